Background: an optimization exercise with open tools, aiming at small area, a short achievable clock period and few clock cycles. Do not read the settings as production practice.
In this exercise RTL edits were held to simulation tests only and were not proved equivalent to the original.
Runs are listed by start time; runs that overlapped did not see each other's results, and the first one shown may already differ from the original design.
Not every run is shown, and edits may drop behaviour that the tests do not exercise.

### flow/flow/run.sh
#!/bin/bash
set -euo pipefail
bash standard.sh SETUP_SLACK_MARGIN=8 finish > standard_flow.log 2>&1
### flow/standard.sh
#!/bin/bash
# synth_recipe.tcl (not shown) runs the flow's synth.tcl, then flattens the netlist and writes it again
# the make line also repeats each setting of config.mk as NAME=value (left out here)
make -C /OpenROAD-flow-scripts/flow DESIGN_CONFIG=/design/flow/config.mk WORK_HOME=/design/flow/orfs CLKGATE_MAP_FILE= SYNTH_SCRIPT=/design/flow/synth_recipe.tcl "${@:-finish}"
### flow/config.mk
export PLATFORM = sky130hd
export DESIGN_NAME = MDU
export DESIGN_NICKNAME = MDU
export VERILOG_FILES = /design/flow/design.v
export SDC_FILE = /design/flow/constraint.sdc
export NUM_CORES = 4
export LEC_CHECK = 0
export ABC_CLOCK_PERIOD_IN_PS = 4000
export CAP_MARGIN = 20
export CORE_MARGIN = 2
export CORE_UTILIZATION = 40
export SLEW_MARGIN = 20
### flow/constraint.sdc
create_clock -name core_clock -period 13.0 [get_ports {clock}]
set_input_delay 2.6000 -clock core_clock [delete_from_list [all_inputs] [get_ports {clock}]]
set_output_delay 2.6000 -clock core_clock [all_outputs]
set_load 0.01 [all_outputs]
### flow/design.v
module Multiplier(
  input  [65:0] s, c,
  input  [66:0] r0, r1, r2, r3,
  input  [3:0]  ng,
  output [73:0] so, co
);
  wire x0 = c[0] ^ s[0] ^ ng[0];
  wire y0 = (c[0] & s[0]) | (c[0] & ng[0]) | (s[0] & ng[0]);
  wire x1 = c[1] ^ s[1] ^ y0;
  wire y1 = (c[1] & s[1]) | (c[1] & y0) | (s[1] & y0);
  wire x2 = c[2] ^ s[2] ^ ng[1];
  wire y2 = (c[2] & s[2]) | (c[2] & ng[1]) | (s[2] & ng[1]);
  wire x3 = r0[2] ^ r1[0] ^ x2;
  wire y3 = (r0[2] & r1[0]) | (r0[2] & x2) | (r1[0] & x2);
  wire x4 = c[3] ^ s[3] ^ y2;
  wire y4 = (c[3] & s[3]) | (c[3] & y2) | (s[3] & y2);
  wire x5 = r0[3] ^ r1[1] ^ y3;
  wire y5 = (r0[3] & r1[1]) | (r0[3] & y3) | (r1[1] & y3);
  wire x6 = c[4] ^ s[4] ^ ng[2];
  wire y6 = (c[4] & s[4]) | (c[4] & ng[2]) | (s[4] & ng[2]);
  wire x7 = r0[4] ^ r1[2] ^ r2[0];
  wire y7 = (r0[4] & r1[2]) | (r0[4] & r2[0]) | (r1[2] & r2[0]);
  wire x8 = x6 ^ y4 ^ x7;
  wire y8 = (x6 & y4) | (x6 & x7) | (y4 & x7);
  wire x9 = c[5] ^ s[5] ^ y6;
  wire y9 = (c[5] & s[5]) | (c[5] & y6) | (s[5] & y6);
  wire x10 = r0[5] ^ r1[3] ^ r2[1];
  wire y10 = (r0[5] & r1[3]) | (r0[5] & r2[1]) | (r1[3] & r2[1]);
  wire x11 = y7 ^ x9 ^ x10;
  wire y11 = (y7 & x9) | (y7 & x10) | (x9 & x10);
  wire x12 = c[6] ^ s[6] ^ ng[3];
  wire y12 = (c[6] & s[6]) | (c[6] & ng[3]) | (s[6] & ng[3]);
  wire x13 = r0[6] ^ r1[4] ^ r2[2];
  wire y13 = (r0[6] & r1[4]) | (r0[6] & r2[2]) | (r1[4] & r2[2]);
  wire x14 = r3[0] ^ x12 ^ y9;
  wire y14 = (r3[0] & x12) | (r3[0] & y9) | (x12 & y9);
  wire x15 = y10 ^ x13 ^ x14;
  wire y15 = (y10 & x13) | (y10 & x14) | (x13 & x14);
  wire x16 = c[7] ^ s[7] ^ y12;
  wire y16 = (c[7] & s[7]) | (c[7] & y12) | (s[7] & y12);
  wire x17 = r0[7] ^ r1[5] ^ r2[3];
  wire y17 = (r0[7] & r1[5]) | (r0[7] & r2[3]) | (r1[5] & r2[3]);
  wire x18 = r3[1] ^ y13 ^ x16;
  wire y18 = (r3[1] & y13) | (r3[1] & x16) | (y13 & x16);
  wire x19 = x17 ^ y14 ^ x18;
  wire y19 = (x17 & y14) | (x17 & x18) | (y14 & x18);
  wire x20 = c[8] ^ s[8] ^ r0[8];
  wire y20 = (c[8] & s[8]) | (c[8] & r0[8]) | (s[8] & r0[8]);
  wire x21 = r1[6] ^ r2[4] ^ r3[2];
  wire y21 = (r1[6] & r2[4]) | (r1[6] & r3[2]) | (r2[4] & r3[2]);
  wire x22 = y16 ^ y17 ^ x20;
  wire y22 = (y16 & y17) | (y16 & x20) | (y17 & x20);
  wire x23 = x21 ^ y18 ^ x22;
  wire y23 = (x21 & y18) | (x21 & x22) | (y18 & x22);
  wire x24 = c[9] ^ s[9] ^ r0[9];
  wire y24 = (c[9] & s[9]) | (c[9] & r0[9]) | (s[9] & r0[9]);
  wire x25 = r1[7] ^ r2[5] ^ r3[3];
  wire y25 = (r1[7] & r2[5]) | (r1[7] & r3[3]) | (r2[5] & r3[3]);
  wire x26 = y20 ^ y21 ^ x24;
  wire y26 = (y20 & y21) | (y20 & x24) | (y21 & x24);
  wire x27 = x25 ^ y22 ^ x26;
  wire y27 = (x25 & y22) | (x25 & x26) | (y22 & x26);
  wire x28 = c[10] ^ s[10] ^ r0[10];
  wire y28 = (c[10] & s[10]) | (c[10] & r0[10]) | (s[10] & r0[10]);
  wire x29 = r1[8] ^ r2[6] ^ r3[4];
  wire y29 = (r1[8] & r2[6]) | (r1[8] & r3[4]) | (r2[6] & r3[4]);
  wire x30 = y24 ^ y25 ^ x28;
  wire y30 = (y24 & y25) | (y24 & x28) | (y25 & x28);
  wire x31 = x29 ^ y26 ^ x30;
  wire y31 = (x29 & y26) | (x29 & x30) | (y26 & x30);
  wire x32 = c[11] ^ s[11] ^ r0[11];
  wire y32 = (c[11] & s[11]) | (c[11] & r0[11]) | (s[11] & r0[11]);
  wire x33 = r1[9] ^ r2[7] ^ r3[5];
  wire y33 = (r1[9] & r2[7]) | (r1[9] & r3[5]) | (r2[7] & r3[5]);
  wire x34 = y28 ^ y29 ^ x32;
  wire y34 = (y28 & y29) | (y28 & x32) | (y29 & x32);
  wire x35 = x33 ^ y30 ^ x34;
  wire y35 = (x33 & y30) | (x33 & x34) | (y30 & x34);
  wire x36 = c[12] ^ s[12] ^ r0[12];
  wire y36 = (c[12] & s[12]) | (c[12] & r0[12]) | (s[12] & r0[12]);
  wire x37 = r1[10] ^ r2[8] ^ r3[6];
  wire y37 = (r1[10] & r2[8]) | (r1[10] & r3[6]) | (r2[8] & r3[6]);
  wire x38 = y32 ^ y33 ^ x36;
  wire y38 = (y32 & y33) | (y32 & x36) | (y33 & x36);
  wire x39 = x37 ^ y34 ^ x38;
  wire y39 = (x37 & y34) | (x37 & x38) | (y34 & x38);
  wire x40 = c[13] ^ s[13] ^ r0[13];
  wire y40 = (c[13] & s[13]) | (c[13] & r0[13]) | (s[13] & r0[13]);
  wire x41 = r1[11] ^ r2[9] ^ r3[7];
  wire y41 = (r1[11] & r2[9]) | (r1[11] & r3[7]) | (r2[9] & r3[7]);
  wire x42 = y36 ^ y37 ^ x40;
  wire y42 = (y36 & y37) | (y36 & x40) | (y37 & x40);
  wire x43 = x41 ^ y38 ^ x42;
  wire y43 = (x41 & y38) | (x41 & x42) | (y38 & x42);
  wire x44 = c[14] ^ s[14] ^ r0[14];
  wire y44 = (c[14] & s[14]) | (c[14] & r0[14]) | (s[14] & r0[14]);
  wire x45 = r1[12] ^ r2[10] ^ r3[8];
  wire y45 = (r1[12] & r2[10]) | (r1[12] & r3[8]) | (r2[10] & r3[8]);
  wire x46 = y40 ^ y41 ^ x44;
  wire y46 = (y40 & y41) | (y40 & x44) | (y41 & x44);
  wire x47 = x45 ^ y42 ^ x46;
  wire y47 = (x45 & y42) | (x45 & x46) | (y42 & x46);
  wire x48 = c[15] ^ s[15] ^ r0[15];
  wire y48 = (c[15] & s[15]) | (c[15] & r0[15]) | (s[15] & r0[15]);
  wire x49 = r1[13] ^ r2[11] ^ r3[9];
  wire y49 = (r1[13] & r2[11]) | (r1[13] & r3[9]) | (r2[11] & r3[9]);
  wire x50 = y44 ^ y45 ^ x48;
  wire y50 = (y44 & y45) | (y44 & x48) | (y45 & x48);
  wire x51 = x49 ^ y46 ^ x50;
  wire y51 = (x49 & y46) | (x49 & x50) | (y46 & x50);
  wire x52 = c[16] ^ s[16] ^ r0[16];
  wire y52 = (c[16] & s[16]) | (c[16] & r0[16]) | (s[16] & r0[16]);
  wire x53 = r1[14] ^ r2[12] ^ r3[10];
  wire y53 = (r1[14] & r2[12]) | (r1[14] & r3[10]) | (r2[12] & r3[10]);
  wire x54 = y48 ^ y49 ^ x52;
  wire y54 = (y48 & y49) | (y48 & x52) | (y49 & x52);
  wire x55 = x53 ^ y50 ^ x54;
  wire y55 = (x53 & y50) | (x53 & x54) | (y50 & x54);
  wire x56 = c[17] ^ s[17] ^ r0[17];
  wire y56 = (c[17] & s[17]) | (c[17] & r0[17]) | (s[17] & r0[17]);
  wire x57 = r1[15] ^ r2[13] ^ r3[11];
  wire y57 = (r1[15] & r2[13]) | (r1[15] & r3[11]) | (r2[13] & r3[11]);
  wire x58 = y52 ^ y53 ^ x56;
  wire y58 = (y52 & y53) | (y52 & x56) | (y53 & x56);
  wire x59 = x57 ^ y54 ^ x58;
  wire y59 = (x57 & y54) | (x57 & x58) | (y54 & x58);
  wire x60 = c[18] ^ s[18] ^ r0[18];
  wire y60 = (c[18] & s[18]) | (c[18] & r0[18]) | (s[18] & r0[18]);
  wire x61 = r1[16] ^ r2[14] ^ r3[12];
  wire y61 = (r1[16] & r2[14]) | (r1[16] & r3[12]) | (r2[14] & r3[12]);
  wire x62 = y56 ^ y57 ^ x60;
  wire y62 = (y56 & y57) | (y56 & x60) | (y57 & x60);
  wire x63 = x61 ^ y58 ^ x62;
  wire y63 = (x61 & y58) | (x61 & x62) | (y58 & x62);
  wire x64 = c[19] ^ s[19] ^ r0[19];
  wire y64 = (c[19] & s[19]) | (c[19] & r0[19]) | (s[19] & r0[19]);
  wire x65 = r1[17] ^ r2[15] ^ r3[13];
  wire y65 = (r1[17] & r2[15]) | (r1[17] & r3[13]) | (r2[15] & r3[13]);
  wire x66 = y60 ^ y61 ^ x64;
  wire y66 = (y60 & y61) | (y60 & x64) | (y61 & x64);
  wire x67 = x65 ^ y62 ^ x66;
  wire y67 = (x65 & y62) | (x65 & x66) | (y62 & x66);
  wire x68 = c[20] ^ s[20] ^ r0[20];
  wire y68 = (c[20] & s[20]) | (c[20] & r0[20]) | (s[20] & r0[20]);
  wire x69 = r1[18] ^ r2[16] ^ r3[14];
  wire y69 = (r1[18] & r2[16]) | (r1[18] & r3[14]) | (r2[16] & r3[14]);
  wire x70 = y64 ^ y65 ^ x68;
  wire y70 = (y64 & y65) | (y64 & x68) | (y65 & x68);
  wire x71 = x69 ^ y66 ^ x70;
  wire y71 = (x69 & y66) | (x69 & x70) | (y66 & x70);
  wire x72 = c[21] ^ s[21] ^ r0[21];
  wire y72 = (c[21] & s[21]) | (c[21] & r0[21]) | (s[21] & r0[21]);
  wire x73 = r1[19] ^ r2[17] ^ r3[15];
  wire y73 = (r1[19] & r2[17]) | (r1[19] & r3[15]) | (r2[17] & r3[15]);
  wire x74 = y68 ^ y69 ^ x72;
  wire y74 = (y68 & y69) | (y68 & x72) | (y69 & x72);
  wire x75 = x73 ^ y70 ^ x74;
  wire y75 = (x73 & y70) | (x73 & x74) | (y70 & x74);
  wire x76 = c[22] ^ s[22] ^ r0[22];
  wire y76 = (c[22] & s[22]) | (c[22] & r0[22]) | (s[22] & r0[22]);
  wire x77 = r1[20] ^ r2[18] ^ r3[16];
  wire y77 = (r1[20] & r2[18]) | (r1[20] & r3[16]) | (r2[18] & r3[16]);
  wire x78 = y72 ^ y73 ^ x76;
  wire y78 = (y72 & y73) | (y72 & x76) | (y73 & x76);
  wire x79 = x77 ^ y74 ^ x78;
  wire y79 = (x77 & y74) | (x77 & x78) | (y74 & x78);
  wire x80 = c[23] ^ s[23] ^ r0[23];
  wire y80 = (c[23] & s[23]) | (c[23] & r0[23]) | (s[23] & r0[23]);
  wire x81 = r1[21] ^ r2[19] ^ r3[17];
  wire y81 = (r1[21] & r2[19]) | (r1[21] & r3[17]) | (r2[19] & r3[17]);
  wire x82 = y76 ^ y77 ^ x80;
  wire y82 = (y76 & y77) | (y76 & x80) | (y77 & x80);
  wire x83 = x81 ^ y78 ^ x82;
  wire y83 = (x81 & y78) | (x81 & x82) | (y78 & x82);
  wire x84 = c[24] ^ s[24] ^ r0[24];
  wire y84 = (c[24] & s[24]) | (c[24] & r0[24]) | (s[24] & r0[24]);
  wire x85 = r1[22] ^ r2[20] ^ r3[18];
  wire y85 = (r1[22] & r2[20]) | (r1[22] & r3[18]) | (r2[20] & r3[18]);
  wire x86 = y80 ^ y81 ^ x84;
  wire y86 = (y80 & y81) | (y80 & x84) | (y81 & x84);
  wire x87 = x85 ^ y82 ^ x86;
  wire y87 = (x85 & y82) | (x85 & x86) | (y82 & x86);
  wire x88 = c[25] ^ s[25] ^ r0[25];
  wire y88 = (c[25] & s[25]) | (c[25] & r0[25]) | (s[25] & r0[25]);
  wire x89 = r1[23] ^ r2[21] ^ r3[19];
  wire y89 = (r1[23] & r2[21]) | (r1[23] & r3[19]) | (r2[21] & r3[19]);
  wire x90 = y84 ^ y85 ^ x88;
  wire y90 = (y84 & y85) | (y84 & x88) | (y85 & x88);
  wire x91 = x89 ^ y86 ^ x90;
  wire y91 = (x89 & y86) | (x89 & x90) | (y86 & x90);
  wire x92 = c[26] ^ s[26] ^ r0[26];
  wire y92 = (c[26] & s[26]) | (c[26] & r0[26]) | (s[26] & r0[26]);
  wire x93 = r1[24] ^ r2[22] ^ r3[20];
  wire y93 = (r1[24] & r2[22]) | (r1[24] & r3[20]) | (r2[22] & r3[20]);
  wire x94 = y88 ^ y89 ^ x92;
  wire y94 = (y88 & y89) | (y88 & x92) | (y89 & x92);
  wire x95 = x93 ^ y90 ^ x94;
  wire y95 = (x93 & y90) | (x93 & x94) | (y90 & x94);
  wire x96 = c[27] ^ s[27] ^ r0[27];
  wire y96 = (c[27] & s[27]) | (c[27] & r0[27]) | (s[27] & r0[27]);
  wire x97 = r1[25] ^ r2[23] ^ r3[21];
  wire y97 = (r1[25] & r2[23]) | (r1[25] & r3[21]) | (r2[23] & r3[21]);
  wire x98 = y92 ^ y93 ^ x96;
  wire y98 = (y92 & y93) | (y92 & x96) | (y93 & x96);
  wire x99 = x97 ^ y94 ^ x98;
  wire y99 = (x97 & y94) | (x97 & x98) | (y94 & x98);
  wire x100 = c[28] ^ s[28] ^ r0[28];
  wire y100 = (c[28] & s[28]) | (c[28] & r0[28]) | (s[28] & r0[28]);
  wire x101 = r1[26] ^ r2[24] ^ r3[22];
  wire y101 = (r1[26] & r2[24]) | (r1[26] & r3[22]) | (r2[24] & r3[22]);
  wire x102 = y96 ^ y97 ^ x100;
  wire y102 = (y96 & y97) | (y96 & x100) | (y97 & x100);
  wire x103 = x101 ^ y98 ^ x102;
  wire y103 = (x101 & y98) | (x101 & x102) | (y98 & x102);
  wire x104 = c[29] ^ s[29] ^ r0[29];
  wire y104 = (c[29] & s[29]) | (c[29] & r0[29]) | (s[29] & r0[29]);
  wire x105 = r1[27] ^ r2[25] ^ r3[23];
  wire y105 = (r1[27] & r2[25]) | (r1[27] & r3[23]) | (r2[25] & r3[23]);
  wire x106 = y100 ^ y101 ^ x104;
  wire y106 = (y100 & y101) | (y100 & x104) | (y101 & x104);
  wire x107 = x105 ^ y102 ^ x106;
  wire y107 = (x105 & y102) | (x105 & x106) | (y102 & x106);
  wire x108 = c[30] ^ s[30] ^ r0[30];
  wire y108 = (c[30] & s[30]) | (c[30] & r0[30]) | (s[30] & r0[30]);
  wire x109 = r1[28] ^ r2[26] ^ r3[24];
  wire y109 = (r1[28] & r2[26]) | (r1[28] & r3[24]) | (r2[26] & r3[24]);
  wire x110 = y104 ^ y105 ^ x108;
  wire y110 = (y104 & y105) | (y104 & x108) | (y105 & x108);
  wire x111 = x109 ^ y106 ^ x110;
  wire y111 = (x109 & y106) | (x109 & x110) | (y106 & x110);
  wire x112 = c[31] ^ s[31] ^ r0[31];
  wire y112 = (c[31] & s[31]) | (c[31] & r0[31]) | (s[31] & r0[31]);
  wire x113 = r1[29] ^ r2[27] ^ r3[25];
  wire y113 = (r1[29] & r2[27]) | (r1[29] & r3[25]) | (r2[27] & r3[25]);
  wire x114 = y108 ^ y109 ^ x112;
  wire y114 = (y108 & y109) | (y108 & x112) | (y109 & x112);
  wire x115 = x113 ^ y110 ^ x114;
  wire y115 = (x113 & y110) | (x113 & x114) | (y110 & x114);
  wire x116 = c[32] ^ s[32] ^ r0[32];
  wire y116 = (c[32] & s[32]) | (c[32] & r0[32]) | (s[32] & r0[32]);
  wire x117 = r1[30] ^ r2[28] ^ r3[26];
  wire y117 = (r1[30] & r2[28]) | (r1[30] & r3[26]) | (r2[28] & r3[26]);
  wire x118 = y112 ^ y113 ^ x116;
  wire y118 = (y112 & y113) | (y112 & x116) | (y113 & x116);
  wire x119 = x117 ^ y114 ^ x118;
  wire y119 = (x117 & y114) | (x117 & x118) | (y114 & x118);
  wire x120 = c[33] ^ s[33] ^ r0[33];
  wire y120 = (c[33] & s[33]) | (c[33] & r0[33]) | (s[33] & r0[33]);
  wire x121 = r1[31] ^ r2[29] ^ r3[27];
  wire y121 = (r1[31] & r2[29]) | (r1[31] & r3[27]) | (r2[29] & r3[27]);
  wire x122 = y116 ^ y117 ^ x120;
  wire y122 = (y116 & y117) | (y116 & x120) | (y117 & x120);
  wire x123 = x121 ^ y118 ^ x122;
  wire y123 = (x121 & y118) | (x121 & x122) | (y118 & x122);
  wire x124 = c[34] ^ s[34] ^ r0[34];
  wire y124 = (c[34] & s[34]) | (c[34] & r0[34]) | (s[34] & r0[34]);
  wire x125 = r1[32] ^ r2[30] ^ r3[28];
  wire y125 = (r1[32] & r2[30]) | (r1[32] & r3[28]) | (r2[30] & r3[28]);
  wire x126 = y120 ^ y121 ^ x124;
  wire y126 = (y120 & y121) | (y120 & x124) | (y121 & x124);
  wire x127 = x125 ^ y122 ^ x126;
  wire y127 = (x125 & y122) | (x125 & x126) | (y122 & x126);
  wire x128 = c[35] ^ s[35] ^ r0[35];
  wire y128 = (c[35] & s[35]) | (c[35] & r0[35]) | (s[35] & r0[35]);
  wire x129 = r1[33] ^ r2[31] ^ r3[29];
  wire y129 = (r1[33] & r2[31]) | (r1[33] & r3[29]) | (r2[31] & r3[29]);
  wire x130 = y124 ^ y125 ^ x128;
  wire y130 = (y124 & y125) | (y124 & x128) | (y125 & x128);
  wire x131 = x129 ^ y126 ^ x130;
  wire y131 = (x129 & y126) | (x129 & x130) | (y126 & x130);
  wire x132 = c[36] ^ s[36] ^ r0[36];
  wire y132 = (c[36] & s[36]) | (c[36] & r0[36]) | (s[36] & r0[36]);
  wire x133 = r1[34] ^ r2[32] ^ r3[30];
  wire y133 = (r1[34] & r2[32]) | (r1[34] & r3[30]) | (r2[32] & r3[30]);
  wire x134 = y128 ^ y129 ^ x132;
  wire y134 = (y128 & y129) | (y128 & x132) | (y129 & x132);
  wire x135 = x133 ^ y130 ^ x134;
  wire y135 = (x133 & y130) | (x133 & x134) | (y130 & x134);
  wire x136 = c[37] ^ s[37] ^ r0[37];
  wire y136 = (c[37] & s[37]) | (c[37] & r0[37]) | (s[37] & r0[37]);
  wire x137 = r1[35] ^ r2[33] ^ r3[31];
  wire y137 = (r1[35] & r2[33]) | (r1[35] & r3[31]) | (r2[33] & r3[31]);
  wire x138 = y132 ^ y133 ^ x136;
  wire y138 = (y132 & y133) | (y132 & x136) | (y133 & x136);
  wire x139 = x137 ^ y134 ^ x138;
  wire y139 = (x137 & y134) | (x137 & x138) | (y134 & x138);
  wire x140 = c[38] ^ s[38] ^ r0[38];
  wire y140 = (c[38] & s[38]) | (c[38] & r0[38]) | (s[38] & r0[38]);
  wire x141 = r1[36] ^ r2[34] ^ r3[32];
  wire y141 = (r1[36] & r2[34]) | (r1[36] & r3[32]) | (r2[34] & r3[32]);
  wire x142 = y136 ^ y137 ^ x140;
  wire y142 = (y136 & y137) | (y136 & x140) | (y137 & x140);
  wire x143 = x141 ^ y138 ^ x142;
  wire y143 = (x141 & y138) | (x141 & x142) | (y138 & x142);
  wire x144 = c[39] ^ s[39] ^ r0[39];
  wire y144 = (c[39] & s[39]) | (c[39] & r0[39]) | (s[39] & r0[39]);
  wire x145 = r1[37] ^ r2[35] ^ r3[33];
  wire y145 = (r1[37] & r2[35]) | (r1[37] & r3[33]) | (r2[35] & r3[33]);
  wire x146 = y140 ^ y141 ^ x144;
  wire y146 = (y140 & y141) | (y140 & x144) | (y141 & x144);
  wire x147 = x145 ^ y142 ^ x146;
  wire y147 = (x145 & y142) | (x145 & x146) | (y142 & x146);
  wire x148 = c[40] ^ s[40] ^ r0[40];
  wire y148 = (c[40] & s[40]) | (c[40] & r0[40]) | (s[40] & r0[40]);
  wire x149 = r1[38] ^ r2[36] ^ r3[34];
  wire y149 = (r1[38] & r2[36]) | (r1[38] & r3[34]) | (r2[36] & r3[34]);
  wire x150 = y144 ^ y145 ^ x148;
  wire y150 = (y144 & y145) | (y144 & x148) | (y145 & x148);
  wire x151 = x149 ^ y146 ^ x150;
  wire y151 = (x149 & y146) | (x149 & x150) | (y146 & x150);
  wire x152 = c[41] ^ s[41] ^ r0[41];
  wire y152 = (c[41] & s[41]) | (c[41] & r0[41]) | (s[41] & r0[41]);
  wire x153 = r1[39] ^ r2[37] ^ r3[35];
  wire y153 = (r1[39] & r2[37]) | (r1[39] & r3[35]) | (r2[37] & r3[35]);
  wire x154 = y148 ^ y149 ^ x152;
  wire y154 = (y148 & y149) | (y148 & x152) | (y149 & x152);
  wire x155 = x153 ^ y150 ^ x154;
  wire y155 = (x153 & y150) | (x153 & x154) | (y150 & x154);
  wire x156 = c[42] ^ s[42] ^ r0[42];
  wire y156 = (c[42] & s[42]) | (c[42] & r0[42]) | (s[42] & r0[42]);
  wire x157 = r1[40] ^ r2[38] ^ r3[36];
  wire y157 = (r1[40] & r2[38]) | (r1[40] & r3[36]) | (r2[38] & r3[36]);
  wire x158 = y152 ^ y153 ^ x156;
  wire y158 = (y152 & y153) | (y152 & x156) | (y153 & x156);
  wire x159 = x157 ^ y154 ^ x158;
  wire y159 = (x157 & y154) | (x157 & x158) | (y154 & x158);
  wire x160 = c[43] ^ s[43] ^ r0[43];
  wire y160 = (c[43] & s[43]) | (c[43] & r0[43]) | (s[43] & r0[43]);
  wire x161 = r1[41] ^ r2[39] ^ r3[37];
  wire y161 = (r1[41] & r2[39]) | (r1[41] & r3[37]) | (r2[39] & r3[37]);
  wire x162 = y156 ^ y157 ^ x160;
  wire y162 = (y156 & y157) | (y156 & x160) | (y157 & x160);
  wire x163 = x161 ^ y158 ^ x162;
  wire y163 = (x161 & y158) | (x161 & x162) | (y158 & x162);
  wire x164 = c[44] ^ s[44] ^ r0[44];
  wire y164 = (c[44] & s[44]) | (c[44] & r0[44]) | (s[44] & r0[44]);
  wire x165 = r1[42] ^ r2[40] ^ r3[38];
  wire y165 = (r1[42] & r2[40]) | (r1[42] & r3[38]) | (r2[40] & r3[38]);
  wire x166 = y160 ^ y161 ^ x164;
  wire y166 = (y160 & y161) | (y160 & x164) | (y161 & x164);
  wire x167 = x165 ^ y162 ^ x166;
  wire y167 = (x165 & y162) | (x165 & x166) | (y162 & x166);
  wire x168 = c[45] ^ s[45] ^ r0[45];
  wire y168 = (c[45] & s[45]) | (c[45] & r0[45]) | (s[45] & r0[45]);
  wire x169 = r1[43] ^ r2[41] ^ r3[39];
  wire y169 = (r1[43] & r2[41]) | (r1[43] & r3[39]) | (r2[41] & r3[39]);
  wire x170 = y164 ^ y165 ^ x168;
  wire y170 = (y164 & y165) | (y164 & x168) | (y165 & x168);
  wire x171 = x169 ^ y166 ^ x170;
  wire y171 = (x169 & y166) | (x169 & x170) | (y166 & x170);
  wire x172 = c[46] ^ s[46] ^ r0[46];
  wire y172 = (c[46] & s[46]) | (c[46] & r0[46]) | (s[46] & r0[46]);
  wire x173 = r1[44] ^ r2[42] ^ r3[40];
  wire y173 = (r1[44] & r2[42]) | (r1[44] & r3[40]) | (r2[42] & r3[40]);
  wire x174 = y168 ^ y169 ^ x172;
  wire y174 = (y168 & y169) | (y168 & x172) | (y169 & x172);
  wire x175 = x173 ^ y170 ^ x174;
  wire y175 = (x173 & y170) | (x173 & x174) | (y170 & x174);
  wire x176 = c[47] ^ s[47] ^ r0[47];
  wire y176 = (c[47] & s[47]) | (c[47] & r0[47]) | (s[47] & r0[47]);
  wire x177 = r1[45] ^ r2[43] ^ r3[41];
  wire y177 = (r1[45] & r2[43]) | (r1[45] & r3[41]) | (r2[43] & r3[41]);
  wire x178 = y172 ^ y173 ^ x176;
  wire y178 = (y172 & y173) | (y172 & x176) | (y173 & x176);
  wire x179 = x177 ^ y174 ^ x178;
  wire y179 = (x177 & y174) | (x177 & x178) | (y174 & x178);
  wire x180 = c[48] ^ s[48] ^ r0[48];
  wire y180 = (c[48] & s[48]) | (c[48] & r0[48]) | (s[48] & r0[48]);
  wire x181 = r1[46] ^ r2[44] ^ r3[42];
  wire y181 = (r1[46] & r2[44]) | (r1[46] & r3[42]) | (r2[44] & r3[42]);
  wire x182 = y176 ^ y177 ^ x180;
  wire y182 = (y176 & y177) | (y176 & x180) | (y177 & x180);
  wire x183 = x181 ^ y178 ^ x182;
  wire y183 = (x181 & y178) | (x181 & x182) | (y178 & x182);
  wire x184 = c[49] ^ s[49] ^ r0[49];
  wire y184 = (c[49] & s[49]) | (c[49] & r0[49]) | (s[49] & r0[49]);
  wire x185 = r1[47] ^ r2[45] ^ r3[43];
  wire y185 = (r1[47] & r2[45]) | (r1[47] & r3[43]) | (r2[45] & r3[43]);
  wire x186 = y180 ^ y181 ^ x184;
  wire y186 = (y180 & y181) | (y180 & x184) | (y181 & x184);
  wire x187 = x185 ^ y182 ^ x186;
  wire y187 = (x185 & y182) | (x185 & x186) | (y182 & x186);
  wire x188 = c[50] ^ s[50] ^ r0[50];
  wire y188 = (c[50] & s[50]) | (c[50] & r0[50]) | (s[50] & r0[50]);
  wire x189 = r1[48] ^ r2[46] ^ r3[44];
  wire y189 = (r1[48] & r2[46]) | (r1[48] & r3[44]) | (r2[46] & r3[44]);
  wire x190 = y184 ^ y185 ^ x188;
  wire y190 = (y184 & y185) | (y184 & x188) | (y185 & x188);
  wire x191 = x189 ^ y186 ^ x190;
  wire y191 = (x189 & y186) | (x189 & x190) | (y186 & x190);
  wire x192 = c[51] ^ s[51] ^ r0[51];
  wire y192 = (c[51] & s[51]) | (c[51] & r0[51]) | (s[51] & r0[51]);
  wire x193 = r1[49] ^ r2[47] ^ r3[45];
  wire y193 = (r1[49] & r2[47]) | (r1[49] & r3[45]) | (r2[47] & r3[45]);
  wire x194 = y188 ^ y189 ^ x192;
  wire y194 = (y188 & y189) | (y188 & x192) | (y189 & x192);
  wire x195 = x193 ^ y190 ^ x194;
  wire y195 = (x193 & y190) | (x193 & x194) | (y190 & x194);
  wire x196 = c[52] ^ s[52] ^ r0[52];
  wire y196 = (c[52] & s[52]) | (c[52] & r0[52]) | (s[52] & r0[52]);
  wire x197 = r1[50] ^ r2[48] ^ r3[46];
  wire y197 = (r1[50] & r2[48]) | (r1[50] & r3[46]) | (r2[48] & r3[46]);
  wire x198 = y192 ^ y193 ^ x196;
  wire y198 = (y192 & y193) | (y192 & x196) | (y193 & x196);
  wire x199 = x197 ^ y194 ^ x198;
  wire y199 = (x197 & y194) | (x197 & x198) | (y194 & x198);
  wire x200 = c[53] ^ s[53] ^ r0[53];
  wire y200 = (c[53] & s[53]) | (c[53] & r0[53]) | (s[53] & r0[53]);
  wire x201 = r1[51] ^ r2[49] ^ r3[47];
  wire y201 = (r1[51] & r2[49]) | (r1[51] & r3[47]) | (r2[49] & r3[47]);
  wire x202 = y196 ^ y197 ^ x200;
  wire y202 = (y196 & y197) | (y196 & x200) | (y197 & x200);
  wire x203 = x201 ^ y198 ^ x202;
  wire y203 = (x201 & y198) | (x201 & x202) | (y198 & x202);
  wire x204 = c[54] ^ s[54] ^ r0[54];
  wire y204 = (c[54] & s[54]) | (c[54] & r0[54]) | (s[54] & r0[54]);
  wire x205 = r1[52] ^ r2[50] ^ r3[48];
  wire y205 = (r1[52] & r2[50]) | (r1[52] & r3[48]) | (r2[50] & r3[48]);
  wire x206 = y200 ^ y201 ^ x204;
  wire y206 = (y200 & y201) | (y200 & x204) | (y201 & x204);
  wire x207 = x205 ^ y202 ^ x206;
  wire y207 = (x205 & y202) | (x205 & x206) | (y202 & x206);
  wire x208 = c[55] ^ s[55] ^ r0[55];
  wire y208 = (c[55] & s[55]) | (c[55] & r0[55]) | (s[55] & r0[55]);
  wire x209 = r1[53] ^ r2[51] ^ r3[49];
  wire y209 = (r1[53] & r2[51]) | (r1[53] & r3[49]) | (r2[51] & r3[49]);
  wire x210 = y204 ^ y205 ^ x208;
  wire y210 = (y204 & y205) | (y204 & x208) | (y205 & x208);
  wire x211 = x209 ^ y206 ^ x210;
  wire y211 = (x209 & y206) | (x209 & x210) | (y206 & x210);
  wire x212 = c[56] ^ s[56] ^ r0[56];
  wire y212 = (c[56] & s[56]) | (c[56] & r0[56]) | (s[56] & r0[56]);
  wire x213 = r1[54] ^ r2[52] ^ r3[50];
  wire y213 = (r1[54] & r2[52]) | (r1[54] & r3[50]) | (r2[52] & r3[50]);
  wire x214 = y208 ^ y209 ^ x212;
  wire y214 = (y208 & y209) | (y208 & x212) | (y209 & x212);
  wire x215 = x213 ^ y210 ^ x214;
  wire y215 = (x213 & y210) | (x213 & x214) | (y210 & x214);
  wire x216 = c[57] ^ s[57] ^ r0[57];
  wire y216 = (c[57] & s[57]) | (c[57] & r0[57]) | (s[57] & r0[57]);
  wire x217 = r1[55] ^ r2[53] ^ r3[51];
  wire y217 = (r1[55] & r2[53]) | (r1[55] & r3[51]) | (r2[53] & r3[51]);
  wire x218 = y212 ^ y213 ^ x216;
  wire y218 = (y212 & y213) | (y212 & x216) | (y213 & x216);
  wire x219 = x217 ^ y214 ^ x218;
  wire y219 = (x217 & y214) | (x217 & x218) | (y214 & x218);
  wire x220 = c[58] ^ s[58] ^ r0[58];
  wire y220 = (c[58] & s[58]) | (c[58] & r0[58]) | (s[58] & r0[58]);
  wire x221 = r1[56] ^ r2[54] ^ r3[52];
  wire y221 = (r1[56] & r2[54]) | (r1[56] & r3[52]) | (r2[54] & r3[52]);
  wire x222 = y216 ^ y217 ^ x220;
  wire y222 = (y216 & y217) | (y216 & x220) | (y217 & x220);
  wire x223 = x221 ^ y218 ^ x222;
  wire y223 = (x221 & y218) | (x221 & x222) | (y218 & x222);
  wire x224 = c[59] ^ s[59] ^ r0[59];
  wire y224 = (c[59] & s[59]) | (c[59] & r0[59]) | (s[59] & r0[59]);
  wire x225 = r1[57] ^ r2[55] ^ r3[53];
  wire y225 = (r1[57] & r2[55]) | (r1[57] & r3[53]) | (r2[55] & r3[53]);
  wire x226 = y220 ^ y221 ^ x224;
  wire y226 = (y220 & y221) | (y220 & x224) | (y221 & x224);
  wire x227 = x225 ^ y222 ^ x226;
  wire y227 = (x225 & y222) | (x225 & x226) | (y222 & x226);
  wire x228 = c[60] ^ s[60] ^ r0[60];
  wire y228 = (c[60] & s[60]) | (c[60] & r0[60]) | (s[60] & r0[60]);
  wire x229 = r1[58] ^ r2[56] ^ r3[54];
  wire y229 = (r1[58] & r2[56]) | (r1[58] & r3[54]) | (r2[56] & r3[54]);
  wire x230 = y224 ^ y225 ^ x228;
  wire y230 = (y224 & y225) | (y224 & x228) | (y225 & x228);
  wire x231 = x229 ^ y226 ^ x230;
  wire y231 = (x229 & y226) | (x229 & x230) | (y226 & x230);
  wire x232 = c[61] ^ s[61] ^ r0[61];
  wire y232 = (c[61] & s[61]) | (c[61] & r0[61]) | (s[61] & r0[61]);
  wire x233 = r1[59] ^ r2[57] ^ r3[55];
  wire y233 = (r1[59] & r2[57]) | (r1[59] & r3[55]) | (r2[57] & r3[55]);
  wire x234 = y228 ^ y229 ^ x232;
  wire y234 = (y228 & y229) | (y228 & x232) | (y229 & x232);
  wire x235 = x233 ^ y230 ^ x234;
  wire y235 = (x233 & y230) | (x233 & x234) | (y230 & x234);
  wire x236 = c[62] ^ s[62] ^ r0[62];
  wire y236 = (c[62] & s[62]) | (c[62] & r0[62]) | (s[62] & r0[62]);
  wire x237 = r1[60] ^ r2[58] ^ r3[56];
  wire y237 = (r1[60] & r2[58]) | (r1[60] & r3[56]) | (r2[58] & r3[56]);
  wire x238 = y232 ^ y233 ^ x236;
  wire y238 = (y232 & y233) | (y232 & x236) | (y233 & x236);
  wire x239 = x237 ^ y234 ^ x238;
  wire y239 = (x237 & y234) | (x237 & x238) | (y234 & x238);
  wire x240 = c[63] ^ s[63] ^ r0[63];
  wire y240 = (c[63] & s[63]) | (c[63] & r0[63]) | (s[63] & r0[63]);
  wire x241 = r1[61] ^ r2[59] ^ r3[57];
  wire y241 = (r1[61] & r2[59]) | (r1[61] & r3[57]) | (r2[59] & r3[57]);
  wire x242 = y236 ^ y237 ^ x240;
  wire y242 = (y236 & y237) | (y236 & x240) | (y237 & x240);
  wire x243 = x241 ^ y238 ^ x242;
  wire y243 = (x241 & y238) | (x241 & x242) | (y238 & x242);
  wire x244 = c[64] ^ s[64] ^ r0[64];
  wire y244 = (c[64] & s[64]) | (c[64] & r0[64]) | (s[64] & r0[64]);
  wire x245 = r1[62] ^ r2[60] ^ r3[58];
  wire y245 = (r1[62] & r2[60]) | (r1[62] & r3[58]) | (r2[60] & r3[58]);
  wire x246 = y240 ^ y241 ^ x244;
  wire y246 = (y240 & y241) | (y240 & x244) | (y241 & x244);
  wire x247 = x245 ^ y242 ^ x246;
  wire y247 = (x245 & y242) | (x245 & x246) | (y242 & x246);
  wire x248 = c[65] ^ s[65] ^ r0[65];
  wire y248 = (c[65] & s[65]) | (c[65] & r0[65]) | (s[65] & r0[65]);
  wire x249 = r1[63] ^ r2[61] ^ r3[59];
  wire y249 = (r1[63] & r2[61]) | (r1[63] & r3[59]) | (r2[61] & r3[59]);
  wire x250 = y244 ^ y245 ^ x248;
  wire y250 = (y244 & y245) | (y244 & x248) | (y245 & x248);
  wire x251 = x249 ^ y246 ^ x250;
  wire y251 = (x249 & y246) | (x249 & x250) | (y246 & x250);
  wire x252 = r0[66] ^ r1[64] ^ r2[62];
  wire y252 = (r0[66] & r1[64]) | (r0[66] & r2[62]) | (r1[64] & r2[62]);
  wire x253 = r3[60] ^ y248 ^ y249;
  wire y253 = (r3[60] & y248) | (r3[60] & y249) | (y248 & y249);
  wire x254 = x252 ^ x253 ^ y250;
  wire y254 = (x252 & x253) | (x252 & y250) | (x253 & y250);
  wire x255 = r1[65] ^ r2[63] ^ r3[61];
  wire y255 = (r1[65] & r2[63]) | (r1[65] & r3[61]) | (r2[63] & r3[61]);
  wire x256 = y252 ^ x255 ^ y253;
  wire y256 = (y252 & x255) | (y252 & y253) | (x255 & y253);
  wire x257 = r1[66] ^ r2[64] ^ r3[62];
  wire y257 = (r1[66] & r2[64]) | (r1[66] & r3[62]) | (r2[64] & r3[62]);
  wire x258 = y255 ^ x257 ^ y256;
  wire y258 = (y255 & x257) | (y255 & y256) | (x257 & y256);
  wire x259 = r2[65] ^ r3[63] ^ y257;
  wire y259 = (r2[65] & r3[63]) | (r2[65] & y257) | (r3[63] & y257);
  wire x260 = r2[66] ^ r3[64] ^ y259;
  wire y260 = (r2[66] & r3[64]) | (r2[66] & y259) | (r3[64] & y259);
  assign so[0] = r0[0];
  assign co[0] = x0;
  assign so[1] = r0[1];
  assign co[1] = x1;
  assign so[2] = y1;
  assign co[2] = x3;
  assign so[3] = x4;
  assign co[3] = x5;
  assign so[4] = y5;
  assign co[4] = x8;
  assign so[5] = y8;
  assign co[5] = x11;
  assign so[6] = y11;
  assign co[6] = x15;
  assign so[7] = y15;
  assign co[7] = x19;
  assign so[8] = y19;
  assign co[8] = x23;
  assign so[9] = y23;
  assign co[9] = x27;
  assign so[10] = y27;
  assign co[10] = x31;
  assign so[11] = y31;
  assign co[11] = x35;
  assign so[12] = y35;
  assign co[12] = x39;
  assign so[13] = y39;
  assign co[13] = x43;
  assign so[14] = y43;
  assign co[14] = x47;
  assign so[15] = y47;
  assign co[15] = x51;
  assign so[16] = y51;
  assign co[16] = x55;
  assign so[17] = y55;
  assign co[17] = x59;
  assign so[18] = y59;
  assign co[18] = x63;
  assign so[19] = y63;
  assign co[19] = x67;
  assign so[20] = y67;
  assign co[20] = x71;
  assign so[21] = y71;
  assign co[21] = x75;
  assign so[22] = y75;
  assign co[22] = x79;
  assign so[23] = y79;
  assign co[23] = x83;
  assign so[24] = y83;
  assign co[24] = x87;
  assign so[25] = y87;
  assign co[25] = x91;
  assign so[26] = y91;
  assign co[26] = x95;
  assign so[27] = y95;
  assign co[27] = x99;
  assign so[28] = y99;
  assign co[28] = x103;
  assign so[29] = y103;
  assign co[29] = x107;
  assign so[30] = y107;
  assign co[30] = x111;
  assign so[31] = y111;
  assign co[31] = x115;
  assign so[32] = y115;
  assign co[32] = x119;
  assign so[33] = y119;
  assign co[33] = x123;
  assign so[34] = y123;
  assign co[34] = x127;
  assign so[35] = y127;
  assign co[35] = x131;
  assign so[36] = y131;
  assign co[36] = x135;
  assign so[37] = y135;
  assign co[37] = x139;
  assign so[38] = y139;
  assign co[38] = x143;
  assign so[39] = y143;
  assign co[39] = x147;
  assign so[40] = y147;
  assign co[40] = x151;
  assign so[41] = y151;
  assign co[41] = x155;
  assign so[42] = y155;
  assign co[42] = x159;
  assign so[43] = y159;
  assign co[43] = x163;
  assign so[44] = y163;
  assign co[44] = x167;
  assign so[45] = y167;
  assign co[45] = x171;
  assign so[46] = y171;
  assign co[46] = x175;
  assign so[47] = y175;
  assign co[47] = x179;
  assign so[48] = y179;
  assign co[48] = x183;
  assign so[49] = y183;
  assign co[49] = x187;
  assign so[50] = y187;
  assign co[50] = x191;
  assign so[51] = y191;
  assign co[51] = x195;
  assign so[52] = y195;
  assign co[52] = x199;
  assign so[53] = y199;
  assign co[53] = x203;
  assign so[54] = y203;
  assign co[54] = x207;
  assign so[55] = y207;
  assign co[55] = x211;
  assign so[56] = y211;
  assign co[56] = x215;
  assign so[57] = y215;
  assign co[57] = x219;
  assign so[58] = y219;
  assign co[58] = x223;
  assign so[59] = y223;
  assign co[59] = x227;
  assign so[60] = y227;
  assign co[60] = x231;
  assign so[61] = y231;
  assign co[61] = x235;
  assign so[62] = y235;
  assign co[62] = x239;
  assign so[63] = y239;
  assign co[63] = x243;
  assign so[64] = y243;
  assign co[64] = x247;
  assign so[65] = y247;
  assign co[65] = x251;
  assign so[66] = x254;
  assign co[66] = y251;
  assign so[67] = x256;
  assign co[67] = y254;
  assign so[68] = x258;
  assign co[68] = 1'b0;
  assign so[69] = x259;
  assign co[69] = y258;
  assign so[70] = x260;
  assign co[70] = 1'b0;
  assign so[71] = r3[65];
  assign co[71] = y260;
  assign so[72] = r3[66];
  assign co[72] = 1'b0;
  assign so[73] = 1'b0;
  assign co[73] = 1'b0;
endmodule
module MDU(
  input         clock,
                reset,
                io_in_valid,
  input  [63:0] io_in_bits_src1,
                io_in_bits_src2,
  input  [6:0]  io_in_bits_func,
  output        io_out_valid,
  output [63:0] io_out_bits
);
  localparam IDLE = 0, MUL = 1, MFIN = 2, PREP = 3, ALIGN = 4, ITER = 5, DFIN = 6;
  reg  [6:0]  st;
  reg         vld;
  reg  [64:0] A;
  reg  [63:0] B;
  reg  [65:0] S, C;
  reg  [6:0]  cnt;
  reg         cy;       
  reg         fhigh;    
  reg         fword;    
  reg         fsign;    
  reg         frem;     
  reg  [3:0]  bone, btwo, bneg;   
  reg         msa;      
  reg         msb;      
  reg         fsel;     
  reg         finv;     
  reg         fmq;      
  reg         fdq;      
  reg         aneg;     
  reg         qneg;     
  assign io_out_valid = vld;
  assign io_out_bits  = C[63:0];
  function automatic [63:0] sext32(input [63:0] x);
    sext32 = {{32{x[31]}}, x[31:0]};
  endfunction
  function automatic [6:0] width64(input [63:0] x);
    reg [63:0]  v, nv;
    reg [383:0] p, np;   
    integer k, i;
    begin
      v = x;
      p = 384'd0;
      for (k = 0; k < 6; k = k + 1) begin
        nv = 64'd0;
        np = 384'd0;
        for (i = 0; i < 32; i = i + 1) begin
          nv[i] = v[2*i+1] | v[2*i];
          np[i*(k+1) +: 7] = v[2*i+1] ? ((p[(2*i+1)*k +: 6] & ((7'd1 << k) - 7'd1)) | (7'd1 << k))
                                      :  (p[(2*i)*k +: 6] & ((7'd1 << k) - 7'd1));
        end
        v = nv;
        p = np;
      end
      width64 = v[0] ? {1'b0, p[5:0]} + 7'd1 : 7'd0;
    end
  endfunction
  wire [3:0]  f      = io_in_bits_func[3:0];
  wire        in_div = f[2];
  wire        in_w   = f[3];
  wire        in_sgn = ~f[0];
  wire [63:0] in_a_div = in_w ? {{32{in_sgn & io_in_bits_src1[31]}}, io_in_bits_src1[31:0]}
                              : io_in_bits_src1;
  wire [63:0] in_b_div = in_w ? {{32{in_sgn & io_in_bits_src2[31]}}, io_in_bits_src2[31:0]}
                              : io_in_bits_src2;
  wire [63:0] in_b_mul = in_w ? sext32(io_in_bits_src2) : io_in_bits_src2;
  function automatic [11:0] booth4(input [8:0] w);
    integer k;
    reg b0, b1, b2;
    begin
      for (k = 0; k < 4; k = k + 1) begin
        b0 = w[2*k]; b1 = w[2*k+1]; b2 = w[2*k+2];
        booth4[k]     = b1 ^ b0;                                 
        booth4[4+k]   = (b2 & ~b1 & ~b0) | (~b2 & b1 & b0);      
        booth4[8+k]   = b2 & ~(b1 & b0);                         
      end
    end
  endfunction
  wire        ninth = fhigh & cnt[3];
  wire [64:0] As    = {msa & A[63], A[63:0]};
  wire [66:0] row [0:3];
  genvar j;
  generate
    for (j = 0; j < 4; j = j + 1) begin : booth
      wire [65:0] m = ({66{bone[j]}} & {As[64], As}) | ({66{btwo[j]}} & {As, 1'b0});
      wire [65:0] x = m ^ {66{bneg[j]}};
      assign row[j] = {~x[65], x};
    end
  endgenerate
  localparam [66:0] NBIAS4 = {5'd0, 62'h2AAA_AAAA_AAAA_AAAB};
  wire [66:0] row1 = ninth ? NBIAS4 : row[1];
  wire [73:0] so, co;
  Multiplier csa (
    .s(S), .c(C), .r0(row[0]), .r1(row1), .r2(row[2]), .r3(row[3]),
    .ng(bneg), .so(so), .co(co)
  );
  wire [8:0]  lowsum = {1'b0, so[7:0]} + {1'b0, co[7:0]} + {8'd0, cy};
  wire        mlast  = fhigh ? ninth : ((&B[63:7]) | ~(|B[63:7]));
  wire        bfill  = fhigh ? (msb & B[63]) : B[63];
  wire [63:0] Bnext  = {{8{bfill}}, B[63:8]};
  wire        p_aneg = fsign & B[63];
  wire        p_bneg = fsign & A[63];
  wire [63:0] p_absb = p_bneg ? (~A[63:0] + 64'd1) : A[63:0];
  wire [6:0]  p_wa   = p_aneg ? width64(~B) + 7'd1 : width64(B);
  wire [6:0]  p_wb   = p_bneg ? width64(~A[63:0]) : width64(A[63:0]);
  wire [7:0]  p_d    = {1'b0, p_wa} - {1'b0, p_wb};
  wire        p_bz   = ~(|A[63:0]);
  wire        p_q0   = p_d[7];
  wire [63:0] p_rema = fword ? sext32(B) : B;
  wire [65:0] it_sum = S + ({1'b0, A} ^ {66{~S[65]}}) + {65'd0, ~S[65]};
  wire        it_q1  = ~it_sum[65];
  wire [63:0] it_q   = {B[62:0], it_q1};
  wire [63:0] it_res = frem ? it_sum[63:0] : it_q;
  wire [63:0] fa_p   = (fsel ? B : S[63:0]) ^ {64{finv}};
  wire [63:0] fa_q   = fmq ? C[63:0] : fdq ? (A[63:0] ^ {64{aneg}}) : 64'd0;
  wire [1:0]  fa_c   = fmq ? {1'b0, cy} : {1'b0, finv} + {1'b0, fdq & aneg};
  wire [63:0] fa_sum = fa_p + fa_q + {62'd0, fa_c};
  always @(posedge clock) begin
    if (reset) begin
      st   <= 7'd1 << IDLE;
      vld  <= 1'b0;
      fsel <= 1'b0;
      finv <= 1'b0;
      fmq  <= 1'b0;
      fdq  <= 1'b0;
    end else begin
      vld  <= 1'b0;
      fsel <= 1'b0;
      finv <= 1'b0;
      fmq  <= 1'b0;
      fdq  <= 1'b0;
      st   <= 7'd0;
      if (st[IDLE]) begin
        if (io_in_valid & ~vld) begin
          if (in_div) begin
            st[PREP] <= 1'b1;
            fsel     <= 1'b1;
            finv     <= in_sgn & in_a_div[63];
          end else
            st[MUL] <= 1'b1;
        end else
          st[IDLE] <= 1'b1;
      end
      if (st[MUL]) begin
        if (mlast) begin
          st[MFIN] <= 1'b1;
          fmq      <= 1'b1;
        end else
          st[MUL] <= 1'b1;
      end
      if (st[MFIN]) begin
        vld      <= 1'b1;
        st[IDLE] <= 1'b1;
      end
      if (st[PREP]) begin
        if (p_bz | p_q0) begin
          vld      <= 1'b1;
          st[IDLE] <= 1'b1;
        end else if (p_d[6:0] == 7'd0)
          st[ITER] <= 1'b1;
        else
          st[ALIGN] <= 1'b1;
      end
      if (st[ALIGN]) st[ITER] <= 1'b1;
      if (st[ITER]) begin
        if (cnt == 7'd0) begin
          if (frem ? (aneg | it_sum[65]) : qneg) begin
            st[DFIN] <= 1'b1;
            fsel     <= ~frem;
            finv     <= frem ? aneg : qneg;
            fdq      <= frem & it_sum[65];
          end else begin
            vld      <= 1'b1;
            st[IDLE] <= 1'b1;
          end
        end else
          st[ITER] <= 1'b1;
      end
      if (st[DFIN]) begin
        vld      <= 1'b1;
        st[IDLE] <= 1'b1;
      end
    end
  end
  always @(posedge clock) begin
    if (st[IDLE]) begin
      cnt   <= 7'd0;
      cy    <= 1'b0;
      S     <= 66'd0;
      C     <= 66'd0;
      fword <= in_w;
      fsign <= in_sgn;
      frem  <= f[1];
      fhigh <= ~in_w & (f[1] | f[0]);
      msa   <= f[1] ^ f[0];
      msb   <= ~f[1] & f[0];
      {bneg, btwo, bone} <= booth4({in_b_mul[7:0], 1'b0});
      if (in_div) begin
        A <= {1'b0, in_b_div};
        B <= in_a_div;
      end else begin
        A <= {1'b0, io_in_bits_src1};
        B <= in_b_mul;
      end
    end
    if (st[MUL]) begin
      if (fhigh & ~ninth) begin
        S  <= so[73:8];
        C  <= co[73:8];
        cy <= lowsum[8];
      end else begin
        S  <= so[65:0];
        C  <= co[65:0];
      end
      if (~fhigh)
        A <= {1'b0, A[55:0], 8'd0};
      B   <= Bnext;
      {bneg, btwo, bone} <= booth4(B[15:7]);
      cnt <= cnt + 7'd1;
    end
    if (st[MFIN] | st[DFIN]) C <= {2'b0, fword ? sext32(fa_sum) : fa_sum};
    if (st[PREP]) begin
      aneg <= p_aneg;
      qneg <= p_aneg ^ p_bneg;
      cnt  <= p_d[6:0];
      S    <= {2'b0, fa_sum};
      A    <= {1'b0, p_absb};
      B    <= 64'd0;
      C    <= {2'b0, frem ? p_rema : {64{p_bz}}};
    end
    if (st[ALIGN]) A <= A << cnt;
    if (st[ITER]) begin
      S <= it_sum;
      B <= it_q;
      if (cnt != 7'd0) A <= A >> 1;
      C   <= {2'b0, fword ? sext32(it_res) : it_res};
      cnt <= cnt - 7'd1;
    end
  end
endmodule
==> flow_summary_export.csv, run 1 <==
group,metric,value,unit
clock_network,holdBufCountCts,0,
detailed_routing,drc_errors,0,
die,io_pins,203,
place,place_congestion,1.02,
logic_synthesis,ys.flop_type,"edfxtp_1",
place,io_buffers,199,
setup_path,cp_slowest_cell,"or4_1",
layout,area_growth,11.0,%
clock_network,clock-sinks,300,
clock_network,cts_tree,"built",
setup_path,crit_path_end_kind,"register",
clock_network,h-tree-depth,2,
worst_hold_path,holdCritPathClass,"register to register",
timing,hold_violations,0,
worst_hold_path,hp-start,"A[12]",
logic_synthesis,yosysSeqAreaShare,15.6,%
clock_network,cts_inserted_buffers,40,
timing,finClkSkew,0.0430,ns
setup_path,critPathMaxFanout,65,
timing,setup_tns,0,ns
timing,tightest_slew,1.18,ns
setup_path,worst_r2r_startpoint,"S[65]",
layout,layout_commonest_cell,"nand2_1",
detailed_routing,ant_nets,0,
timing,rsz0062_at_grt,"true",
layout,final_cell_mix,"nand2_1 (755), xnor2_1 (495), nor2_1 (469), a21oi_1 (458), o21ai_0 (423)",
setup_path,cp.required,13.36,ns
global_routing,antenna_found_initial,5,
detailed_routing,wirelength,270,mm
die,chipHeight,367,µm
place,dpl.hpwl,194,mm
clock_network,clk_pin_slew,0.07,ns
detailed_routing,wl_per_cell,32.2,µm
logic_synthesis,avgSynthCellArea,7.75,µm²
worst_hold_path,hold-path-endpoint,"A[11]",
detailed_routing,via_per_inst,6.77,
timing,finalSetupViolCount,0,
die,fp.dieW,367,µm
global_routing,grt_first_pass_wirelength,382,mm
die,core_area,131000,µm²
global_routing,grt_pass1_vias,52900,
clock_network,clock_latency,0.63,ns
timing,fmax,0.192,GHz
layout,postLayoutCoreUtil,44.6,%
detailed_routing,dr.first_iter.drc_count,9625,
setup_path,cp-start-kind,"register",
logic_synthesis,ys_warn_count,1,
layout,nFillCells,13200,
timing,finalCriticalPeriod,5.20,ns
job,drv_cap,0,
die,start_util,40.2,%
clock_network,clock_path_buffers,3,
setup_path,rrSetupSlack,7.80,ns
setup_path,rr_worst_depth,13,
setup_path,criticalPathCategory,"register to register",
timing,layout_setup_ws,7.80,ns
layout,fin_nets,7207,
worst_hold_path,hold_depth,1,
logic_synthesis,yosysUniqueCellTypes,96,
setup_path,path_cells,"buf_12, xnor2_1, ha_1, a21o_1, a41oi_2, a21oi_1, o31a_1, o211a_1, or4_1, a31o_2, nand2_2, a211oi_1, nor4_1",
setup_path,r2r_end,"C[58]",
global_routing,grt_start_max_net_pins,122,
logic_synthesis,syn_area,52600,µm²
layout,n_antenna_cell,0,
detailed_routing,vias,56600,
global_routing,globalRoute.totalOverflow,0,
detailed_routing,drtPass1Iterations,9,
logic_synthesis,async_reset_ff_share,0,%
setup_path,max_stage_delay,0.48,ns
setup_path,critPathArrivalTime,5.56,ns
timing,drv_slew,0,
logic_synthesis,synth_edf_count,221,
layout,final_layout_size_suffix_gt1_share,9.14,%
clock_network,cts_root_buf,"clkbuf_16",
logic_synthesis,syn-num-nets,7421,
place,place_ws,5.75,ns
die,rows,133,
global_routing,grt_use_total,38.2,%
status,outcome,"finished clean",
timing,period_share,40.0,%
timing,maxSlewHeadroom,21.0,%
logic_synthesis,syn_inst,6792,
die,dieArea,135000,µm²
logic_synthesis,synth-seq-cells,300,
[layout make-up]
type                       instances  area (µm²)  area share (%)
tap                             1755        2200            3.76
sequential                       300        8250            14.1
inverter                         340        1280            2.19
clock inverter                    24         184           0.315
clock buffer                      49        1070            1.82
timing repair buffer             484        4440            7.59
multi-input combinational       5412       41000            70.2
[critical path, delay by kind of cell, from the launching register on]
kind | cells | cell delay, ns
AO/OA/AOI/OAI | 7 | 2.11
XOR/XNOR | 1 | 0.27
adder cells (fa/ha/maj) | 1 | 0.37
buffers and inverters | 1 | 0.21
flip-flops | 1 | 0.45
AND/OR/NAND/NOR | 3 | 1.28
[cell families (layout without fill, tap and decap cells)]
kind of cell / count (synthesis) / after routing / share of synthesized area, %
AO/OA/AOI/OAI: 2083 / 2083 / 26.1
AND/OR/NAND/NOR: 1815 / 1817 / 15.6
buffers and inverters: 1082 / 897 / 8.23
XOR/XNOR: 655 / 655 / 10.9
adder cells (fa/ha/maj): 491 / 491 / 15.5
multiplexers: 366 / 366 / 8.10
flip-flops: 300 / 300 / 15.6
[synth_stat cells, types with 63 or more instances]
cell type  number  area (µm²)
fa_1          266        5330
a21o_1        114         856
a31oi_1        84         526
nor2_1        481        1810
ha_1          225        2820
nor3_1         73         365
xnor2_1       502        4400
o221ai_1       65         569
a22oi_1       276        2070
o21ai_0       434        2170
mux2i_1       299        2990
a21oi_1       464        2320
a211oi_1      106         796
clkbuf_1      511        1920
edfxtp_1      221        6640
nand2_1       760        2850
dfxtp_1        79        1580
nand4_1        82         513
xor2_1        153        1340
buf_1         145         544
nand3_1        85         425
a221oi_1       63         552
buf_4          65         488
nor2b_1        65         407
inv_1         334        1250
[per-layer routing]
| layer | up-vias | track usage (%) | part of all wire, % | routed length [µm] |
|---|---|---|---|---|
| met4 | 10 | 18.3 | 6.1 | 16600 |
| li1 | 23900 | - | - | - |
| met5 | - | 0.321 | 0.081 | 218 |
| met1 | 27300 | 50.8 | 38 | 102000 |
| met2 | 4553 | 56.3 | 41 | 111000 |
| met3 | 841 | 11.7 | 15 | 39900 |
[flip-flops by register name, indices dropped and copies added, names as in the netlist, 4 cells and up]
| name | cells |
|---|---|
| A | 65 |
| B | 64 |
| C | 66 |
| S | 66 |
| bneg | 4 |
| bone | 4 |
| btwo | 4 |
| cnt | 7 |
| st | 6 |
[stage by stage]
step                instances  area [µm²]  hold slack, ns
finish                   8364       58400           0.470
global route             8364       58400           0.497
CTS                      8336       57800           0.477
detailed placement       8183       55300           0.466
global placement         8183       55300           0.453
floorplan                6792       52600           0.465
[timing repair]
item                                    in CTS  in global routing
gates resized for setup                    114                 90
setup buffers                               77                 27
pin swaps                                   14                 26
gates cloned                                 3                  1
endpoints found under the setup margin     146                 63
[how the worst max path moves through the flow]
stage	endpoint	depth (start not counted)	slack [ns]	startpoint
finish	C[58]	13	7.80	S[65]
global route	C[58]	13	7.90	S[65]
CTS	C[63]	14	8.00	bone[3]
detailed placement	C[57]	16	5.75	fmq
global placement	C[57]	16	5.73	fmq
floorplan	C[57]	20	8.05	aneg
Testbench counts, summed over its fixed seeds: cycles 15,935.
Power of run 1 is not shown: the default activity estimate is doubtful for this run.
==> run 2: changes to the inputs <==
--- a/flow/design.v
+++ b/flow/design.v
@@ -686,6 +686,7 @@
   output [63:0] io_out_bits
 );
-  localparam IDLE = 0, MUL = 1, MFIN = 2, PREP = 3, ALIGN = 4, ITER = 5, DFIN = 6;
-  reg  [6:0]  st;
+  localparam IDLE = 0, MUL = 1, MFIN = 2, PREP = 3, ALIGN = 4, ITER = 5, DFIN = 6,
+             MFAST = 7;
+  reg  [7:0]  st;
   reg         vld;
   reg  [64:0] A;
@@ -704,5 +705,6 @@
   reg         finv;     
   reg         fmq;      
-  reg         fdq;      
+  reg         nA, nB;   
+  reg         fres;     
   reg         aneg;     
   reg         qneg;     
@@ -767,4 +769,6 @@
   localparam [66:0] NBIAS4 = {5'd0, 62'h2AAA_AAAA_AAAA_AAAB};
   wire [66:0] row1 = ninth ? NBIAS4 : row[1];
+  wire [7:0]  hsum  = {1'b0, wA} + {1'b0, wB};
+  wire        hfast = fhigh & (cnt == 7'd0) & (hsum <= 8'd62);
   wire [73:0] so, co;
   Multiplier csa (
@@ -776,9 +780,10 @@
   wire        bfill  = fhigh ? (msb & B[63]) : B[63];
   wire [63:0] Bnext  = {{8{bfill}}, B[63:8]};
-  wire        p_aneg = fsign & B[63];
-  wire        p_bneg = fsign & A[63];
-  wire [63:0] p_absb = p_bneg ? (~A[63:0] + 64'd1) : A[63:0];
-  wire [6:0]  p_wa   = p_aneg ? width64(~B) + 7'd1 : width64(B);
-  wire [6:0]  p_wb   = p_bneg ? width64(~A[63:0]) : width64(A[63:0]);
+  wire        p_aneg = nB;
+  wire        p_bneg = nA;
+  wire [6:0]  wB     = width64(B ^ {64{nB}});
+  wire [6:0]  wA     = width64(A[63:0] ^ {64{nA}});
+  wire [6:0]  p_wa   = wB + {6'd0, nB};
+  wire [6:0]  p_wb   = wA;
   wire [7:0]  p_d    = {1'b0, p_wa} - {1'b0, p_wb};
   wire        p_bz   = ~(|A[63:0]);
@@ -788,17 +793,15 @@
   wire        it_q1  = ~it_sum[65];
   wire [63:0] it_q   = {B[62:0], it_q1};
-  wire [63:0] it_res = frem ? it_sum[63:0] : it_q;
   wire [63:0] fa_p   = (fsel ? B : S[63:0]) ^ {64{finv}};
-  wire [63:0] fa_q   = fmq ? C[63:0] : fdq ? (A[63:0] ^ {64{aneg}}) : 64'd0;
-  wire [1:0]  fa_c   = fmq ? {1'b0, cy} : {1'b0, finv} + {1'b0, fdq & aneg};
-  wire [63:0] fa_sum = fa_p + fa_q + {62'd0, fa_c};
+  wire [63:0] fa_q   = fmq ? C[63:0] : 64'd0;
+  wire        fa_c   = fmq ? cy : finv;
+  wire [63:0] fa_sum = fa_p + fa_q + {63'd0, fa_c};
   always @(posedge clock) begin
     if (reset) begin
-      st   <= 7'd1 << IDLE;
+      st   <= 8'd1 << IDLE;
       vld  <= 1'b0;
       fsel <= 1'b0;
       finv <= 1'b0;
       fmq  <= 1'b0;
-      fdq  <= 1'b0;
     end else begin
       vld  <= 1'b0;
@@ -806,6 +809,5 @@
       finv <= 1'b0;
       fmq  <= 1'b0;
-      fdq  <= 1'b0;
-      st   <= 7'd0;
+      st   <= 8'd0;
       if (st[IDLE]) begin
         if (io_in_valid & ~vld) begin
@@ -820,5 +822,7 @@
       end
       if (st[MUL]) begin
-        if (mlast) begin
+        if (hfast)
+          st[MFAST] <= 1'b1;
+        else if (mlast) begin
           st[MFIN] <= 1'b1;
           fmq      <= 1'b1;
@@ -826,5 +830,5 @@
           st[MUL] <= 1'b1;
       end
-      if (st[MFIN]) begin
+      if (st[MFIN] | st[MFAST]) begin
         vld      <= 1'b1;
         st[IDLE] <= 1'b1;
@@ -842,9 +846,8 @@
       if (st[ITER]) begin
         if (cnt == 7'd0) begin
-          if (frem ? (aneg | it_sum[65]) : qneg) begin
+          if (frem | qneg) begin
             st[DFIN] <= 1'b1;
             fsel     <= ~frem;
             finv     <= frem ? aneg : qneg;
-            fdq      <= frem & it_sum[65];
           end else begin
             vld      <= 1'b1;
@@ -855,6 +858,12 @@
       end
       if (st[DFIN]) begin
-        vld      <= 1'b1;
-        st[IDLE] <= 1'b1;
+        if (frem & S[65])
+          st[DFIN] <= 1'b1;   
+        else begin
+          vld      <= 1'b1;
+          st[IDLE] <= 1'b1;
+        end
+        fsel <= fsel;
+        finv <= finv;
       end
     end
@@ -864,5 +873,5 @@
       cnt   <= 7'd0;
       cy    <= 1'b0;
-      S     <= 66'd0;
+      S     <= {in_div & ~(in_sgn & in_b_div[63]), 65'd0};
       C     <= 66'd0;
       fword <= in_w;
@@ -872,4 +881,11 @@
       msa   <= f[1] ^ f[0];
       msb   <= ~f[1] & f[0];
+      if (in_div) begin
+        nA <= in_sgn & in_b_div[63];
+        nB <= in_sgn & in_a_div[63];
+      end else begin
+        nA <= (f[1] ^ f[0]) & io_in_bits_src1[63];
+        nB <= ~f[1] & f[0] & io_in_bits_src2[63];
+      end
       {bneg, btwo, bone} <= booth4({in_b_mul[7:0], 1'b0});
       if (in_div) begin
@@ -894,7 +910,10 @@
       B   <= Bnext;
       {bneg, btwo, bone} <= booth4(B[15:7]);
+      fres <= (nA ^ nB) & (|A[63:0]) & (|B);
       cnt <= cnt + 7'd1;
     end
     if (st[MFIN] | st[DFIN]) C <= {2'b0, fword ? sext32(fa_sum) : fa_sum};
+    if (st[DFIN]) S <= it_sum;   
+    if (st[MFAST]) C <= {2'b0, {64{fres}}};
     if (st[PREP]) begin
       aneg <= p_aneg;
@@ -902,5 +921,5 @@
       cnt  <= p_d[6:0];
       S    <= {2'b0, fa_sum};
-      A    <= {1'b0, p_absb};
+      A    <= {1'b0, it_sum[63:0]};
       B    <= 64'd0;
       C    <= {2'b0, frem ? p_rema : {64{p_bz}}};
@@ -911,5 +930,5 @@
       B <= it_q;
       if (cnt != 7'd0) A <= A >> 1;
-      C   <= {2'b0, fword ? sext32(it_res) : it_res};
+      C   <= {2'b0, fword ? sext32(it_q) : it_q};
       cnt <= cnt - 7'd1;
     end
--- a/flow/config.mk
+++ b/flow/config.mk
@@ -9,4 +9,5 @@
 export CAP_MARGIN = 20
 export CORE_MARGIN = 2
-export CORE_UTILIZATION = 40
+export CORE_UTILIZATION = 60
+export PLACE_DENSITY = 0.72
 export SLEW_MARGIN = 20
==> run 2 against run 1 <==
Critical path depth up 11. Final cell count down 13%. Highest routed layer unchanged. Non-clock buffer count down 10. Largest cell class unchanged. Setup slack better by 0.11 ns. Critical path type unchanged. Sequential share of layout area up 1.2 points. Die area down 37%. First-iteration DRC count up 6.4%. Sequential cell count up 2. Critical endpoint is now vld.
==> flow_summary_export.csv, run 2 <==
group,metric,value,unit
status,outcome,"finished clean",
clock_network,clock_latency,0.62,ns
timing,finClkSkew,0.0251,ns
logic_synthesis,ys_warn_count,1,
detailed_routing,via_per_inst,7.55,
global_routing,globalRoute.totalOverflow,0,
layout,fin_nets,6711,
timing,period_share,39.1,%
logic_synthesis,synth_area_leaders,"edfxtp_1 (14%), fa_1 (11%), xnor2_1 (7.0%)",
clock_network,clock_path_buffers,3,
logic_synthesis,ys.flop_type,"edfxtp_1",
die,rows,105,
global_routing,antenna_found_initial,11,
place,io_buffers,199,
place,place_congestion,1.10,
logic_synthesis,async_reset_ff_share,0,%
logic_synthesis,synth_top_area_cell,"edfxtp_1",
logic_synthesis,syn-num-nets,6917,
layout,area_growth,10.2,%
setup_path,criticalPathCategory,"register to register",
worst_hold_path,holdCritPathClass,"register to register",
detailed_routing,ant_nets,0,
timing,finalCriticalPeriod,5.09,ns
timing,setup_tns,0,ns
logic_synthesis,syn_inst,6346,
setup_path,cp-start-kind,"register",
die,io_pins,203,
clock_network,clock-sinks,302,
clock_network,holdBufCountCts,0,
setup_path,critPathMaxFanout,5,
detailed_routing,drtPass1Iterations,13,
layout,final_layout_size_suffix_gt1_share,9.72,%
detailed_routing,drc_errors,0,
clock_network,h-tree-depth,2,
logic_synthesis,yosysSeqAreaShare,16.8,%
place,dpl.hpwl,176,mm
timing,maxSlewHeadroom,15.7,%
layout,largestRegisters,"C: 66 flops, S: 66 flops, A: 65 flops",
logic_synthesis,yosysUniqueCellTypes,101,
logic_synthesis,yosysTopAreaCellShare,13.6,%
logic_synthesis,synth_edf_count,223,
global_routing,grt_pass1_vias,50900,
logic_synthesis,avgSynthCellArea,7.79,µm²
job,drv_cap,0,
die,start_util,60.4,%
timing,tightest_slew,1.26,ns
setup_path,cp.required,13.48,ns
global_routing,grt_use_total,55.2,%
die,fp.dieW,291,µm
timing,rsz0062_at_grt,"true",
global_routing,grt_first_pass_wirelength,346,mm
clock_network,clk_pin_slew,0.06,ns
detailed_routing,vias,54800,
die,core_area,81800,µm²
layout,layout_commonest_cell,"nand2_1",
timing,finalSetupViolCount,0,
clock_network,cts_inserted_buffers,43,
detailed_routing,wl_per_cell,33.7,µm
global_routing,grt_start_max_net_pins,88,
logic_synthesis,synth-seq-cells,302,
clock_network,cts_tree,"built",
detailed_routing,dr.first_iter.drc_count,10200,
setup_path,crit_path_end_kind,"register",
logic_synthesis,syn_area,49400,µm²
detailed_routing,wirelength,244,mm
layout,nFillCells,7098,
timing,hold_violations,0,
die,chipHeight,291,µm
clock_network,cts_root_buf,"clkbuf_16",
logic_synthesis,synth_commonest_cells,"nand2_1 (712), clkbuf_1 (512), a21oi_1 (481)",
layout,final_cell_mix,"nand2_1 (706), a21oi_1 (465), xnor2_1 (393), o21ai_0 (392), nor2_1 (390)",
setup_path,critPathArrivalTime,5.57,ns
timing,fmax,0.197,GHz
logic_synthesis,synth.most_common_cell,"nand2_1",
die,dieArea,84700,µm²
timing,drv_slew,0,
==> run 2: final timing paths <==
path	to	start	slack (ns)	cells past startpoint
worst min register to register	cy	cy	0.53	2
worst max register to register	vld	B[57]	7.91	24
worst max-delay path	vld	B[57]	7.91	24
worst min-delay path	cy	cy	0.53	2
==> run 2: cell families after synthesis <==
group	Yosys count	share of synthesized area [%]
adder cells (fa/ha/maj)	433	15.0
flip-flops	302	16.8
XOR/XNOR	537	9.52
multiplexers	331	7.76
AND/OR/NAND/NOR	1739	16.3
buffers and inverters	1042	8.51
AO/OA/AOI/OAI	1962	26.2
==> run 2: repair_timing <==
item,CTS,global route
cloned,0,2
setup buffers,67,31
pin swaps,13,28
resized for setup,91,101
setup endpoints to repair,129,70
==> run 2: final cells by class <==
class                      count  area [µm²]  share of cell area, %
multi-input combinational   5002       37800                   69.5
sequential                   302        8320                   15.3
timing repair buffer         474        4340                   7.96
tap                         1070        1340                   2.46
inverter                     317        1190                   2.19
clock buffer                  56        1190                   2.18
clock inverter                22         226                  0.416
antenna                        8        20.0                 0.0368
==> run 2: critical path, stage by stage (launching register included) <==
cell,delay [ns]
edfxtp_1,0.54
buf_4,0.24
nand4_1,0.32
mux2i_4,0.28
and2_4,0.19
and3b_4,0.22
nand3_4,0.15
nor4_4,0.36
a21oi_2,0.11
buf_6,0.17
ha_4,0.26
nor2b_4,0.23
ha_4,0.25
ha_1,0.28
nor2b_4,0.13
o21ai_2,0.07
a21oi_2,0.13
o21ai_1,0.07
nand2b_1,0.12
a21oi_2,0.07
nor2b_1,0.17
o21a_1,0.19
inv_2,0.06
a221oi_4,0.27
nor2_1,0.07
==> run 2: per-stage QoR <==
| stage | cell area, µm² | std cells | hold slack, ns | setup slack [ns] | util [%] |
|---|---|---|---|---|---|
| global placement | 51200 | 7064 | 0.508 | 6.71 | 62.5 |
| CTS | 53600 | 7209 | 0.528 | 7.99 | 65.5 |
| finish | 54400 | 7251 | 0.532 | 7.91 | 66.5 |
| floorplan | 49400 | 6346 | 0.453 | 8.07 | - |
| global route | 54400 | 7245 | 0.583 | 7.80 | 66.5 |
| detailed placement | 51200 | 7064 | 0.519 | 6.63 | 62.5 |
==> run 2: routing by layer <==
layer,global-route usage (%),part of all wire [%]
met4,33.3,8.7
met5,0.681,0.072
met2,74.8,38
met3,29.1,19
met1,68.7,34
Testbench counts for the RTL of run 2, summed over its fixed seeds: cycles 15,629.
Power of run 2 is left out: the tool's default activity adds up to more than one toggle a clock period on the data nets, which glitch-free logic cannot reach.
==> run 3: changes to the inputs <==
--- a/flow/config.mk
+++ b/flow/config.mk
@@ -9,5 +9,4 @@
 export CAP_MARGIN = 20
 export CORE_MARGIN = 2
-export CORE_UTILIZATION = 60
-export PLACE_DENSITY = 0.72
+export CORE_UTILIZATION = 40
 export SLEW_MARGIN = 20
==> run 3 against run 2 <==
Final area grew 2.1%. Synthesized cell count unchanged. Utilization shrank 21 points.
==> flow_summary_export.csv, run 3 <==
group,metric,value,unit
detailed_routing,highest_layer,"met5",
logic_synthesis,async_reset_ff_share,0,%
logic_synthesis,synth-seq-cells,302,
layout,final_layout_size_suffix_gt1_share,10.4,%
status,outcome,"finished clean",
place,dpl.hpwl,185,mm
timing,finalCriticalPeriod,5.02,ns
detailed_routing,wl_per_cell,33.2,µm
detailed_routing,dr.first_iter.drc_count,9118,
logic_synthesis,synth_area_leaders,"edfxtp_1 (14%), fa_1 (11%), xnor2_1 (7.0%)",
logic_synthesis,ys.flop_type,"edfxtp_1",
logic_synthesis,yosysUniqueCellTypes,101,
global_routing,grt_pass1_vias,50300,
detailed_routing,met1_length,95.5,mm
global_routing,grt_first_pass_wirelength,364,mm
detailed_routing,wl_met3,43.4,mm
clock_network,clock-sinks,302,
global_routing,grt_use_total,39.6,%
detailed_routing,wirelength,260,mm
detailed_routing,via_per_inst,6.86,
timing,drv_slew,0,
die,io_pins,203,
layout,fin_nets,6732,
setup_path,critPathArrivalTime,5.53,ns
timing,finalSetupViolCount,0,
logic_synthesis,avgSynthCellArea,7.79,µm²
die,core_area,122000,µm²
timing,rsz0062_at_grt,"true",
logic_synthesis,synth.most_common_cell,"nand2_1",
clock_network,cts_root_buf,"clkbuf_16",
detailed_routing,drtPass1Iterations,7,
die,dieArea,126000,µm²
logic_synthesis,syn-num-nets,6917,
clock_network,h-tree-depth,2,
die,start_util,40.4,%
setup_path,path_cells,"clkbuf_8, buf_8, mux2i_2, a211oi_1, a21oi_1, nor2_1, a21oi_1, o22ai_1, nand2_1, o21ai_0",
detailed_routing,ant_nets,0,
layout,layout_commonest_cell,"nand2_1",
clock_network,clk_pin_slew,0.06,ns
logic_synthesis,synth_edf_count,223,
layout,final_cell_mix,"nand2_1 (704), a21oi_1 (465), o21ai_0 (391), xnor2_1 (391), nor2_1 (389)",
global_routing,globalRoute.totalOverflow,0,
clock_network,clock_path_buffers,3,
timing,maxSlewHeadroom,11.5,%
timing,setup_tns,0,ns
global_routing,grt_start_max_net_pins,122,
setup_path,cp-start-kind,"input port",
place,place_congestion,1.05,
detailed_routing,met2_length,102,mm
clock_network,cts_inserted_buffers,43,
job,drv_cap,0,
die,rows,128,
logic_synthesis,syn_area,49400,µm²
global_routing,antenna_found_initial,12,
die,chipHeight,355,µm
setup_path,criticalPathCategory,"input port to register",
logic_synthesis,yosysSeqAreaShare,16.8,%
clock_network,cts_tree,"built",
logic_synthesis,synth_top_area_cell,"edfxtp_1",
timing,period_share,38.6,%
setup_path,cp.required,13.50,ns
place,io_buffers,199,
clock_network,clock_latency,0.67,ns
logic_synthesis,ys_warn_count,1,
setup_path,crit_top_cell,"a21oi_1",
logic_synthesis,syn_inst,6346,
clock_network,holdBufCountCts,0,
logic_synthesis,yosysTopAreaCellShare,13.6,%
setup_path,cp_slowest_cell,"mux2i_2",
detailed_routing,drc_errors,0,
setup_path,crit_path_end_kind,"register",
timing,tightest_slew,1.32,ns
logic_synthesis,synth_commonest_cells,"nand2_1 (712), clkbuf_1 (512), a21oi_1 (481)",
layout,largestRegisters,"C: 66 flops, S: 66 flops, A: 65 flops",
detailed_routing,vias,53700,
layout,area_growth,12.5,%
setup_path,max_stage_delay,0.68,ns
die,fp.dieW,355,µm
worst_hold_path,holdCritPathClass,"register to register",
timing,hold_violations,0,
setup_path,critPathMaxFanout,86,
timing,fmax,0.199,GHz
timing,finClkSkew,0.0277,ns
-- run 3: cell counts after synthesis --
Identical to the previous run, type by type.
-- run 3: timing repair --
| action | 4_1_cts | 5_1_grt |
|---|---|---|
| endpoints found under the setup margin | 116 | 65 |
| buffers inserted | 70 | 37 |
| gates cloned | 1 | 1 |
| resized for setup | 113 | 102 |
| pin swaps | 10 | 44 |
-- run 3: worst max-delay path, delay by kind of cell --
family,cells,cell delay [ns]
AO/OA/AOI/OAI,5,0.91
AND/OR/NAND/NOR,2,0.18
buffers and inverters,2,1.04
multiplexers,1,0.68
-- run 3: per-layer routing --
metal	up-vias	track usage, %
li1	22300	-
met1	25900	51.8
met2	4531	54.9
met3	917	15.8
met4	6	22.3
met5	-	0
-- run 3: through the flow --
step | instances | hold WS, ns | setup WS [ns] | util (%) | cell area, µm²
3_5_place_dp | 7632 | 0.524 | 6.71 | 42.6 | 52000
5_1_grt | 7820 | 0.561 | 7.79 | 45.5 | 55600
6_report | 7821 | 0.546 | 7.98 | 45.5 | 55600
2_1_floorplan | 6346 | 0.453 | 8.07 | - | 49400
4_1_cts | 7782 | 0.544 | 7.97 | 44.8 | 54700
3_3_place_gp | 7631 | 0.519 | 6.50 | 42.6 | 52000
-- run 3: cell type report --
cell class	instances	area, µm²
antenna	1	2.50
clock buffer	54	1200
clock inverter	25	305
fill	12200	66600
inverter	317	1190
multi-input combinational	5002	38000
sequential	302	8310
tap	1625	2030
timing repair buffer	495	4550
-- run 3: path summary, 6_finish.rpt --
path                      start     to  slack, ns  cells after the start
max          io_in_bits_func[2]  A[24]       7.98                     10
min                          cy     cy       0.55                      2
max reg2reg             bneg[0]  C[33]       7.99                     12
min reg2reg                  cy     cy       0.55                      2
-- run 3: cells by family (layout without fill, tap and decap cells) --
group	Yosys count	in the layout	share of synthesized area, %
AOI/OAI and AO/OA	1962	1962	26.2
xor gates and xnor gates	537	537	9.52
adders and majority gates	433	433	15.0
buffers and inverters	1042	891	8.51
DFF	302	302	16.8
muxes	331	331	7.76
other	0	1	0
and+or+nand+nor	1739	1739	16.3
Power of run 3 is left out for the same reason.
==> run 4: changes to the inputs <==
--- a/flow/design.v
+++ b/flow/design.v
@@ -789,5 +789,4 @@
   wire        p_bz   = ~(|A[63:0]);
   wire        p_q0   = p_d[7];
-  wire [63:0] p_rema = fword ? sext32(B) : B;
   wire [65:0] it_sum = S + ({1'b0, A} ^ {66{~S[65]}}) + {65'd0, ~S[65]};
   wire        it_q1  = ~it_sum[65];
@@ -797,4 +796,5 @@
   wire        fa_c   = fmq ? cy : finv;
   wire [63:0] fa_sum = fa_p + fa_q + {63'd0, fa_c};
+  wire [63:0] c_res = st[ITER] ? it_q : st[PREP] ? (frem ? B : {64{p_bz}}) : fa_sum;
   always @(posedge clock) begin
     if (reset) begin
@@ -870,4 +870,8 @@
   end
   always @(posedge clock) begin
+    S <= {2'b0, fa_sum};
+    C <= {2'b0, fword ? sext32(c_res) : c_res};
+    B <= Bnext;
+    {bneg, btwo, bone} <= booth4(B[15:7]);
     if (st[IDLE]) begin
       cnt   <= 7'd0;
@@ -908,10 +912,7 @@
       if (~fhigh)
         A <= {1'b0, A[55:0], 8'd0};
-      B   <= Bnext;
-      {bneg, btwo, bone} <= booth4(B[15:7]);
       fres <= (nA ^ nB) & (|A[63:0]) & (|B);
       cnt <= cnt + 7'd1;
     end
-    if (st[MFIN] | st[DFIN]) C <= {2'b0, fword ? sext32(fa_sum) : fa_sum};
     if (st[DFIN]) S <= it_sum;   
     if (st[MFAST]) C <= {2'b0, {64{fres}}};
@@ -920,15 +921,15 @@
       qneg <= p_aneg ^ p_bneg;
       cnt  <= p_d[6:0];
-      S    <= {2'b0, fa_sum};
       A    <= {1'b0, it_sum[63:0]};
       B    <= 64'd0;
-      C    <= {2'b0, frem ? p_rema : {64{p_bz}}};
     end
-    if (st[ALIGN]) A <= A << cnt;
+    if (st[ALIGN]) begin
+      A <= A << cnt;
+      B <= 64'd0;
+    end
     if (st[ITER]) begin
       S <= it_sum;
       B <= it_q;
       if (cnt != 7'd0) A <= A >> 1;
-      C   <= {2'b0, fword ? sext32(it_q) : it_q};
       cnt <= cnt - 7'd1;
     end
==> run 4 against run 3 <==
Register-to-register slack lost 0.03 ns. Still clean on timing, DRC and antenna. Clock-buffer cell count grew 2. Utilization shrank 0.43 points. Final area shrank 4.0%. Die area shrank 3.0%. Hold slack lost 0.0087 ns. Non-clock buffer count shrank 72. Via count shrank 0.70%. Largest cell class unchanged. Sequential share of layout area shrank 3.1 points. Clock skew grew 0.023 ns.
==> flow_summary_export.csv, run 4 <==
group,metric,value,unit
status,outcome,"finished clean",
detailed_routing,ant_nets,0,
logic_synthesis,yosysSeqAreaShare,13.0,%
worst_hold_path,hold-path-endpoint,"cy",
global_routing,grt_use_total,43.5,%
die,fp.dieW,350,µm
logic_synthesis,synth.most_common_cell,"nand2_1",
logic_synthesis,avgSynthCellArea,7.43,µm²
global_routing,antenna_found_initial,25,
clock_network,holdBufCountCts,0,
logic_synthesis,async_reset_ff_share,0,%
timing,finClkSkew,0.0510,ns
global_routing,grt_start_max_net_pins,109,
timing,maxSlewHeadroom,17.6,%
detailed_routing,drtPass1Iterations,8,
timing,finalSetupViolCount,0,
die,core_area,118000,µm²
setup_path,critPathMaxFanout,19,
worst_hold_path,holdCritPathClass,"register to register",
logic_synthesis,ys_warn_count,1,
timing,fmax,0.198,GHz
timing,finalCriticalPeriod,5.04,ns
setup_path,cp_slowest_cell,"nor4_1",
job,drv_cap,0,
worst_hold_path,hold_depth,2,
die,io_pins,203,
die,chipHeight,350,µm
timing,setup_tns,0,ns
clock_network,cts_inserted_buffers,42,
clock_network,clock_path_buffers,3,
clock_network,clock_latency,0.67,ns
setup_path,rr_worst_depth,12,
place,place_congestion,1.07,
logic_synthesis,yosysUniqueCellTypes,107,
detailed_routing,drc_errors,0,
setup_path,critPathArrivalTime,5.57,ns
timing,tightest_slew,1.24,ns
layout,layout_commonest_cell,"nand2_1",
layout,nFillCells,12000,
setup_path,cp.required,13.53,ns
layout,seq_area,6340,µm²
logic_synthesis,syn_area,47900,µm²
die,rows,126,
logic_synthesis,ys.flop_type,"dfxtp_1",
setup_path,criticalPathCategory,"register to register",
logic_synthesis,syn-num-nets,7022,
timing,rsz0062_at_grt,"true",
setup_path,crit_path_end_kind,"register",
worst_hold_path,hp-start,"cy",
place,io_buffers,199,
setup_path,max_stage_delay,1.02,ns
timing,hold_violations,0,
die,start_util,40.5,%
logic_synthesis,syn_inst,6451,
detailed_routing,vias,53300,
layout,final_cell_mix,"nand2_1 (783), a21oi_1 (485), nor2_1 (452), xnor2_1 (401), o21ai_0 (352)",
layout,area_growth,11.4,%
die,dieArea,123000,µm²
logic_synthesis,synth_area_leaders,"dfxtp_1 (12%), fa_1 (11%), xnor2_1 (7.4%)",
timing,period_share,38.8,%
setup_path,path_cells,"buf_4, nor2_1, nand2_1, nor4_1, nand3_4, a21oi_4, a21oi_2, a211oi_2, and2_1, buf_4, nand2_1, o21ai_0",
layout,final_layout_size_suffix_gt1_share,10.2,%
clock_network,clock-sinks,302,
detailed_routing,wl_per_cell,35.1,µm
layout,fin_nets,6761,
place,dpl.hpwl,209,mm
global_routing,grt_first_pass_wirelength,384,mm
global_routing,globalRoute.totalOverflow,0,
logic_synthesis,yosysTopAreaCellShare,11.9,%
logic_synthesis,synth-seq-cells,302,
setup_path,r2r_end,"C[45]",
logic_synthesis,synth_top_area_cell,"dfxtp_1",
clock_network,h-tree-depth,2,
global_routing,grt_pass1_vias,49800,
logic_synthesis,synth_commonest_cells,"nand2_1 (792), clkbuf_1 (519), a21oi_1 (490)",
clock_network,cts_root_buf,"clkbuf_16",
clock_network,clk_pin_slew,0.06,ns
logic_synthesis,synth_edf_count,17,
setup_path,rrSetupSlack,7.96,ns
detailed_routing,wirelength,275,mm
setup_path,cp-start-kind,"register",
setup_path,worst_r2r_startpoint,"A[50]",
layout,largestRegisters,"C: 66 flops, S: 66 flops, A: 65 flops",
timing,drv_slew,0,
detailed_routing,via_per_inst,6.80,
detailed_routing,dr.first_iter.drc_count,7633,
layout,multi_input_area,38500,µm²
clock_network,cts_tree,"built",
-- run 4: cell types whose count changed after synthesis, moves of 41 or more --
cell      previous run  this run
dfxtp_1             79       285
inv_1              314       261
nand2_1            712       792
a221oi_1            35        81
a32oi_1             75         6
o221ai_1            74       119
edfxtp_1           223        17
a22oi_1            301       260
nor2_1             406       464
-- run 4: what timing repair did --
| item | in CTS | in global routing |
|---|---|---|
| pin swaps | 19 | 52 |
| gates resized for setup | 125 | 120 |
| buffers inserted | 30 | 25 |
| hold endpoints to repair | 0 | 0 |
| gates cloned | 3 | 1 |
| setup endpoints to repair | 101 | 51 |
-- run 4: stage by stage --
step / cells / hold WS (ns) / util, % / cell area [µm²] / setup WS [ns]
after floorplan: 6451 / 0.451 / - / 47900 / 8.11
after global placement: 7686 / 0.505 / 42.5 / 50300 / 6.52
after detailed placement: 7686 / 0.511 / 42.5 / 50300 / 6.53
after CTS: 7797 / 0.522 / 44.4 / 52600 / 7.98
after global routing: 7824 / 0.575 / 45.0 / 53300 / 7.84
final: 7834 / 0.537 / 45.1 / 53400 / 7.96
-- run 4: area by class of cell --
cell class / instances / area share (%)
flip-flops and latches: 302 / 11.9
clock inverters: 22 / 0.614
multi-input cells: 5154 / 72.2
repair buffers: 423 / 7.39
well taps: 1600 / 3.75
diodes: 10 / 0.0469
inverters: 267 / 1.89
clock buffers: 56 / 2.22
-- run 4: how the worst max path moves through the flow --
stage,end,depth (start not counted),from
floorplan,st[5],23,nB
global placement,S[62],15,fsel
detailed placement,S[62],15,fsel
CTS,vld,19,B[17]
global route,st[1],20,A[35]
finish,C[45],12,A[50]
-- run 4: worst max-delay path: cells and delay by family (launching register included) --
kind                   cells  cell delay, ns
AO/OA/AOI/OAI              4            1.73
flip-flops                 1            0.30
buffers and inverters      2            0.52
AND/OR/NAND/NOR            6            2.34
-- run 4: cell families after synthesis --
| group | after synthesis | synth area share, % |
|---|---|---|
| AOI/OAI and AO/OA | 1994 | 27.7 |
| xor gates and xnor gates | 527 | 9.65 |
| adders and majority gates | 433 | 15.5 |
| buffers and inverters | 995 | 8.41 |
| DFF | 302 | 13.0 |
| muxes | 297 | 7.62 |
| and+or+nand+nor | 1903 | 18.2 |
-- run 4: per-layer routing --
metal / vias up / share of wire (%) / global-route usage [%]
li1: 22400 / - / -
met1: 26200 / 39 / 56.9
met2: 3840 / 41 / 62.2
met3: 835 / 12 / 12.5
met4: 16 / 8.1 / 28.7
met5: - / 0.037 / 0
Testbench counts for the RTL of run 4, summed over its fixed seeds: cycles 15,629.
Power of run 4 is not shown: the default activity estimate is doubtful for this run.
==> run 5: changes to the inputs <==
--- a/flow/design.v
+++ b/flow/design.v
@@ -789,4 +789,5 @@
   wire        p_bz   = ~(|A[63:0]);
   wire        p_q0   = p_d[7];
+  wire [63:0] p_rema = fword ? sext32(B) : B;
   wire [65:0] it_sum = S + ({1'b0, A} ^ {66{~S[65]}}) + {65'd0, ~S[65]};
   wire        it_q1  = ~it_sum[65];
@@ -796,5 +797,4 @@
   wire        fa_c   = fmq ? cy : finv;
   wire [63:0] fa_sum = fa_p + fa_q + {63'd0, fa_c};
-  wire [63:0] c_res = st[ITER] ? it_q : st[PREP] ? (frem ? B : {64{p_bz}}) : fa_sum;
   always @(posedge clock) begin
     if (reset) begin
@@ -871,5 +871,5 @@
   always @(posedge clock) begin
     S <= {2'b0, fa_sum};
-    C <= {2'b0, fword ? sext32(c_res) : c_res};
+    C <= {2'b0, fword ? sext32(fa_sum) : fa_sum};
     B <= Bnext;
     {bneg, btwo, bone} <= booth4(B[15:7]);
@@ -923,4 +923,5 @@
       A    <= {1'b0, it_sum[63:0]};
       B    <= 64'd0;
+      C    <= {2'b0, frem ? p_rema : {64{p_bz}}};
     end
     if (st[ALIGN]) begin
@@ -932,4 +933,5 @@
       B <= it_q;
       if (cnt != 7'd0) A <= A >> 1;
+      C   <= {2'b0, fword ? sext32(it_q) : it_q};
       cnt <= cnt - 7'd1;
     end
==> run 5 against run 4 <==
Clock skew down 0.024 ns. Synthesized cell count down 0.64%. Global-route usage is 3.5 points lower. Register-to-register slack got worse by 0.05 ns. Synthesized area shrank 1.5%. First-iteration DRC count grew 7.6%. Hold slack improved by 0.0034 ns. Critical path type unchanged.
==> flow_summary_export.csv, run 5 <==
group,metric,value,unit
logic_synthesis,synth-seq-cells,302,
setup_path,worst_r2r_startpoint,"B[52]",
timing,fmax,0.197,GHz
setup_path,critPathArrivalTime,5.56,ns
die,rows,125,
timing,maxSlewHeadroom,22.9,%
global_routing,antenna_found_initial,8,
setup_path,path_cells,"or4_1, o22ai_2, nand2_1, inv_2, nand2_1, a211o_1, a32oi_4, ha_4, nor3b_1, ha_1, nor3_1, a31o_2, a22oi_2, o32ai_2, nand4_1, a31oi_1, nor2_1",
layout,final_cell_mix,"nand2_1 (820), a21oi_1 (539), o21ai_0 (443), nor2_1 (411), xnor2_1 (399)",
setup_path,criticalPathCategory,"register to register",
clock_network,clock-sinks,302,
logic_synthesis,avgSynthCellArea,7.36,µm²
setup_path,cp.required,13.47,ns
setup_path,rr_worst_depth,17,
global_routing,grt_start_max_net_pins,144,
logic_synthesis,synth_edf_count,17,
global_routing,grt_pass1_vias,49400,
detailed_routing,drtPass1Iterations,11,
clock_network,cts_root_buf,"clkbuf_16",
place,dpl.hpwl,188,mm
timing,finalSetupViolCount,0,
setup_path,rrSetupSlack,7.91,ns
layout,seq_area,6330,µm²
timing,setup_tns,0,ns
die,io_pins,203,
timing,hold_violations,0,
worst_hold_path,hold-path-endpoint,"cy",
logic_synthesis,synth.area.mux_share,7.34,%
die,chipHeight,347,µm
worst_hold_path,hold_depth,2,
setup_path,crit_path_end_kind,"register",
timing,finalCriticalPeriod,5.09,ns
layout,multi_input_area,37900,µm²
timing,period_share,39.1,%
logic_synthesis,ys.flop_type,"dfxtp_1",
detailed_routing,drc_errors,0,
logic_synthesis,syn-num-nets,6981,
logic_synthesis,synth-adder-area-share,15.7,%
timing,tightest_slew,1.16,ns
detailed_routing,dr.first_iter.drc_count,8212,
clock_network,clock_latency,0.63,ns
logic_synthesis,yosysTopAreaCellShare,12.1,%
global_routing,grt_use_total,40.0,%
logic_synthesis,synth_commonest_cells,"nand2_1 (827), a21oi_1 (548), clkbuf_1 (496)",
die,start_util,40.5,%
setup_path,crit_top_cell,"nand2_1",
worst_hold_path,hp-start,"cy",
layout,area_growth,11.9,%
detailed_routing,ant_nets,0,
logic_synthesis,synth-simple-area-share,17.8,%
logic_synthesis,syn_area,47200,µm²
global_routing,grt_first_pass_wirelength,355,mm
setup_path,cp_slowest_cell,"nor3b_1",
logic_synthesis,syn_inst,6410,
status,outcome,"finished clean",
die,dieArea,121000,µm²
logic_synthesis,async_reset_ff_share,0,%
layout,final_layout_size_suffix_gt1_share,9.81,%
die,core_area,117000,µm²
layout,layout_commonest_cell,"nand2_1",
logic_synthesis,synth_compound_area_share,27.7,%
die,fp.dieW,347,µm
clock_network,clock_path_buffers,3,
logic_synthesis,synth_top_family_by_area,"compound AO/OA/AOI/OAI gates",
job,drv_cap,0,
detailed_routing,via_per_inst,6.78,
clock_network,h-tree-depth,2,
clock_network,clk_pin_slew,0.07,ns
place,place_congestion,1.12,
timing,finClkSkew,0.0267,ns
setup_path,max_stage_delay,0.73,ns
logic_synthesis,synth_area_leaders,"dfxtp_1 (12%), fa_1 (11%), xnor2_1 (7.5%)",
setup_path,critPathMaxFanout,9,
layout,fin_nets,6772,
layout,nFillCells,11700,
detailed_routing,vias,52600,
clock_network,cts_tree,"built",
logic_synthesis,synth_top_area_cell,"dfxtp_1",
logic_synthesis,ys_warn_count,1,
logic_synthesis,yosysUniqueCellTypes,105,
detailed_routing,wirelength,254,mm
timing,rsz0062_at_grt,"true",
logic_synthesis,synth.most_common_cell,"nand2_1",
clock_network,cts_inserted_buffers,41,
global_routing,globalRoute.totalOverflow,0,
logic_synthesis,synthXorXnorAreaFrac,9.89,%
logic_synthesis,yosysSeqAreaShare,13.2,%
layout,largestRegisters,"C: 66 flops, S: 66 flops, A: 65 flops",
place,io_buffers,199,
timing,drv_slew,0,
setup_path,cp-start-kind,"register",
detailed_routing,wl_per_cell,32.7,µm
worst_hold_path,holdCritPathClass,"register to register",
clock_network,holdBufCountCts,0,
setup_path,r2r_end,"st[1]",
## run 5: cell types whose count changed in the layout (fill, tap and decap cells not counted), sizes merged, moves of 20 or more
cell / before / now
o21ai: 378 / 471
a21oi: 494 / 550
o221ai: 120 / 81
nor2: 465 / 427
nand2: 794 / 829
a211oi: 72 / 40
buf: 222 / 247
nand4: 78 / 57
nor2b: 83 / 103
o22a: 25 / 5
## run 5: kinds of logic after synthesis
| group | Yosys count |
|---|---|
| multiplexers | 288 |
| adder cells (fa/ha/maj) | 433 |
| XOR/XNOR | 533 |
| AND/OR/NAND/NOR | 1856 |
| flip-flops | 302 |
| buffers and inverters | 971 |
| AO/OA/AOI/OAI | 2027 |
## run 5: layout make-up
| cell class | instances | area share, % |
|---|---|---|
| Timing Repair Buffer | 449 | 7.92 |
| Inverter | 270 | 1.92 |
| Multi-Input combinational cell | 5137 | 71.8 |
| Clock inverter | 15 | 0.401 |
| Sequential cell | 302 | 12.0 |
| Clock buffer | 58 | 2.32 |
| Tap cell | 1524 | 3.61 |
| Antenna cell | 2 | 0.00948 |
## run 5: repair_timing
item                                    4_1_cts  5_1_grt
setup buffers                                25       41
endpoints found under the setup margin       96       48
gates cloned                                  0        5
pin swaps                                    30       42
gates resized for setup                     129      105
## run 5: worst max-delay path by stage
| stage | cells after the start | endpoint | from | slack, ns |
|---|---|---|---|---|
| floorplan | 8 | A[5] | io_in_bits_func[2] | 8.36 |
| global placement | 22 | st[0] | nB | 6.71 |
| detailed placement | 22 | st[0] | nB | 6.68 |
| CTS | 23 | vld | B[45] | 7.98 |
| global route | 17 | st[1] | B[52] | 7.82 |
| finish | 17 | st[1] | B[52] | 7.91 |
## run 5: routing by layer
layer	track usage, %	share of wire (%)	up-vias
li1	-	-	22200
met1	52.2	38	25300
met2	56.9	40	4233
met3	15.5	16	820
met4	20.5	6.6	4
met5	0	0.010	-
## run 5: metrics by stage
stage / utilization [%] / instances / worst slack (ns) / area, µm² / hold slack (ns)
final: 45.3 / 7757 / 7.91 / 52800 / 0.540
after global routing: 45.3 / 7755 / 7.82 / 52800 / 0.586
after CTS: 44.5 / 7709 / 7.98 / 51900 / 0.527
after detailed placement: 42.6 / 7611 / 6.68 / 49600 / 0.516
after global placement: 42.6 / 7611 / 6.71 / 49600 / 0.507
after floorplan: - / 6410 / 8.36 / 47200 / 0.462
## run 5: worst max-delay path: cells and delay by family (launching register included)
| kind | cells | cell delay (ns) |
|---|---|---|
| AND/OR/NAND/NOR | 7 | 2.21 |
| adder cells (fa/ha/maj) | 2 | 0.64 |
| buffers and inverters | 1 | 0.13 |
| AO/OA/AOI/OAI | 7 | 1.48 |
| flip-flops | 1 | 0.47 |
Testbench counts for the RTL of run 5, summed over its fixed seeds: cycles 15,629.
Power of run 5 is not shown: the default activity estimate is doubtful for this run.
==> run 6: changes to the inputs <==
--- a/flow/design.v
+++ b/flow/design.v
@@ -789,5 +789,4 @@
   wire        p_bz   = ~(|A[63:0]);
   wire        p_q0   = p_d[7];
-  wire [63:0] p_rema = fword ? sext32(B) : B;
   wire [65:0] it_sum = S + ({1'b0, A} ^ {66{~S[65]}}) + {65'd0, ~S[65]};
   wire        it_q1  = ~it_sum[65];
@@ -797,4 +796,5 @@
   wire        fa_c   = fmq ? cy : finv;
   wire [63:0] fa_sum = fa_p + fa_q + {63'd0, fa_c};
+  wire [63:0] c_res = st[ITER] ? it_q : st[PREP] ? (frem ? B : {64{p_bz}}) : fa_sum;
   always @(posedge clock) begin
     if (reset) begin
@@ -838,7 +838,5 @@
           vld      <= 1'b1;
           st[IDLE] <= 1'b1;
-        end else if (p_d[6:0] == 7'd0)
-          st[ITER] <= 1'b1;
-        else
+        end else
           st[ALIGN] <= 1'b1;
       end
@@ -871,5 +869,5 @@
   always @(posedge clock) begin
     S <= {2'b0, fa_sum};
-    C <= {2'b0, fword ? sext32(fa_sum) : fa_sum};
+    C <= {2'b0, fword ? sext32(c_res) : c_res};
     B <= Bnext;
     {bneg, btwo, bone} <= booth4(B[15:7]);
@@ -923,5 +921,4 @@
       A    <= {1'b0, it_sum[63:0]};
       B    <= 64'd0;
-      C    <= {2'b0, frem ? p_rema : {64{p_bz}}};
     end
     if (st[ALIGN]) begin
@@ -933,5 +930,4 @@
       B <= it_q;
       if (cnt != 7'd0) A <= A >> 1;
-      C   <= {2'b0, fword ? sext32(it_q) : it_q};
       cnt <= cnt - 7'd1;
     end
==> run 6 against run 5 <==
Global-route usage grew 1.7 points. Die area is essentially flat. Critical path depth grew 4. Utilization shrank 0.48 points. Register-to-register slack gained 0.098 ns. Final area shrank 1.1%. Synthesized area is essentially flat. Critical path type unchanged. Largest cell class unchanged. Highest routed layer unchanged.
==> flow_summary_export.csv, run 6 <==
group,metric,value,unit
setup_path,cp-start-kind,"register",
logic_synthesis,syn_area,47200,µm²
timing,tightest_slew,1.29,ns
logic_synthesis,synth-seq-cells,302,
place,place_ws,6.81,ns
timing,finClkSkew,0.0260,ns
setup_path,cp_slowest_cell,"dfxtp_2",
setup_path,critPathArrivalTime,5.50,ns
logic_synthesis,yosysUniqueCellTypes,96,
die,dieArea,121000,µm²
clock_network,cts_root_buf,"clkbuf_16",
logic_synthesis,syn_inst,6303,
detailed_routing,drtPass1Iterations,6,
timing,fmax,0.200,GHz
logic_synthesis,syn-num-nets,6874,
logic_synthesis,async_reset_ff_share,0,%
layout,final_layout_size_suffix_gt1_share,9.18,%
clock_network,clock_path_buffers,3,
die,core_area,117000,µm²
place,place_congestion,1.08,
logic_synthesis,synth.most_common_cell,"nand2_1",
place,dp.cells,7507,
timing,finalSetupViolCount,0,
setup_path,critPathMaxFanout,7,
timing,finalCriticalPeriod,4.99,ns
logic_synthesis,avgSynthCellArea,7.48,µm²
setup_path,rr_worst_depth,21,
die,fp.dieW,347,µm
global_routing,antenna_found_initial,21,
job,drv_cap,0,
layout,seq_area,6320,µm²
die,chipHeight,347,µm
detailed_routing,vias,52700,
setup_path,r2r_end,"st[1]",
setup_path,rrSetupSlack,8.01,ns
clock_network,cts_inserted_buffers,44,
setup_path,max_stage_delay,0.58,ns
detailed_routing,ant_nets,0,
timing,drv_slew,0,
layout,largestRegisters,"C: 66 flops, S: 66 flops, A: 65 flops",
layout,area_growth,10.7,%
setup_path,criticalPathCategory,"register to register",
timing,period_share,38.4,%
global_routing,globalRoute.totalOverflow,0,
clock_network,h-tree-depth,2,
place,io_buffers,199,
die,start_util,40.5,%
setup_path,crit_path_end_kind,"register",
logic_synthesis,synth_edf_count,17,
clock_network,clock_latency,0.62,ns
worst_hold_path,hold_depth,2,
setup_path,crit_cells,21,
place,dpl.hpwl,199,mm
detailed_routing,dr.first_iter.drc_count,8620,
detailed_routing,wl_per_cell,34.3,µm
detailed_routing,wirelength,262,mm
layout,final_cells,7632,
layout,fin_nets,6641,
timing,rsz0062_at_grt,"true",
logic_synthesis,yosysSeqAreaShare,13.2,%
timing,hold_violations,0,
timing,maxSlewHeadroom,13.2,%
setup_path,crit_family,"compound AO/OA/AOI/OAI gates",
die,rows,125,
logic_synthesis,ys_warn_count,1,
layout,nFillCells,11800,
worst_hold_path,holdCritPathClass,"register to register",
worst_hold_path,hold-path-endpoint,"A[32]",
logic_synthesis,ys.flop_type,"dfxtp_1",
setup_path,path_cells,"nand4_1, mux2i_1, and4_4, nand2b_4, a31oi_4, a22oi_2, ha_1, xor2_2, and2b_2, buf_4, ha_4, a21o_1, nor2_1, mux2i_1, o21ai_1, a31oi_1, o21bai_1, a21oi_1, o2111a_1, o32a_1, nor2_1",
layout,layout_commonest_cell,"nand2_1",
logic_synthesis,synth_top_area_cell,"dfxtp_1",
global_routing,grt_first_pass_wirelength,366,mm
logic_synthesis,synth_area_leaders,"dfxtp_1 (12%), fa_1 (11%), xnor2_1 (7.4%)",
setup_path,worst_r2r_startpoint,"B[41]",
status,outcome,"finished clean",
setup_path,cp.required,13.52,ns
timing,layout_setup_ws,8.01,ns
die,io_pins,203,
global_routing,grt_use_total,41.7,%
clock_network,clk_pin_slew,0.06,ns
logic_synthesis,yosysTopAreaCellShare,12.1,%
logic_synthesis,synth_commonest_cells,"nand2_1 (732), a21oi_1 (554), clkbuf_1 (481)",
worst_hold_path,hp-start,"A[33]",
clock_network,clock-sinks,302,
layout,multi_input_area,37600,µm²
detailed_routing,drc_errors,0,
setup_path,path_buf_inv,1,
clock_network,holdBufCountCts,0,
global_routing,grt_pass1_vias,48600,
timing,setup_tns,0,ns
detailed_routing,via_per_inst,6.91,
clock_network,cts_tree,"built",
layout,final_cell_mix,"nand2_1 (728), a21oi_1 (548), o21ai_0 (412), xnor2_1 (396), nor2_1 (382)",
global_routing,grt_start_max_net_pins,85,
run 6: changes by cell type after synthesis, moves of 16 or more:
cell | previous run | this run
mux2i_1 | 221 | 237
nor2_1 | 425 | 391
nand2_1 | 827 | 732
o21ai_0 | 452 | 426
o31ai_1 | 45 | 14
nor2b_1 | 103 | 72
o211ai_1 | 35 | 51
o221ai_1 | 81 | 108
a221oi_1 | 68 | 86
o21bai_1 | 31 | 48
nor3_1 | 77 | 55
run 6: worst max path at each step:
stage                from    end
detailed placement     nB    vld
finish              B[41]  st[1]
global placement       nB    vld
CTS                 A[45]  st[1]
floorplan            fsel  S[56]
global route        B[42]    vld
run 6: repair_timing:
| item | 4_1_cts | 5_1_grt |
|---|---|---|
| endpoints found under the setup margin | 93 | 50 |
| buffers inserted | 12 | 23 |
| gates cloned | 2 | 4 |
| pin swaps | 13 | 30 |
| gates resized for setup | 81 | 101 |
run 6: stage by stage:
stage,utilization [%],area (µm²),hold slack (ns)
2_1_floorplan,-,47200,0.432
6_report,44.8,52200,0.579
5_1_grt,44.8,52200,0.583
4_1_cts,44.2,51500,0.556
3_3_place_gp,42.6,49600,0.551
3_5_place_dp,42.6,49600,0.566
run 6: final cells by class:
cell class              instances  area share [%]
inverters                     268            1.93
diodes                         10          0.0479
clock inverters                17           0.544
repair buffers                415            7.39
multi-input cells            5039            72.1
well taps                    1524            3.65
clock buffers                  57            2.28
flip-flops and latches        302            12.1
run 6: layer usage:
metal	part of all wire, %	wire length (µm)	track usage [%]	up-vias
li1	-	-	-	22000
met5	0.035	92	0	-
met1	38	99300	54.2	25700
met2	40	105000	58.6	4160
met4	8.4	22000	28.8	14
met3	14	35900	12.7	789
run 6: cell families after synthesis:
| family | after synthesis | share of synthesized area [%] |
|---|---|---|
| flip-flops | 302 | 13.2 |
| AO/OA/AOI/OAI | 2073 | 28.6 |
| buffers and inverters | 963 | 8.33 |
| AND/OR/NAND/NOR | 1700 | 16.5 |
| adder cells (fa/ha/maj) | 433 | 15.7 |
| XOR/XNOR | 527 | 9.79 |
| multiplexers | 305 | 7.87 |
run 6: worst reg2reg max path, delay by kind of cell, from the launching register on:
kind,cells,cell delay (ns)
AO/OA/AOI/OAI,9,1.74
AND/OR/NAND/NOR,6,1.29
flip-flops,1,0.58
adder cells (fa/ha/maj),2,0.53
multiplexers,2,0.41
XOR/XNOR,1,0.20
buffers and inverters,1,0.15
Testbench counts for the RTL of run 6, summed over its fixed seeds: cycles 15,713.
Power of run 6 is not shown: the default activity estimate is doubtful for this run.
==> run 7: changes to the inputs <==
--- a/flow/design.v
+++ b/flow/design.v
@@ -838,5 +838,7 @@
           vld      <= 1'b1;
           st[IDLE] <= 1'b1;
-        end else
+        end else if (p_d[6:0] == 7'd0)
+          st[ITER] <= 1'b1;
+        else
           st[ALIGN] <= 1'b1;
       end
--- a/flow/config.mk
+++ b/flow/config.mk
@@ -6,4 +6,5 @@
 export NUM_CORES = 4
 export LEC_CHECK = 0
+export ABC_AREA = 1
 export ABC_CLOCK_PERIOD_IN_PS = 4000
 export CAP_MARGIN = 20
==> run 7 against run 6 <==
Still clean on timing, DRC and antenna. Hold slack got worse by 0.049 ns. Final cell count up 28%. Global-route usage up 7.5 points. Synthesized cell count up 31%. Utilization down 0.45 points. Largest cell class unchanged.
==> flow_summary_export.csv, run 7 <==
group,metric,value,unit
status,outcome,"finished clean",
clock_network,clock_path_buffers,3,
place,dpl.hpwl,257,mm
detailed_routing,vias,63200,
timing,finClkSkew,0.0384,ns
detailed_routing,wirelength,327,mm
timing,finalSetupViolCount,0,
timing,fmax,0.193,GHz
logic_synthesis,synth_edf_count,17,
global_routing,grt_use_total,49.1,%
clock_network,holdBufCountCts,0,
place,place_congestion,1.18,
timing,maxSlewHeadroom,7.05,%
setup_path,cp.required,13.59,ns
setup_path,cp_slowest_cell,"o22ai_1",
layout,final_cell_mix,"nand2_1 (2057), inv_1 (922), o21ai_0 (710), nor2_1 (624), a21oi_1 (573)",
setup_path,rr_worst_depth,14,
job,drv_cap,0,
clock_network,clock-sinks,302,
logic_synthesis,yosysUniqueCellTypes,61,
setup_path,endpoint,"C[11]",
logic_synthesis,synth.most_common_cell,"nand2_1",
setup_path,r2r_end,"C[11]",
setup_path,crit_top_cell,"nand2_1",
logic_synthesis,ys.flop_type,"dfxtp_1",
die,core_area,124000,µm²
layout,layout_commonest_cell,"nand2_1",
die,rows,129,
detailed_routing,drc_errors,0,
logic_synthesis,synth_area_leaders,"nand2_1 (16%), dfxtp_1 (11%), fa_1 (11%)",
logic_synthesis,synth-seq-cells,302,
die,chipHeight,357,µm
setup_path,cp-start-kind,"register",
global_routing,grt_start_max_net_pins,89,
worst_hold_path,holdCritPathClass,"register to register",
detailed_routing,ant_nets,0,
layout,nFillCells,13500,
die,io_pins,203,
logic_synthesis,yosysTopAreaCellShare,15.5,%
setup_path,max_stage_delay,0.97,ns
layout,fin_nets,8657,
timing,hold_violations,0,
timing,drv_slew,0,
logic_synthesis,yosysSeqAreaShare,12.4,%
global_routing,globalRoute.totalOverflow,0,
setup_path,crit_path_end_kind,"register",
clock_network,clk_pin_slew,0.06,ns
detailed_routing,wl_per_cell,33.4,µm
clock_network,cts_inserted_buffers,44,
timing,period_share,39.8,%
logic_synthesis,synth_commonest_cells,"nand2_1 (2065), inv_1 (936), o21ai_0 (715)",
setup_path,criticalPathCategory,"register to register",
die,start_util,40.3,%
detailed_routing,drtPass1Iterations,17,
global_routing,antenna_found_initial,34,
setup_path,startpoint,"A[24]",
logic_synthesis,syn_area,49900,µm²
die,fp.dieW,357,µm
timing,setup_tns,0,ns
clock_network,clock_latency,0.68,ns
layout,area_growth,10.0,%
clock_network,cts_tree,"built",
global_routing,grt_pass1_vias,56600,
layout,largestRegisters,"C: 66 flops, S: 66 flops, A: 65 flops",
logic_synthesis,syn-num-nets,8819,
setup_path,path_cells,"inv_1, nand4_1, nor2_1, nand3_1, nor2_1, nand2_2, nand2_2, buf_4, o21ai_0, o22ai_1, nand2_1, nand3_1, nand2_1, nand2_1",
setup_path,rrSetupSlack,7.82,ns
global_routing,grt_first_pass_wirelength,440,mm
logic_synthesis,async_reset_ff_share,0,%
logic_synthesis,ys_warn_count,1,
timing,finalCriticalPeriod,5.18,ns
logic_synthesis,synth_top_area_cell,"nand2_1",
logic_synthesis,avgSynthCellArea,6.05,µm²
clock_network,h-tree-depth,2,
die,dieArea,128000,µm²
setup_path,critPathMaxFanout,59,
logic_synthesis,syn_inst,8248,
timing,tightest_slew,1.38,ns
clock_network,cts_root_buf,"clkbuf_16",
setup_path,worst_r2r_startpoint,"A[24]",
detailed_routing,via_per_inst,6.46,
place,io_buffers,199,
detailed_routing,dr.first_iter.drc_count,11400,
setup_path,critPathArrivalTime,5.77,ns
layout,final_layout_size_suffix_gt1_share,6.02,%
timing,rsz0062_at_grt,"true",
run 7: cell count changes in the layout (fill, tap and decap cells not counted), sizes merged, moves of 245 or more:
cell / previous run / this run
inv: 264 / 951
nand2: 733 / 2091
o21ai: 444 / 751
xnor2: 397 / 88
nor2: 393 / 664
o22ai: 62 / 307
nand3: 82 / 472
run 7: layout make-up:
type / count / area (µm²) / share of cell area, %
diodes: 32 / 80.1 / 0.146
clock buffers: 60 / 1280 / 2.34
clock inverters: 20 / 289 / 0.526
inverters: 977 / 3720 / 6.77
multi-input cells: 6369 / 37700 / 68.6
flip-flops and latches: 302 / 6240 / 11.4
well taps: 1637 / 2050 / 3.73
repair buffers: 390 / 3600 / 6.56
repair inverters: 2 / 10.0 / 0.0182
run 7: worst min-delay path by stage:
stage,startpoint,end,slack (ns),cells after the start
2_1_floorplan,st[6],st[6],0.46,2
3_3_place_gp,st[6],st[6],0.51,2
3_5_place_dp,st[6],st[6],0.51,2
4_1_cts,st[6],st[6],0.52,2
5_1_grt,A[54],A[53],0.55,2
6_report,st[6],st[6],0.53,2
run 7: critical path, delay by kind of cell, from the launching register on:
family / cells / cell delay, ns
AO/OA/AOI/OAI: 2 / 1.16
flip-flops: 1 / 0.58
AND/OR/NAND/NOR: 10 / 1.83
buffers and inverters: 2 / 1.49
run 7: metal layers:
metal	share of wire, %	global-route usage, %	vias up
met5	0.20	2.11	-
met4	9.9	37.6	32
met3	16	24.7	1284
met2	38	66.0	5362
met1	36	58.8	29600
li1	-	-	27000
run 7: logic make-up after synthesis:
family / synth area share, %
multiplexers: 0.441
adder cells (fa/ha/maj): 14.8
XOR/XNOR: 6.82
flip-flops: 12.4
AND/OR/NAND/NOR: 28.8
buffers and inverters: 12.7
AO/OA/AOI/OAI: 23.9
run 7: per-stage QoR:
| step | utilization [%] | area, µm² | worst slack (ns) | hold WS (ns) | cells |
|---|---|---|---|---|---|
| after floorplan | - | 49900 | 8.89 | 0.457 | 8248 |
| final | 44.4 | 54900 | 7.82 | 0.530 | 9789 |
| after detailed placement | 42.5 | 52600 | 6.99 | 0.511 | 9640 |
| after CTS | 43.9 | 54300 | 7.98 | 0.521 | 9725 |
| after global placement | 42.5 | 52600 | 7.03 | 0.511 | 9640 |
| after global routing | 44.3 | 54900 | 7.81 | 0.555 | 9764 |
run 7: timing repair:
| action | CTS | global route |
|---|---|---|
| buffers inserted | 3 | 28 |
| resized for setup | 23 | 57 |
| gates cloned | 2 | 3 |
| endpoints found under the setup margin | 86 | 99 |
| pin swaps | 1 | 11 |
Testbench counts for the RTL of run 7, summed over its fixed seeds: cycles 15,629.
Power of run 7 is not shown: the default activity estimate is doubtful for this run.

==> port drivers added, routing unchanged <==
The flow's constraints put no driver on any port. The routed layouts listed below were extracted and timed again, unchanged, in two steps. Step 1, drivers: a clkbuf_16 drives clock and a buf_2 each remaining input, both assumed. Step 2 adds t to the input delays and takes it off the output delays; t is the mean of the earliest and latest rising clock arrival at the registers after step 1. Input paths then give back, and output paths get back, about the clock's delay inside the block. a / b / c = no drivers / after step 1 / after step 2; a / b = the first two.
run	shift t [ns]	setup WS [ns]	worst setup path at the end	worst data-port slew with drivers (ns)	cell pins on the clock port's net
run 1	0.688	7.803 / 7.803 / 7.456	input to register	0.07	1
run 2	0.685	7.914 / 7.914 / 7.408	input to register	0.16	1
run 3	0.734	7.976 / 7.992 / 7.283	input to register	0.20	1
run 4	0.734	7.959 / 7.959 / 7.321	input to register	0.10	1
run 5	0.686	7.913 / 7.913 / 7.469	input to register	0.06	1
run 6	0.686	8.011 / 8.011 / 7.398	input to register	0.10	1
run 7	0.740	7.820 / 7.820 / 7.279	input to register	0.07	1
After both steps every run listed still meets setup and hold. The setup slack of run 3, which loses most, moves by +0.016 ns with the drivers and by -0.693 ns with both steps.
